Background: an optimization exercise with open tools, aiming at a short achievable clock period and few clock cycles. Do not read the settings as production practice.
Where RTL was checked, it was by simulation tests only, not by an equivalence proof against the original.
Order is by start time. A run may have started before the one above it ended, and the first run may already hold edits.
The series may have gaps, and a smaller design here may also do less where the tests do not look.
For run 1, only the layout was checked, not whether the RTL still works.
Power figures rest on the tool's default switching activity, not on a simulated workload.

==> flow/design.v <==
module add(sum,carry_overflow,A,B,cin);
	input signed [63:0] A,B;
	input cin;
	output signed [63:0] sum;
	output signed carry_overflow;
	wire [18:0] carry;
	wire [2:0] t1,t2,t3;
	genvar i;
	CLA_FULL c1(sum[3:0],carry[0],A[3:0],B[3:0],cin);
	generate for(i=0;i<14;i=i+1)
		CLA_FULL c2(sum[7+4*i:4+4*i],carry[1+i],A[7+4*i:4+4*i],B[7+4*i:4+4*i],carry[0+i]);
	endgenerate
	CLA_FULL c16(sum[63:60],carry[18],A[63:60],B[63:60],carry[14]);
	generate for(i=0;i<3;i=i+1)
	begin
    		and gate2(t1[i],A[i+60],B[i+60]);
    		and gate3(t2[i],B[i+60],carry[i+14]);
    		and gate4(t3[i],A[i+60],carry[i+14]);
    		or gate5(carry[i+1+14],t1[i],t2[i],t3[i]);
	end
	endgenerate
       	xor(carry_overflow,carry[17],carry[18]);
endmodule 
module PG(p, g, a, b);
	input a, b;
	output p, g;
	and G1 (g, a, b);
	xor G2 (p, a, b);
endmodule
module CLA(g0, p0, g1, p1, g2, p2, g3, p3, c0, c1, c2, c3, c4);
	input g0, p0, g1, p1, g2, p2, g3, p3, c0;
	output c1, c2, c3, c4;
	wire t1, t2, t3, t4, t5, t6, t7, t8, t9, t10;
	and G1(t1, p0, c0);
	or G2(c1, t1, g0);
	and G3(t2, c0, p0, p1);
	and G4(t3, g0, p1);
	or G5(c2, g1, t2, t3);
	and G6(t4, c0, p0, p1, p2);
	and G7(t5, g0, p1, p2);
	and G8(t6, g1, p2);
	or G9(c3, g2, t4, t5, t6);
	and G10(t7, c0, p0, p1, p2, p3);
	and G11(t8, g0, p1, p2, p3);
	and G12(t9, g1, p2, p3);
	and G13(t10, g2, p3);
	or G14(c4, g3, t7, t8, t9, t10);
endmodule
module SUM(p0, c0, p1, c1, p2, c2, p3, c3, sum0, sum1, sum2, sum3);
	input p0, c0, p1, c1, p2, c2, p3, c3;
	output sum0, sum1, sum2, sum3;
	xor G1(sum0, p0, c0);
	xor G2(sum1, p1, c1);
	xor G3(sum2, p2, c2);
	xor G4(sum3, p3, c3);
endmodule
module CLA_FINAL(a3, b3, a2, b2, a1, b1, a0, b0, c0, c4, sum3, sum2, sum1, sum0);
	input a3, b3, a2, b2, a1, b1, a0, b0, c0;
	output c4, sum3, sum2, sum1, sum0;
	wire g0, p0, g1, p1, g2, p2, g3, p3, c1, c2, c3;
	PG B1(p0, g0, a0, b0);
	PG B2(p1, g1, a1, b1);
	PG B3(p2, g2, a2, b2);
	PG B4(p3, g3, a3, b3);
	CLA B5(g0, p0, g1, p1, g2, p2, g3, p3, c0, c1, c2, c3, c4);
	SUM B6(p0, c0, p1, c1, p2, c2, p3, c3, sum0, sum1, sum2, sum3);
endmodule
module CLA_FULL(sum,cout,a,b,cin);
	input [3:0] a,b;
	input cin;
	output [3:0] sum;
	output cout;
	CLA_FINAL F1(a[3], b[3], a[2], b[2], a[1], b[1], a[0], b[0], cin, cout, sum[3], sum[2], sum[1], sum[0]);
endmodule
module sub(sum,carry_overflow,A,B);
input signed [63:0] A,B;
output signed [63:0] sum;
output signed carry_overflow;
genvar i;
wire [63:0] Y;
generate for(i=0;i<64;i=i+1)
    not gate0(Y[i],B[i]);
endgenerate
add s1(sum, carry_overflow,A,Y,1'b1);
endmodule 
module and64(out,A,B);
input [63:0] A,B;
output [63:0] out;
genvar i;
generate for (i = 0; i <64;i=i+1)
 begin
   and g1(out[i],A[i],B[i]);
 end
endgenerate
endmodule
module xor64(out,A,B);
input [63:0] A,B;
output [63:0] out;
genvar i;
generate for (i = 0; i <64;i=i+1)
 begin
   xor g1(out[i],A[i],B[i]);
 end
endgenerate
endmodule
module alu (control,A,B,out,carry_overflow);
input [1:0] control;
input signed [63:0] A,B;
output reg[63:0] out ;
reg [1:0] x;
output reg carry_overflow;
wire [63:0] sum_out,and_out,xor_out,sub_out;
wire carry_sum,carry_sub;
   add module1(sum_out,carry_sum,A,B,1'b0);
   and64 module2(and_out,A,B);
   xor64 module3(xor_out,A,B);
   sub module4(sub_out,carry_sub,B,A);
   always@(*)
   begin
	x=control;
       if(x==2'b00)
	begin
       	out=sum_out;
	    carry_overflow=carry_sum;
	end
       else if(x==2'b01)
       begin
            out=sub_out;
            carry_overflow=carry_sub;
       end
       else if(x==2'b10)
       begin
           out=and_out;
           carry_overflow=1'b0;
       end
       else
        begin
            out=xor_out;
            carry_overflow=1'b0;
	end
   end
endmodule
module fetch(PC, ins, icode, ifun, rA, rB, valC, valP, instr_valid, imem_error);
input [63:0] PC;
input [79:0] ins;           
output reg [3:0] icode;
output reg [3:0] ifun;
output reg [3:0] rA;
output reg [3:0] rB;
output reg [63:0] valC;
output reg [63:0] valP;
output reg instr_valid;
output reg imem_error;
reg need_regids,need_valC;
always @(*)
begin
	icode=ins[7:4];
	ifun=ins[3:0];
	imem_error=(PC>64'd1023);
	if(icode==4'h0)		 
	begin
		instr_valid=1;
		need_regids=0;
		need_valC=0;
	end
	else if(icode==4'h1)	 
	begin
		instr_valid=1;
		need_regids=0;
		need_valC=0;
	end
	else if(icode==4'h2)	 
	begin
		instr_valid=(ifun<4'h7);
		need_regids=1;
		need_valC=0;
	end
	else if(icode==4'h3)	 
	begin
		instr_valid=1;
		need_regids=1;
		need_valC=1;
	end
	else if(icode==4'h4)	 
	begin
		instr_valid=1;
		need_regids=1;
		need_valC=1;
	end
	else if(icode==4'h5)	 
	begin
		instr_valid=1;
		need_regids=1;
		need_valC=1;
	end
	else if(icode==4'h6)	 
	begin
		instr_valid=(ifun<4'h4);
		need_regids=1;
		need_valC=0;
	end
	else if(icode==4'h7)	 
	begin
		instr_valid=(ifun<4'h7);
		need_regids=0;
		need_valC=1;
	end
	else if(icode==4'h8)	 
	begin
		instr_valid=1;
		need_regids=0;
		need_valC=1;
	end
	else if(icode==4'h9)	 
	begin
		instr_valid=1;
		need_regids=0;
		need_valC=0;
	end
	else if(icode==4'hA)	 
	begin
		instr_valid=1;
		need_regids=1;
		need_valC=0;
	end
	else if(icode==4'hB)	 
	begin
		instr_valid=1;
		need_regids=1;
		need_valC=0;
	end
	else
	begin
		instr_valid=0;
		need_regids=0;
		need_valC=0;
	end
	if(need_regids==0)
	begin
		rA=4'hF;
		rB=4'hF;
	end
	else
	begin
		rA=ins[15:12];
		rB=ins[11:8];
	end
	if(need_regids==1)
		valC=ins[79:16];
	else
		valC=ins[71:8];
	valP=PC+{60'b0,need_valC,2'b0,need_regids}+64'd1;
end
endmodule
module Register(icode,Cnd,rA,rB,valA,valB,valE,valM,wen,clk);
input [3:0] icode;
input Cnd;
input [3:0] rA;
input [3:0] rB;
input [63:0] valE;
input [63:0] valM;
input wen;
input clk;
output reg [63:0] valA;
output reg [63:0] valB;
reg [63:0]reg_store[14:0];
reg [3:0] srcA,srcB,destM,destE;
always @(*)
begin
	srcA=4'hF;
	srcB=4'hF;
	if(icode==4'h2)	 
	begin
		srcA=rA;
	end
	else if(icode==4'h4)	 
	begin
		srcA=rA;
		srcB=rB;
	end
	else if(icode==4'h5)	 
	begin
		srcB=rB;
	end
	else if(icode==4'h6)	 
	begin
		srcA=rA;
		srcB=rB;
	end
	else if(icode==4'h8)	 
	begin
		srcB=4;
	end
	else if(icode==4'h9)	 
	begin
		srcA=4;
		srcB=4;
	end
	else if(icode==4'hA)	 
	begin
		srcA=rA;
		srcB=4;
	end
	else if(icode==4'hB)	 
	begin
		srcA=4;
		srcB=4;
	end
	valA=(srcA!=4'hF) ? reg_store[srcA] : 64'b0;
	valB=(srcB!=4'hF) ? reg_store[srcB] : 64'b0;
end
always @(*)
begin
	destM=4'hF;
	destE=4'hF;
	if((icode==4'h2) && (Cnd==1'b1))	 
	begin
		destE=rB;
	end
	else if(icode==4'h3)	 
	begin
		destE=rB;
	end
	else if(icode==4'h5)	 
	begin
		destM=rA;
	end
	else if(icode==4'h6)	 
	begin
		destE=rB;
	end
	else if(icode==4'h8)	 
	begin
		destE=4;
	end
	else if(icode==4'h9)	 
	begin
		destE=4;
	end
	else if(icode==4'hA)	 
	begin
		destE=4;
	end
	else if(icode==4'hB)	 
	begin
		destM=rA;
		destE=4;
	end
end
always @(posedge clk)
begin
	if(wen && destE!=4'hF && destE!=destM)
		reg_store[destE]<=valE;
	if(wen && destM!=4'hF)
		reg_store[destM]<=valM;
end
endmodule
module execute(icode,ifun,valC,valA,valB,valE,Cnd,cc_en,rst,clk);
input [3:0] icode;
input [3:0] ifun;
input [63:0] valC;
input [63:0] valA;
input [63:0] valB;
input cc_en;
input rst;
input clk;
output reg [63:0] valE;
output reg Cnd;
reg [63:0] aluA, aluB;
wire [63:0] alu_out;
reg [1:0] alufun;
wire overflow;
reg ZF,SF,OF;
reg set_cc;
alu ALU(alufun,aluA,aluB,alu_out,overflow);
always @(*)
begin
	alufun=2'b00;
	aluA=64'b0;
	aluB=64'b0;
	set_cc=1'b0;
	if(icode==4'h2)	 
	begin
		aluA=valA;
	end
	else if(icode==4'h3)	 
	begin
		aluA=valC;
	end
	else if(icode==4'h4)	 
	begin
		aluA=valC;
		aluB=valB;
	end
	else if(icode==4'h5)	 
	begin
		aluA=valC;
		aluB=valB;
	end
	else if(icode==4'h6)	 
	begin
		alufun=ifun[1:0];
		aluA=valA;
		aluB=valB;
		set_cc=1'b1;
	end
	else if(icode==4'h8)	 
	begin
		aluA=-64'h8;
		aluB=valB;
	end
	else if(icode==4'h9)	 
	begin
		aluA=64'h8;
		aluB=valB;
	end
	else if(icode==4'hA)	 
	begin
		aluA=-64'h8;
		aluB=valB;
	end
	else if(icode==4'hB)	 
	begin
		aluA=64'h8;
		aluB=valB;
	end
	valE=alu_out;
	Cnd=1'b0;
	if(icode==4'h2 || icode==4'h7)
	begin
		if(ifun==4'h0)
			Cnd=1'b1;
		else if(ifun==4'h1) 
			Cnd=((SF^OF)|ZF);
		else if(ifun==4'h2) 
			Cnd=SF^OF;
		else if(ifun==4'h3) 
			Cnd=ZF;
		else if(ifun==4'h4) 
			Cnd=~ZF;
		else if(ifun==4'h5) 
			Cnd=(~SF^OF);
		else if(ifun==4'h6) 
			Cnd=((~SF^OF)&~ZF);
	end
end
always @(posedge clk)
begin
	if(rst)
	begin
		ZF<=1'b0;
		SF<=1'b0;
		OF<=1'b0;
	end
	else if(set_cc==1'b1 && cc_en==1'b1)
	begin
		ZF<=(valE==64'b0);
		SF<=valE[63];
		OF<=overflow;
	end
end
endmodule
module Memory(icode,valE,valA,valP,instr_valid,imem_error,mem_addr,mem_data,mem_write,stat);
input [3:0] icode;
input [63:0] valE;
input [63:0] valA;
input [63:0] valP;
input instr_valid;
input imem_error;
output reg [63:0] mem_addr;
output reg [63:0] mem_data;
output reg mem_write;
output reg [1:0] stat;
reg mem_read;
reg dmem_error;
always @(*)
begin
	mem_write=1'b0;
	mem_read=1'b0;
	mem_addr=valE;
	mem_data=valA;
	if(icode==4'h4)	 
	begin
		mem_write=1'b1;
		mem_addr=valE;
		mem_data=valA;
	end
	else if(icode==4'h5)	 
	begin
		mem_read=1'b1;
		mem_addr=valE;
	end
	else if(icode==4'h8)	 
	begin
		mem_write=1'b1;
		mem_addr=valE;
		mem_data=valP;
	end
	else if(icode==4'h9)	 
	begin
		mem_read=1'b1;
		mem_addr=valA;
	end
	else if(icode==4'hA)	 
	begin
		mem_write=1'b1;
		mem_addr=valE;
		mem_data=valA;
	end
	else if(icode==4'hB)	 
	begin
		mem_read=1'b1;
		mem_addr=valA;
	end
	dmem_error=(mem_read|mem_write) && (mem_addr>64'd127);
	if(imem_error==1'b1)
		stat=2'b10;
	else if(instr_valid==1'b0)
		stat=2'b11;
	else if(icode==4'h0)
		stat=2'b01;
	else if(dmem_error==1'b1)
		stat=2'b10;
	else
		stat=2'b00;
end
endmodule
module pc_update(PC,icode,Cnd,valC,valM,valP);
input [3:0]icode;
input Cnd;
input [63:0]valC;
input [63:0]valM;
input [63:0]valP;
output reg [63:0]PC;
always @(*)
begin
	if(icode==4'h7 && Cnd==1'b1)	 
        PC=valC;
	else if(icode==4'h8)	 
        PC=valC;
	else if(icode==4'h9)	 
        PC=valM;
	else
        PC=valP;
end
endmodule
module y86_seq(clk, rst, imem_addr, imem_data, dmem_addr, dmem_wdata, dmem_we, dmem_rdata, stat);
input clk;
input rst;
output [63:0] imem_addr;
input [79:0] imem_data;
output [63:0] dmem_addr;
output [63:0] dmem_wdata;
output dmem_we;
input [63:0] dmem_rdata;
output [1:0] stat;
reg [63:0] PC_in;
reg [1:0] stat_reg;
wire [63:0] PC;
wire [3:0] icode;
wire [3:0] ifun;
wire [3:0] rA;
wire [3:0] rB;
wire [63:0] valC;
wire [63:0] valP;
wire [63:0] valA;
wire [63:0] valB;
wire [63:0] valM;
wire [63:0] valE;
wire [63:0] mem_addr;
wire [63:0] mem_data;
wire mem_write;
wire instr_valid;
wire Cnd;
wire imem_error;
wire [1:0] i_stat;
wire commit = (stat_reg==2'b00) && (i_stat==2'b00) && !rst;
assign imem_addr = PC_in;
assign dmem_addr = mem_addr;
assign dmem_wdata = mem_data;
assign dmem_we = mem_write & commit;
assign valM = dmem_rdata;
assign stat = stat_reg;
fetch FETCH(.PC(PC_in),.ins(imem_data),.icode(icode),.ifun(ifun),.rA(rA),.rB(rB),.valC(valC),.valP(valP),.instr_valid(instr_valid),.imem_error(imem_error));
Register REGISTER(.icode(icode),.Cnd(Cnd),.rA(rA),.rB(rB),.valA(valA),.valB(valB),.valE(valE),.valM(valM),.wen(commit),.clk(clk));
execute EXECUTE(.icode(icode),.ifun(ifun),.valC(valC),.valA(valA),.valB(valB),.valE(valE),.Cnd(Cnd),.cc_en(commit),.rst(rst),.clk(clk));
Memory MEMORY(.icode(icode),.valE(valE),.valA(valA),.valP(valP),.instr_valid(instr_valid),.imem_error(imem_error),.mem_addr(mem_addr),.mem_data(mem_data),.mem_write(mem_write),.stat(i_stat));
pc_update PC_UPDATE(.PC(PC),.icode(icode),.Cnd(Cnd),.valC(valC),.valM(valM),.valP(valP));
always @(posedge clk)
begin
	if(rst)
	begin
		PC_in<=64'b0;
		stat_reg<=2'b00;
	end
	else if(stat_reg==2'b00)
	begin
		stat_reg<=i_stat;
		if(commit)
			PC_in<=PC;
	end
end
endmodule
==> flow/run.sh <==
#!/bin/bash
# synth_recipe.tcl (not shown) runs the flow's synth.tcl, then flattens the netlist and writes it again
# the make line also repeats each setting of config.mk as NAME=value (left out here)
make -C /OpenROAD-flow-scripts/flow DESIGN_CONFIG=/design/flow/config.mk WORK_HOME=/design/flow/orfs CLKGATE_MAP_FILE= SYNTH_SCRIPT=/design/flow/synth_recipe.tcl finish
==> flow/config.mk <==
export PLATFORM = sky130hd
export DESIGN_NAME = y86_seq
export DESIGN_NICKNAME = y86_seq
export VERILOG_FILES = /design/flow/design.v
export SDC_FILE = /design/flow/constraint.sdc
export NUM_CORES = 4
export LEC_CHECK = 0
export CAP_MARGIN = 20
export CORE_MARGIN = 2
export CORE_UTILIZATION = 25
export PLACE_DENSITY = 0.45
export SLEW_MARGIN = 20
==> flow/constraint.sdc <==
create_clock -name core_clock -period 32.0 [get_ports {clk}]
set_input_delay 6.4000 -clock core_clock [delete_from_list [all_inputs] [get_ports {clk}]]
set_output_delay 6.4000 -clock core_clock [all_outputs]
set_load 0.01 [all_outputs]
==> flow_metrics.py, run 1 <==
metrics = {
    "logic_synthesis": {
        "avgSynthCellArea_um2": 9.51,
        "seq_area_frac_synth": 0.408,
        "yosysWarnings": 7,
        "synth_flop_cell": "edfxtp_1",
        "ys_ff_latch": 1029,
        "synth-edff-count": 960,
        "synth.cell_area_um2": 74100,
        "synthCells": 7793,
        "async_reset_ff_frac": 0,
        "synth_cell_type_count": 94,
    },
    "route": {
        "ant_nets": 0,
        "detail_route.first_pass.iterations": 7,
        "avgViaCountPerCell": 6.04,
        "drc": 0,
        "vias": 72700,
        "drt_wl_total_um": 458000,
        "drt_iter0_markers": 11800,
        "wl_per_cell_um": 38.0,
    },
    "critical_path": {
        "worstReg2RegStart": "REGISTER.reg_store[0][1]",
        "rrSetupSlack_ns": 10.93,
        "critPathSlowestCell": "a21oi_1",
        "cp.required_ns": 25.60,
        "crit_path_start_kind": "primary input",
        "path_class": "in2out",
        "cpPeakStageDelay_ns": 0.79,
        "crit_fanout": 45,
        "cp.buffers_inverters": 12,
        "cpLargestDelayFamily": "compound AO/OA/AOI/OAI gates",
        "critical_path_arrival_ns": 24.62,
        "crit_path_end_kind": "output port",
        "reg2reg_to": "REGISTER.reg_store[3][11]",
        "r2r_cells": 101,
    },
    "sta": {
        "fin_setup_tns_ns": 0,
        "final-max-slew-violation-count": 0,
        "worstMarginPinSlew_ns": 1.37,
        "min_period_ns": 31.02,
        "timing.fmax_mhz": 32.2,
        "slew_headroom": 0.0856,
        "min_period_over_period": 0.969,
        "hold-worst-slack_ns": 0.519,
        "clock_skew_ns": 0.0635,
        "rsz0062_at_grt": "no",
        "setup_viol_count_final": 0,
        "setup_ws_ns": 0.980,
        "hold_violations": 0,
    },
    "clock_network": {
        "numCtsBuffers": 118,
        "clock_latency_ns": 0.84,
        "clk_pin_slew_ns": 0.06,
        "cts_tree": "built",
        "cts_hold_buffers": 0,
        "cts_sinks": 1029,
        "htreeDepth": 3,
        "cts_buffer_depth": 3,
        "clockRootBuffer": "clkbuf_16",
    },
    "global_routing": {
        "grtUsageMet1": 0.380,
        "met3_usage": 0.0730,
        "grt.total_usage": 0.291,
        "grt_pass1_wl_um": 608000,
        "grt_pass1_vias": 67400,
        "antenna_found_initial": 75,
        "busiest_layer": "met2",
        "overflow": 0,
        "grt_max_degree": 151,
        "use_met2": 0.430,
    },
    "worst_hold_path": {
        "worstHoldStart": "EXECUTE.SF",
        "hp-class": "reg2reg",
        "min_to": "EXECUTE.SF",
        "hold_path_depth": 2,
    },
    "power": {
        "fin_total_pwr_mw": 4.93,
        "power_density_nw_per_um2": 55.9,
        "ir_drop_mv": 0.0475,
        "leakagePower_nw": 31.7,
    },
    "placed_design": {
        "placed_area_um2": 84000,
        "dp_slack_ns": 0.184,
        "place_congestion": 1.02,
        "numPortBuffers": 340,
        "place_inst": 11800,
        "hpwl_um": 304000,
    },
    "run": {
        "cap_viol_max_count": 0,
    },
    "floorplan": {
        "start_util": 0.252,
        "rows": 199,
        "die_w_um": 548,
        "io_pins": 341,
        "fp.dieH_um": 548,
        "core_um2": 294000,
        "die_area_um2": 301000,
    },
    "finish": {
        "drive_gt1_frac": 0.233,
        "syn2layout_area_growth_pct": 19.0,
        "largest_reg_flops": 960,
        "nets": 8338,
        "fin_cells": 12000,
        "postLayoutCoreUtil": 0.300,
        "design_area_um2": 88200,
    },
    "outcome": {
        "status": "complete, no violations",
    },
}
## how the worst max path moves through the flow
stage / to / depth (start not counted) / from / slack, ns
2_1_floorplan: REGISTER.reg_store[11][0] / 103 / imem_data[6] / 0.47
3_3_place_gp: dmem_we / 100 / imem_data[12] / -0.1
3_5_place_dp: dmem_we / 100 / imem_data[12] / 0.18
4_1_cts: dmem_we / 103 / imem_data[12] / 0.07
5_1_grt: dmem_we / 100 / imem_data[12] / 0.01
6_report: dmem_we / 94 / imem_data[5] / 0.98
## final cells by class
class / instances / area [um^2]
tap: 3919 / 4900
antenna: 28 / 70.1
clock buffer: 136 / 3080
clock inverter: 84 / 943
timing repair buffer: 862 / 7660
multi-input combinational: 5842 / 40800
inverter: 145 / 544
sequential: 1029 / 30200
fill: 30600 / 206000
## routing by layer
layer	up-vias	share of wire
met5	-	0.00059
met1	36600	0.39
met2	5474	0.42
li1	29400	-
met4	36	0.072
met3	1202	0.12
## logic make-up (layout without fill, tap and decap cells)
family          after synthesis  in the layout  synth area share
fa+ha+maj                   194            194            0.0359
simple gates               2508           2508             0.146
xor+xnor                    102            102            0.0121
mux                        1143           1143             0.174
flops                      1029           1029             0.408
buf+inv                     922           1227            0.0537
compound gates             1895           1895             0.170
other cells                   0             28                 0
## power by group
part	internal (mW)	switching, mW	total (mW)
logic	0.735	1.11	1.84
clock network	0.841	0.644	1.48
registers	1.60	0.00311	1.60
total	3.18	1.75	4.93
## tightest hold or removal path: cells and delay by family, from the launching register on
kind / cells / cell delay, ns
flip-flops: 1 / 0.32
AO/OA/AOI/OAI: 2 / 0.16
## timing repair
| action | in CTS | in global routing |
|---|---|---|
| setup endpoints to repair | 0 | 3 |
| buffers inserted | 0 | 4 |
| resized for setup | 0 | 35 |
## cells in the final DEF (no fill, tap or decap), types with 31 or more instances in the layout
master / instances
nand2_1: 1309
edfxtp_1: 960
mux2_2: 942
a21oi_1: 538
buf_4: 494
nor2_1: 458
nand3_1: 317
clkdlybuf4s50_1: 317
o21ai_0: 188
a31oi_1: 174
ha_1: 163
inv_1: 142
o22ai_1: 139
mux2i_1: 137
clkbuf_16: 122
and3_1: 116
a221oi_1: 96
a211oi_1: 84
o21bai_1: 77
a311oi_1: 73
dfxtp_1: 69
a22oi_1: 62
nor3_1: 56
xnor2_1: 55
o22a_1: 54
mux2_4: 49
a32oi_1: 48
xor2_1: 47
nor4_1: 45
o211ai_1: 42
a221o_1: 42
nand4_1: 31
fa_1: 31
## synth_stat cells, types with 15 or more instances
cell type / n / area, um^2
nand4_1: 31 / 194
a221oi_1: 99 / 867
nor3_1: 61 / 305
mux2_4: 49 / 736
dfxtp_1: 69 / 1380
xor2_1: 47 / 412
a32oi_1: 48 / 420
or2_2: 15 / 93.8
o31ai_1: 21 / 158
a21o_1: 30 / 225
inv_1: 142 / 533
buf_1: 80 / 300
clkbuf_1: 509 / 1910
nor4_1: 45 / 282
a311oi_1: 73 / 639
nand3_1: 318 / 1590
and3_1: 116 / 726
xnor2_1: 55 / 482
nand2b_1: 24 / 150
or3_1: 26 / 163
buf_4: 72 / 541
nor2b_1: 29 / 181
mux2_2: 942 / 10600
a31oi_1: 178 / 1110
mux2i_1: 137 / 1370
o221ai_1: 30 / 263
o22a_1: 54 / 473
nand2_1: 1313 / 4930
o22ai_1: 143 / 895
o21bai_1: 78 / 586
a21oi_1: 559 / 2800
a22oi_1: 62 / 465
buf_6: 17 / 191
o211ai_1: 42 / 315
edfxtp_1: 960 / 28800
fa_1: 31 / 621
a221o_1: 42 / 420
nor2_1: 473 / 1780
o21ai_0: 204 / 1020
ha_1: 163 / 2040
a211oi_1: 86 / 646
a211o_1: 21 / 184
buf_2: 99 / 495
o21a_1: 19 / 143
==> run 2: changes to the inputs <==
==> flow/design.v (replaced) <==
module y86_seq(clk, rst, imem_addr, imem_data, dmem_addr, dmem_wdata, dmem_we, dmem_rdata, stat);
input clk;
input rst;
output [63:0] imem_addr;
input [79:0] imem_data;
output [63:0] dmem_addr;
output [63:0] dmem_wdata;
output dmem_we;
input [63:0] dmem_rdata;
output [1:0] stat;
localparam [3:0] IHALT=4'h0, INOP=4'h1, ICMOV=4'h2, IIRMOV=4'h3, IRMMOV=4'h4, IMRMOV=4'h5,
                 IOPQ=4'h6, IJXX=4'h7, ICALL=4'h8, IRET=4'h9, IPUSH=4'hA, IPOP=4'hB;
localparam [3:0] RSP=4'h4, RNONE=4'hF;
function cond;
	input [3:0] fn;
	input zf, sf, of;
	begin
		case (fn)
			4'h0: cond = 1'b1;
			4'h1: cond = (sf ^ of) | zf;
			4'h2: cond = sf ^ of;
			4'h3: cond = zf;
			4'h4: cond = ~zf;
			4'h5: cond = ~(sf ^ of);
			default: cond = ~(sf ^ of) & ~zf;
		endcase
	end
endfunction
function [66:0] opq;
	input [1:0] fn;
	input [63:0] a, b;
	reg [63:0] r;
	reg o, z;
	begin
		case (fn)
			2'd0: begin r = b + a; o = (a[63] == b[63]) && (r[63] != a[63]); z = ((a ^ b) == {a[62:0] | b[62:0], 1'b0}); end
			2'd1: begin r = b - a; o = (a[63] != b[63]) && (r[63] != b[63]); z = (a == b); end
			2'd2: begin r = b & a; o = 1'b0; z = (r == 64'd0); end
			default: begin r = b ^ a; o = 1'b0; z = (a == b); end
		endcase
		opq = {o, r[63], z, r};
	end
endfunction
reg [1:0] stat_reg;
reg ZF, SF, OF;
wire [63:0] rf [0:15];
assign rf[15] = 64'd0;
reg [9:0] pc;           
reg pc_adr;             
reg ret_pend;           
reg [3:0] bt_v;
reg [9:0] bt_tag [0:3];
reg [3:0] bt_fn [0:3];
reg [9:0] bt_tgt [0:3];
reg bt_tadr [0:3];
reg [1:0] bt_c [0:3];   
reg bt_sk [0:3];        
reg [1:0] bt_ptr;
reg [3:0] rs_v;
reg [10:0] rs_a [0:3];
reg [1:0] rs_sp;        
reg xv;
reg [3:0] x_ic0, x_fn0, x_rA0, x_rB0;
reg [63:0] x_valC;
reg [10:0] x_valP;
reg x_rp;               
reg [10:0] x_rtgt;
reg [3:1] x_v, x_op, x_mv, x_mve;
reg [3:0] x_fn [1:3];
reg [3:0] x_rA [1:3];
reg [3:0] x_rB [1:3];
reg x_bv;               
reg [1:0] x_bi;         
reg skp;                
reg [3:0] skp_fn;
reg [3:0] x_bfn;
reg x_bpred;            
reg [9:0] x_alt;        
reg x_alt_adr;
assign stat = stat_reg;
assign imem_addr = {54'd0, pc};
wire run = (stat_reg == 2'b00);
reg [63:0] x_a0, x_b0;
reg [63:0] x_a [1:3];
reg [63:0] x_b [1:3];
wire [63:0] a0 = x_a0;
wire [63:0] b0 = x_b0;
wire [63:0] bm8 = b0 - 64'd8;
wire [63:0] bp8 = b0 + 64'd8;
wire [66:0] alu0 = opq(x_fn0[1:0], a0, b0);
reg x_c0;               
reg x_skip0;            
reg [2:0] x_selA [1:3]; 
reg [2:0] x_selB [1:3];
wire cnd0 = x_c0;
wire skip0 = x_skip0;
wire [7:0] lo_bc = {1'b0, b0[6:0]} + {1'b0, x_valC[6:0]};
wire [56:0] hx = b0[63:7] ^ x_valC[63:7];
wire hz0 = (hx == {b0[62:7] | x_valC[62:7], 1'b0});      
wire hz1 = (hx == {57{1'b1}});                              
wire bc_bad = lo_bc[7] ? !hz1 : !hz0;
wire sp_lo_ok = (b0[7:0] >= 8'd8) && (b0[7:0] <= 8'd135);
wire bm8_bad = (b0[63:8] != 56'd0) || !sp_lo_ok;
wire a0_bad = (a0[63:7] != 57'd0);
reg [63:0] e0, wdata0;
reg [6:0] addr0;
reg rd0, wr0, fault0;
reg [3:0] dE0, dM0;
reg zf0, sf0, of0;
always @(*) begin
	e0 = a0; wdata0 = a0; addr0 = lo_bc[6:0]; rd0 = 1'b0; wr0 = 1'b0; fault0 = 1'b0;
	dE0 = RNONE; dM0 = RNONE;
	zf0 = ZF; sf0 = SF; of0 = OF;
	case (x_ic0)
		ICMOV: begin if (cnd0) dE0 = x_rB0; end
		IIRMOV: begin e0 = x_valC; dE0 = x_rB0; end
		IRMMOV: begin wr0 = 1'b1; fault0 = bc_bad; end
		IMRMOV: begin rd0 = 1'b1; dM0 = x_rA0; fault0 = bc_bad; end
		IOPQ: begin e0 = alu0[63:0]; zf0 = alu0[64]; sf0 = alu0[65]; of0 = alu0[66]; dE0 = x_rB0; end
		ICALL: begin e0 = bm8; addr0 = bm8[6:0]; wr0 = 1'b1; wdata0 = {53'd0, x_valP}; dE0 = RSP; fault0 = bm8_bad; end
		IRET: begin e0 = bp8; addr0 = a0[6:0]; rd0 = 1'b1; dE0 = RSP; fault0 = a0_bad; end
		IPUSH: begin e0 = bm8; addr0 = bm8[6:0]; wr0 = 1'b1; dE0 = RSP; fault0 = bm8_bad; end
		IPOP: begin e0 = bp8; addr0 = a0[6:0]; rd0 = 1'b1; dE0 = RSP; dM0 = x_rA0; fault0 = a0_bad; end
		default: ;
	endcase
	if (dE0 == dM0) dE0 = RNONE;
	if (skip0) begin dE0 = RNONE; zf0 = ZF; sf0 = SF; of0 = OF; end
end
wire xfault = xv && fault0;
assign dmem_addr = {57'd0, addr0};
assign dmem_wdata = wdata0;
assign dmem_we = xv && wr0 && !fault0 && run && !rst;
wire [63:0] sa [0:3];
wire [3:0] sd [0:3];            
wire [63:0] se [0:3];           
wire [2:0] scc [0:3];           
assign sa[0] = a0;
assign sd[0] = dE0;
assign se[0] = e0;
assign scc[0] = {of0, sf0, zf0};
genvar gk, gj;
generate for (gk = 1; gk < 4; gk = gk + 1) begin : g_slot
	reg [63:0] a, b;
	integer j;
	always @(*) begin
		a = x_a[gk];
		b = x_b[gk];
		for (j = 0; j < gk; j = j + 1) begin
			if (x_selA[gk][j]) a = sa[j];
			if (x_selB[gk][j]) b = sa[j];
		end
	end
	wire [66:0] alu = opq(x_fn[gk][1:0], a, b);
	wire c = cond(x_fn[gk], scc[gk-1][0], scc[gk-1][1], scc[gk-1][2]);
	assign sa[gk] = a;
	assign sd[gk] = (x_v[gk] && (x_op[gk] || (x_mv[gk] && c))) ? x_rB[gk] : RNONE;
	assign se[gk] = x_op[gk] ? alu[63:0] : a;
	assign scc[gk] = (x_v[gk] && x_op[gk]) ? alu[66:64] : scc[gk-1];
end endgenerate
wire xgo = xv && run;
wire ccZ = xv ? scc[3][0] : ZF;
wire ccS = xv ? scc[3][1] : SF;
wire ccO = xv ? scc[3][2] : OF;
wire btaken = cond(x_bfn, scc[3][0], scc[3][1], scc[3][2]);
wire mispred = xv && x_bv && (btaken != x_bpred);
wire ret_bad = xv && (x_ic0 == IRET) && x_rp && !((dmem_rdata[63:11] == 53'd0) && (dmem_rdata[10:0] == x_rtgt));
genvar gi;
generate for (gi = 0; gi < 15; gi = gi + 1) begin : g_rf
	reg [63:0] r;
	assign rf[gi] = r;
	always @(posedge clk) begin
		if (xgo) begin
			if (sd[3] == gi) r <= se[3];
			else if (sd[2] == gi) r <= se[2];
			else if (sd[1] == gi) r <= se[1];
			else if (dM0 == gi) r <= dmem_rdata;
			else if (dE0 == gi) r <= e0;
		end
	end
end endgenerate
wire [7:0] ib [0:9];
generate for (gi = 0; gi < 10; gi = gi + 1) begin : g_ib
	assign ib[gi] = imem_data[8*gi+7:8*gi];
end endgenerate
wire [3:0] f_ic0 = ib[0][7:4];
wire [3:0] f_fn0 = ib[0][3:0];
wire [3:0] f_rA0 = ib[1][7:4];
wire [3:0] f_rB0 = ib[1][3:0];
reg f_ok0, f_regs0, f_cont0;
always @(*) begin
	f_ok0 = 1'b1; f_regs0 = 1'b0; f_cont0 = 1'b0;
	case (f_ic0)
		IHALT: ;
		INOP: ;
		ICMOV: begin f_ok0 = (f_fn0 < 4'h7); f_regs0 = 1'b1; f_cont0 = 1'b1; end
		IIRMOV, IRMMOV, IMRMOV: f_regs0 = 1'b1;
		IOPQ: begin f_ok0 = (f_fn0 < 4'h4); f_regs0 = 1'b1; f_cont0 = 1'b1; end
		IJXX: f_ok0 = (f_fn0 < 4'h7);
		ICALL: ;
		IRET: ;
		IPUSH: begin f_regs0 = 1'b1; f_cont0 = 1'b1; end
		IPOP: f_regs0 = 1'b1;
		default: f_ok0 = 1'b0;
	endcase
end
wire [63:0] f_valC = f_regs0 ? imem_data[79:16] : imem_data[71:8];
reg [3:0] f_sA0, f_sB0;
always @(*) begin
	f_sA0 = RNONE; f_sB0 = RNONE;
	case (f_ic0)
		ICMOV: f_sA0 = f_rA0;
		IRMMOV: begin f_sA0 = f_rA0; f_sB0 = f_rB0; end
		IMRMOV: f_sB0 = f_rB0;
		IOPQ: begin f_sA0 = f_rA0; f_sB0 = f_rB0; end
		ICALL: f_sB0 = RSP;
		IRET: begin f_sA0 = RSP; f_sB0 = RSP; end
		IPUSH: begin f_sA0 = f_rA0; f_sB0 = RSP; end
		IPOP: begin f_sA0 = RSP; f_sB0 = RSP; end
		default: ;
	endcase
end
wire [3:1] p_op, p_mv;
wire [3:0] p_fn [1:3];
wire [3:0] p_rA [1:3];
wire [3:0] p_rB [1:3];
generate for (gi = 1; gi < 4; gi = gi + 1) begin : g_pos
	assign p_op[gi] = (ib[2*gi][7:4] == IOPQ) && (ib[2*gi][3:0] < 4'h4);
	assign p_mv[gi] = (ib[2*gi][7:4] == ICMOV) && (ib[2*gi][3:0] < 4'h7);
	assign p_fn[gi] = ib[2*gi][3:0];
	assign p_rA[gi] = ib[2*gi+1][7:4];
	assign p_rB[gi] = ib[2*gi+1][3:0];
end endgenerate
wire [3:0] lt0 = (f_ic0 == IOPQ) ? f_rB0 : (f_ic0 == IPUSH) ? RSP : RNONE;
wire cc0 = (f_ic0 == IOPQ);
wire cc1 = cc0 | p_op[1];
wire cc2 = cc1 | p_op[2];
wire [3:0] lt1 = (p_op[1] || (p_mv[1] && cc0)) ? p_rB[1] : RNONE;
wire [3:0] lt2 = (p_op[2] || (p_mv[2] && cc1)) ? p_rB[2] : RNONE;
function hit3;
	input [3:0] r, l0, l1, l2;
	hit3 = (r != RNONE) && (r == l0 || r == l1 || r == l2);
endfunction
wire [3:1] p_fit;
assign p_fit[1] = (p_op[1] && !hit3(p_rA[1], lt0, RNONE, RNONE) && !hit3(p_rB[1], lt0, RNONE, RNONE))
               || (p_mv[1] && !hit3(p_rA[1], lt0, RNONE, RNONE));
assign p_fit[2] = (p_op[2] && !hit3(p_rA[2], lt0, lt1, RNONE) && !hit3(p_rB[2], lt0, lt1, RNONE))
               || (p_mv[2] && !hit3(p_rA[2], lt0, lt1, RNONE));
assign p_fit[3] = (p_op[3] && !hit3(p_rA[3], lt0, lt1, lt2) && !hit3(p_rB[3], lt0, lt1, lt2))
               || (p_mv[3] && !hit3(p_rA[3], lt0, lt1, lt2));
wire [3:1] f_v;
assign f_v[1] = f_cont0 && p_fit[1];
assign f_v[2] = f_v[1] && p_fit[2];
assign f_v[3] = f_v[2] && p_fit[3];
wire [3:1] f_op = p_op;
wire [3:1] f_mv = p_mv;
wire [3:1] f_mve = {p_mv[3] && !cc2, p_mv[2] && !cc1, p_mv[1] && !cc0};
wire [3:0] f_fn [1:3];
wire [3:0] f_rA [1:3];
wire [3:0] f_rB [1:3];
generate for (gi = 1; gi < 4; gi = gi + 1) begin : g_fs
	assign f_fn[gi] = p_fn[gi];
	assign f_rA[gi] = p_rA[gi];
	assign f_rB[gi] = p_rB[gi];
end endgenerate
reg [3:0] f_len;
always @(*) begin
	if (f_ic0 == IIRMOV || f_ic0 == IRMMOV || f_ic0 == IMRMOV) f_len = 4'd10;
	else if (f_ic0 == IJXX || f_ic0 == ICALL) f_len = 4'd9;
	else if (!f_regs0) f_len = 4'd1;
	else if (f_v[3]) f_len = 4'd8;
	else if (f_v[2]) f_len = 4'd6;
	else if (f_v[1]) f_len = 4'd4;
	else f_len = 4'd2;
end
wire [3:0] rid [0:7];
assign rid[0] = f_sA0;
assign rid[1] = f_sB0;
assign rid[2] = f_rA[1];
assign rid[3] = f_rB[1];
assign rid[4] = f_rA[2];
assign rid[5] = f_rB[2];
assign rid[6] = f_rA[3];
assign rid[7] = f_rB[3];
wire [63:0] rdv [0:7];
generate for (gi = 0; gi < 8; gi = gi + 1) begin : g_rd
	reg [63:0] v;
	always @(*) begin
		v = rf[rid[gi]];
		if (xgo && rid[gi] != RNONE) begin
			if (dE0 == rid[gi]) v = e0;
			if (dM0 == rid[gi]) v = dmem_rdata;
			if (sd[1] == rid[gi]) v = se[1];
			if (sd[2] == rid[gi]) v = se[2];
			if (sd[3] == rid[gi]) v = se[3];
		end
	end
	assign rdv[gi] = v;
end endgenerate
wire f_skip0 = skp && cond(skp_fn, ccZ, ccS, ccO);
wire f_c0 = cond(f_fn0, ccZ, ccS, ccO);
wire [3:0] f_rBs [0:3];
wire [3:0] f_byp;
assign f_rBs[0] = f_rB0;
assign f_byp[0] = (f_ic0 == ICMOV) && f_c0 && !f_skip0 && (f_rB0 != RNONE);
generate for (gi = 1; gi < 4; gi = gi + 1) begin : g_byp
	assign f_rBs[gi] = f_rB[gi];
	assign f_byp[gi] = f_v[gi] && f_mve[gi] && cond(f_fn[gi], ccZ, ccS, ccO) && (f_rB[gi] != RNONE);
end endgenerate
reg [2:0] f_selA [1:3];
reg [2:0] f_selB [1:3];
integer sk, sj;
always @(*) begin
	for (sk = 1; sk < 4; sk = sk + 1) begin
		f_selA[sk] = 3'd0; f_selB[sk] = 3'd0;
		for (sj = 0; sj < sk; sj = sj + 1) begin
			f_selA[sk][sj] = f_byp[sj] && (f_rBs[sj] == f_rA[sk]);
			f_selB[sk][sj] = f_byp[sj] && (f_rBs[sj] == f_rB[sk]);
		end
	end
end
reg [1:0] f_fault;
always @(*) begin
	if (pc_adr) f_fault = 2'b10;
	else if (!f_ok0) f_fault = 2'b11;
	else if (f_ic0 == IHALT) f_fault = 2'b01;
	else f_fault = 2'b00;
end
reg [10:1] bt_hit;
reg [1:0] bt_hi [1:10];
reg bt_self;
integer k, o;
always @(*) begin
	bt_self = 1'b0;
	for (o = 1; o <= 10; o = o + 1) begin
		bt_hit[o] = 1'b0; bt_hi[o] = 2'd0;
	end
	for (k = 0; k < 4; k = k + 1) begin
		if (bt_v[k] && bt_tag[k] == pc) bt_self = 1'b1;
		for (o = 1; o <= 10; o = o + 1)
			if (bt_v[k] && {1'b0, bt_tag[k]} == {1'b0, pc} + o) begin bt_hit[o] = 1'b1; bt_hi[o] = k; end
	end
end
wire [11:0] cn [1:10];          
wire [11:0] ca [1:10];          
wire [3:0] cf [1:10];           
wire [10:1] csk;                
wire [10:1] cp;                 
wire [10:1] ch;                 
wire [1:0] cbi [1:10];          
generate for (gi = 1; gi <= 10; gi = gi + 1) begin : g_cand
	wire [10:0] sq = {1'b0, pc} + gi;
	wire [10:0] sb = {1'b0, pc} + gi + 9;
	wire [1:0] bi = bt_hi[gi];
	wire [11:0] tg = {bt_tadr[bi], bt_tgt[bi]};
	reg [11:0] sbc;
	integer kk;
	always @(*) begin
		sbc = {1'b0, sb};
		for (kk = 0; kk < 4; kk = kk + 1)
			if (bt_v[kk] && bt_fn[kk] == 4'h0 && {1'b0, bt_tag[kk]} == sb) sbc = {bt_tadr[kk], bt_tgt[kk]};
	end
	assign cf[gi] = bt_fn[bi];
	assign csk[gi] = bt_sk[bi];
	assign cbi[gi] = bi;
	assign cp[gi] = !bt_sk[bi] && ((bt_fn[bi] == 4'h0) || bt_c[bi][1]);
	assign ch[gi] = bt_hit[gi];
	assign cn[gi] = !bt_hit[gi] ? {1'b0, sq} : cp[gi] ? tg : sbc;
	assign ca[gi] = cp[gi] ? sbc : tg;
end endgenerate
wire f_fold = ch[f_len] && (f_ic0 != IJXX) && (f_ic0 != ICALL) && (f_ic0 != IRET);
wire f_sk = f_fold && csk[f_len];
wire [3:0] f_bfn = cf[f_len];
wire f_bpred = cp[f_len];
wire f_jtaken = cond(f_fn0, ccZ, ccS, ccO);
wire f_tadr = (f_valC[63:10] != 54'd0);
wire [10:0] rs_top = rs_a[rs_sp];
wire f_rp = (f_ic0 == IRET) && rs_v[rs_sp];
reg [11:0] f_next;
always @(*) begin
	if (f_ic0 == ICALL || (f_ic0 == IJXX && f_jtaken)) f_next = {f_tadr, f_valC[9:0]};
	else if (f_ic0 == IRET) f_next = {rs_top[10], rs_top[9:0]};
	else if (f_ic0 == IJXX) f_next = {1'b0, pc} + 12'd9;
	else f_next = cn[f_len];
end
wire [9:0] f_npc = f_next[9:0];
wire f_nadr = f_next[11] | f_next[10];
wire [11:0] f_altv = ca[f_len];
wire [9:0] f_alt = f_altv[9:0];
wire f_altadr = f_altv[11] | f_altv[10];
wire f_real = run && !ret_pend && !mispred && !ret_bad && !xfault;
wire f_issue = f_real && (f_fault == 2'b00);
always @(posedge clk) begin
	if (rst) begin
		stat_reg <= 2'b00;
		ZF <= 1'b0; SF <= 1'b0; OF <= 1'b0;
		pc <= 10'd0; pc_adr <= 1'b0;
		ret_pend <= 1'b0;
		skp <= 1'b0;
		xv <= 1'b0;
		bt_v <= 4'd0;
		bt_ptr <= 2'd0;
		rs_v <= 4'd0;
		rs_sp <= 2'd0;
	end
	else if (run) begin
		if (xfault) stat_reg <= 2'b10;
		else if (f_real) stat_reg <= f_fault;
		if (xgo) begin ZF <= scc[3][0]; SF <= scc[3][1]; OF <= scc[3][2]; end
		if (ret_bad || ret_pend) begin
			pc <= dmem_rdata[9:0]; pc_adr <= (dmem_rdata[63:10] != 54'd0);
		end
		else if (mispred) begin
			pc <= x_alt; pc_adr <= x_alt_adr;
		end
		else begin
			pc <= f_npc; pc_adr <= f_nadr;
		end
		ret_pend <= f_issue && (f_ic0 == IRET) && !f_rp;
		skp <= f_issue && f_sk;
		xv <= f_issue && (f_ic0 != IJXX);
		if (!pc_adr && f_ic0 == IJXX && f_ok0 && !bt_self) begin
			bt_v[bt_ptr] <= 1'b1;
			bt_ptr <= bt_ptr + 2'd1;
			bt_c[bt_ptr] <= (!f_tadr && (f_valC[9:0] <= pc)) ? 2'b10 : 2'b01;
		end
		if (xv && x_bv) begin
			if (btaken && bt_c[x_bi] != 2'b11) bt_c[x_bi] <= bt_c[x_bi] + 2'd1;
			if (!btaken && bt_c[x_bi] != 2'b00) bt_c[x_bi] <= bt_c[x_bi] - 2'd1;
		end
		if (f_issue && f_ic0 == ICALL) begin
			rs_v[rs_sp + 2'd1] <= 1'b1;
			rs_sp <= rs_sp + 2'd1;
		end
		else if (f_issue && f_ic0 == IRET) begin
			rs_v[rs_sp] <= 1'b0;
			rs_sp <= rs_sp - 2'd1;
		end
	end
end
integer m;
always @(posedge clk) begin
	if (!pc_adr && f_ic0 == IJXX && f_ok0 && !bt_self) begin
		bt_tag[bt_ptr] <= pc;
		bt_fn[bt_ptr] <= f_fn0;
		bt_tgt[bt_ptr] <= f_valC[9:0];
		bt_tadr[bt_ptr] <= f_tadr;
		bt_sk[bt_ptr] <= (f_fn0 != 4'h0) && !f_tadr && ({1'b0, f_valC[9:0]} == {1'b0, pc} + 11'd11)
			&& (((ib[9][7:4] == IOPQ) && (ib[9][3:0] < 4'h4)) || ((ib[9][7:4] == ICMOV) && (ib[9][3:0] < 4'h7)));
	end
	if (f_issue && f_ic0 == ICALL)
		rs_a[rs_sp + 2'd1] <= {1'b0, pc} + 11'd9;
	x_ic0 <= f_ic0; x_fn0 <= f_fn0; x_rA0 <= f_rA0; x_rB0 <= f_rB0;
	x_a0 <= rdv[0]; x_b0 <= rdv[1];
	x_valC <= f_valC;
	x_valP <= {1'b0, pc} + 11'd9;
	x_rp <= f_rp;
	x_rtgt <= rs_top;
	x_v <= f_v; x_op <= f_op; x_mv <= f_mv; x_mve <= f_mve;
	for (m = 1; m < 4; m = m + 1) begin
		x_fn[m] <= f_fn[m]; x_rA[m] <= f_rA[m]; x_rB[m] <= f_rB[m];
		x_a[m] <= rdv[2*m]; x_b[m] <= rdv[2*m+1];
		x_selA[m] <= f_selA[m]; x_selB[m] <= f_selB[m];
	end
	x_bv <= f_fold && !f_sk;
	x_bi <= cbi[f_len];
	x_c0 <= f_c0;
	x_skip0 <= f_skip0;
	skp_fn <= cf[f_len];
	x_bfn <= f_bfn;
	x_bpred <= f_bpred;
	x_alt <= f_alt;
	x_alt_adr <= f_altadr;
end
endmodule
--- a/flow/config.mk
+++ b/flow/config.mk
@@ -10,2 +10,3 @@
 export CORE_UTILIZATION = 25
+export MIN_ROUTING_LAYER = met2
 export PLACE_DENSITY = 0.45
==> run 2 against run 1 <==
Effect of this change: the run now fails in global routing; synthesized cell count rose to 4.9 times the previous value; area after synthesis rose to 3.5 times the previous value.
==> flow_metrics.py, run 2 <==
metrics = {
    "clock_network": {
        "post-cts-setup-buffers": 0,
        "clockRootBuffer": "clkbuf_16",
        "cts_buffer_depth": 5,
        "htreeDepth": 5,
        "cts-resized-gates": 0,
        "cts_sinks": 1828,
        "numCtsBuffers": 309,
        "cts_hold_buffers": 0,
    },
    "floorplan": {
        "fp.dieH_um": 1020,
        "io_pins": 341,
        "die_w_um": 1020,
        "start_util": 0.251,
        "rows": 374,
    },
    "logic_synthesis": {
        "yosysWarnings": 41,
        "synth.most_common_cell": "nor2_1",
        "synth_flop_cell": "edfxtp_1",
        "avgSynthCellArea_um2": 6.84,
        "ys_ff_latch": 1828,
        "synth_top_area_share": 0.129,
        "synth-edff-count": 1116,
        "synthCells": 38000,
        "synth_area_leaders": "edfxtp_1 13%, a22oi_1 7.3%, a21oi_1 6.4%, nor2_1 6.2%, clkbuf_1 5.5%",
        "async_reset_ff_frac": 0,
        "seq_area_frac_synth": 0.184,
        "synth.cell_area_um2": 260000,
        "synth_cell_type_count": 138,
        "yosys.area.top_type": "edfxtp_1",
        "synth_common_cells": "4,264 x nor2_1, 3,804 x clkbuf_1, 3,532 x nand2_1",
    },
    "placed_design": {
        "dp_slack_ns": 16.62,
        "numPortBuffers": 229,
        "hpwl_um": 2670000,
        "placed_area_um2": 289000,
        "place_inst": 49600,
        "place_congestion": 1.64,
    },
    "global_routing": {
        "grt_max_degree": 108,
        "grt_pass1_wl_um": 5300000,
        "overflow": 85300,
        "grt.total_usage": 1.13,
        "grt_pass1_vias": 582000,
    },
    "outcome": {
        "firstError": "[ERROR GRT-0116] Global routing finished with congestion. Check the congestion regions in the DRC Viewer.",
        "status": "aborted with a tool error",
        "failed_stage": "global routing",
    },
}
## run 2: cell count changes after synthesis, moves of 717 or more
cell      previous run  this run
a22oi_1             62      2515
a211oi_1            86      1009
clkbuf_1           509      3804
a21oi_1            559      3316
mux2i_1            137       958
nand2_1           1313      3532
inv_1              142      1004
o211ai_1            42      1177
buf_1               80       797
o21ai_0            204      2579
xnor2_1             55      1036
nor2_1             473      4264
## run 2: per-layer routing
| layer | GRT usage | GRT overflow |
|---|---|---|
| met5 | 1.09 | 3647 |
| met4 | 1.02 | 9190 |
| met3 | 1.26 | 48100 |
| met2 | 1.08 | 24300 |
| met1 | - | - |
## run 2: cell families after synthesis
kind of cell,after synthesis,synth area share
other,1,0.0000144
adder cells (fa/ha/maj),879,0.0426
flip-flops,1828,0.184
AO/OA/AOI/OAI,14500,0.372
XOR/XNOR,1375,0.0488
multiplexers,1383,0.0563
buffers and inverters,6274,0.0953
AND/OR/NAND/NOR,11700,0.202
## run 2: how the worst max path moves through the flow
| stage | start | endpoint | cells after the start |
|---|---|---|---|
| after detailed placement | imem_data[4] | pc[7] | 24 |
| after CTS | rst | dmem_we | 5 |
| after global placement | imem_data[4] | pc[7] | 24 |
| after floorplan | rst | dmem_we | 4 |
## run 2: power groups by stage
stage | combinational, mW | sequential (mW) | clock (mW)
2_1_floorplan | 5.50 | 2.85 | 0
3_3_place_gp | 12.2 | 3.17 | 0
4_1_cts | 12.2 | 3.11 | 3.76
3_5_place_dp | 12.1 | 3.16 | 0
Testbench counts for the RTL of run 2, summed over its fixed seeds: cycles 11,934.
==> run 3: changes to the inputs <==
--- a/flow/design.v
+++ b/flow/design.v
@@ -1 +1,7 @@
+module y86_we_gate(we, rst, dmem_we);
+input we;
+input rst;
+output dmem_we;
+assign dmem_we = we & ~rst;
+endmodule
 module y86_seq(clk, rst, imem_addr, imem_data, dmem_addr, dmem_wdata, dmem_we, dmem_rdata, stat);
@@ -67,6 +73,6 @@
 reg [10:0] x_rtgt;
-reg [3:1] x_v, x_op, x_mv, x_mve;
-reg [3:0] x_fn [1:3];
-reg [3:0] x_rA [1:3];
-reg [3:0] x_rB [1:3];
+reg [1:1] x_v, x_op, x_mv, x_mve;
+reg [3:0] x_fn [1:1];
+reg [3:0] x_rA [1:1];
+reg [3:0] x_rB [1:1];
 reg x_bv;               
@@ -83,4 +89,4 @@
 reg [63:0] x_a0, x_b0;
-reg [63:0] x_a [1:3];
-reg [63:0] x_b [1:3];
+reg [63:0] x_a [1:1];
+reg [63:0] x_b [1:1];
 wire [63:0] a0 = x_a0;
@@ -92,4 +98,4 @@
 reg x_skip0;            
-reg [2:0] x_selA [1:3]; 
-reg [2:0] x_selB [1:3];
+reg [0:0] x_selA [1:1]; 
+reg [0:0] x_selB [1:1];
 wire cnd0 = x_c0;
@@ -131,7 +137,8 @@
 assign dmem_wdata = wdata0;
-assign dmem_we = xv && wr0 && !fault0 && run && !rst;
-wire [63:0] sa [0:3];
-wire [3:0] sd [0:3];            
-wire [63:0] se [0:3];           
-wire [2:0] scc [0:3];           
+wire we_x = xv && wr0 && !fault0 && run;
+y86_we_gate WE_GATE(.we(we_x), .rst(rst), .dmem_we(dmem_we));
+wire [63:0] sa [0:1];
+wire [3:0] sd [0:1];            
+wire [63:0] se [0:1];           
+wire [2:0] scc [0:1];           
 assign sa[0] = a0;
@@ -141,3 +148,3 @@
 genvar gk, gj;
-generate for (gk = 1; gk < 4; gk = gk + 1) begin : g_slot
+generate for (gk = 1; gk < 2; gk = gk + 1) begin : g_slot
 	reg [63:0] a, b;
@@ -160,6 +167,6 @@
 wire xgo = xv && run;
-wire ccZ = xv ? scc[3][0] : ZF;
-wire ccS = xv ? scc[3][1] : SF;
-wire ccO = xv ? scc[3][2] : OF;
-wire btaken = cond(x_bfn, scc[3][0], scc[3][1], scc[3][2]);
+wire ccZ = xv ? scc[1][0] : ZF;
+wire ccS = xv ? scc[1][1] : SF;
+wire ccO = xv ? scc[1][2] : OF;
+wire btaken = cond(x_bfn, scc[1][0], scc[1][1], scc[1][2]);
 wire mispred = xv && x_bv && (btaken != x_bpred);
@@ -172,5 +179,3 @@
 		if (xgo) begin
-			if (sd[3] == gi) r <= se[3];
-			else if (sd[2] == gi) r <= se[2];
-			else if (sd[1] == gi) r <= se[1];
+			if (sd[1] == gi) r <= se[1];
 			else if (dM0 == gi) r <= dmem_rdata;
@@ -221,7 +226,7 @@
 end
-wire [3:1] p_op, p_mv;
-wire [3:0] p_fn [1:3];
-wire [3:0] p_rA [1:3];
-wire [3:0] p_rB [1:3];
-generate for (gi = 1; gi < 4; gi = gi + 1) begin : g_pos
+wire [1:1] p_op, p_mv;
+wire [3:0] p_fn [1:1];
+wire [3:0] p_rA [1:1];
+wire [3:0] p_rB [1:1];
+generate for (gi = 1; gi < 2; gi = gi + 1) begin : g_pos
 	assign p_op[gi] = (ib[2*gi][7:4] == IOPQ) && (ib[2*gi][3:0] < 4'h4);
@@ -234,6 +239,2 @@
 wire cc0 = (f_ic0 == IOPQ);
-wire cc1 = cc0 | p_op[1];
-wire cc2 = cc1 | p_op[2];
-wire [3:0] lt1 = (p_op[1] || (p_mv[1] && cc0)) ? p_rB[1] : RNONE;
-wire [3:0] lt2 = (p_op[2] || (p_mv[2] && cc1)) ? p_rB[2] : RNONE;
 function hit3;
@@ -242,20 +243,14 @@
 endfunction
-wire [3:1] p_fit;
+wire [1:1] p_fit;
 assign p_fit[1] = (p_op[1] && !hit3(p_rA[1], lt0, RNONE, RNONE) && !hit3(p_rB[1], lt0, RNONE, RNONE))
                || (p_mv[1] && !hit3(p_rA[1], lt0, RNONE, RNONE));
-assign p_fit[2] = (p_op[2] && !hit3(p_rA[2], lt0, lt1, RNONE) && !hit3(p_rB[2], lt0, lt1, RNONE))
-               || (p_mv[2] && !hit3(p_rA[2], lt0, lt1, RNONE));
-assign p_fit[3] = (p_op[3] && !hit3(p_rA[3], lt0, lt1, lt2) && !hit3(p_rB[3], lt0, lt1, lt2))
-               || (p_mv[3] && !hit3(p_rA[3], lt0, lt1, lt2));
-wire [3:1] f_v;
+wire [1:1] f_v;
 assign f_v[1] = f_cont0 && p_fit[1];
-assign f_v[2] = f_v[1] && p_fit[2];
-assign f_v[3] = f_v[2] && p_fit[3];
-wire [3:1] f_op = p_op;
-wire [3:1] f_mv = p_mv;
-wire [3:1] f_mve = {p_mv[3] && !cc2, p_mv[2] && !cc1, p_mv[1] && !cc0};
-wire [3:0] f_fn [1:3];
-wire [3:0] f_rA [1:3];
-wire [3:0] f_rB [1:3];
-generate for (gi = 1; gi < 4; gi = gi + 1) begin : g_fs
+wire [1:1] f_op = p_op;
+wire [1:1] f_mv = p_mv;
+wire [1:1] f_mve = p_mv[1] && !cc0;
+wire [3:0] f_fn [1:1];
+wire [3:0] f_rA [1:1];
+wire [3:0] f_rB [1:1];
+generate for (gi = 1; gi < 2; gi = gi + 1) begin : g_fs
 	assign f_fn[gi] = p_fn[gi];
@@ -269,4 +264,2 @@
 	else if (!f_regs0) f_len = 4'd1;
-	else if (f_v[3]) f_len = 4'd8;
-	else if (f_v[2]) f_len = 4'd6;
 	else if (f_v[1]) f_len = 4'd4;
@@ -274,3 +267,3 @@
 end
-wire [3:0] rid [0:7];
+wire [3:0] rid [0:3];
 assign rid[0] = f_sA0;
@@ -279,8 +272,4 @@
 assign rid[3] = f_rB[1];
-assign rid[4] = f_rA[2];
-assign rid[5] = f_rB[2];
-assign rid[6] = f_rA[3];
-assign rid[7] = f_rB[3];
-wire [63:0] rdv [0:7];
-generate for (gi = 0; gi < 8; gi = gi + 1) begin : g_rd
+wire [63:0] rdv [0:3];
+generate for (gi = 0; gi < 4; gi = gi + 1) begin : g_rd
 	reg [63:0] v;
@@ -292,4 +281,2 @@
 			if (sd[1] == rid[gi]) v = se[1];
-			if (sd[2] == rid[gi]) v = se[2];
-			if (sd[3] == rid[gi]) v = se[3];
 		end
@@ -300,7 +287,7 @@
 wire f_c0 = cond(f_fn0, ccZ, ccS, ccO);
-wire [3:0] f_rBs [0:3];
-wire [3:0] f_byp;
+wire [3:0] f_rBs [0:1];
+wire [1:0] f_byp;
 assign f_rBs[0] = f_rB0;
 assign f_byp[0] = (f_ic0 == ICMOV) && f_c0 && !f_skip0 && (f_rB0 != RNONE);
-generate for (gi = 1; gi < 4; gi = gi + 1) begin : g_byp
+generate for (gi = 1; gi < 2; gi = gi + 1) begin : g_byp
 	assign f_rBs[gi] = f_rB[gi];
@@ -308,8 +295,8 @@
 end endgenerate
-reg [2:0] f_selA [1:3];
-reg [2:0] f_selB [1:3];
+reg [0:0] f_selA [1:1];
+reg [0:0] f_selB [1:1];
 integer sk, sj;
 always @(*) begin
-	for (sk = 1; sk < 4; sk = sk + 1) begin
-		f_selA[sk] = 3'd0; f_selB[sk] = 3'd0;
+	for (sk = 1; sk < 2; sk = sk + 1) begin
+		f_selA[sk] = 1'd0; f_selB[sk] = 1'd0;
 		for (sj = 0; sj < sk; sj = sj + 1) begin
@@ -407,3 +394,3 @@
 		else if (f_real) stat_reg <= f_fault;
-		if (xgo) begin ZF <= scc[3][0]; SF <= scc[3][1]; OF <= scc[3][2]; end
+		if (xgo) begin ZF <= scc[1][0]; SF <= scc[1][1]; OF <= scc[1][2]; end
 		if (ret_bad || ret_pend) begin
@@ -458,3 +445,3 @@
 	x_v <= f_v; x_op <= f_op; x_mv <= f_mv; x_mve <= f_mve;
-	for (m = 1; m < 4; m = m + 1) begin
+	for (m = 1; m < 2; m = m + 1) begin
 		x_fn[m] <= f_fn[m]; x_rA[m] <= f_rA[m]; x_rB[m] <= f_rB[m];
==> flow/flow/run.sh (new file) <==
#!/bin/bash
# The standard layout (standard synthesis, floorplan, placement, CTS, routing), with:
#  - the port buffers made of sky130_fd_sc_hd__buf_4 cells instead of the cell buffer_ports
#    picks on its own (every port still gets its buffer);
#  - timing repair asked to leave 19 ns of setup slack where it can (the clock, its period and
#    the constraints are the design's own), free to resize cells to other footprints, without
#    cloning gates.
# Everything ORFS prints goes to standard_flow.log; each step's own log stays under orfs/logs.
set -euo pipefail
bash standard.sh 'BUFFER_PORTS_ARGS=-buffer_cell sky130_fd_sc_hd__buf_4' SETUP_SLACK_MARGIN=19 \
  SKIP_GATE_CLONING=1 MATCH_CELL_FOOTPRINT=0 finish > standard_flow.log 2>&1
==> flow/standard.sh (new file) <==
#!/bin/bash
# synth_recipe.tcl (not shown) runs the flow's synth.tcl, then flattens the netlist and writes it again
# the make line also repeats each setting of config.mk as NAME=value (left out here)
make -C /OpenROAD-flow-scripts/flow DESIGN_CONFIG=/design/flow/config.mk WORK_HOME=/design/flow/orfs CLKGATE_MAP_FILE= SYNTH_SCRIPT=/design/flow/synth_recipe.tcl "${@:-finish}"
--- a/flow/config.mk
+++ b/flow/config.mk
@@ -8,6 +8,8 @@
 export CAP_MARGIN = 20
+export CELL_PAD_IN_SITES_DETAIL_PLACEMENT = 1
+export CELL_PAD_IN_SITES_GLOBAL_PLACEMENT = 1
 export CORE_MARGIN = 2
-export CORE_UTILIZATION = 25
-export MIN_ROUTING_LAYER = met2
-export PLACE_DENSITY = 0.45
+export CORE_UTILIZATION = 22
+export PLACE_DENSITY = 0.4
 export SLEW_MARGIN = 20
+export SYNTH_HIERARCHICAL = 1
removed: flow/run.sh
==> run 3 against run 2 <==
Effect of this change: synthesized cell count shrank 44%; the layout now fails its checks (antenna rules); area after synthesis shrank 38%.
==> flow_metrics.py, run 3 <==
metrics = {
    "logic_synthesis": {
        "synth_simple_gate_area_frac": 0.188,
        "synth.cell_area_um2": 162000,
        "seq_area_frac_synth": 0.260,
        "synthXorXnorAreaFrac": 0.0581,
        "synth_top_family_by_area": "compound AO/OA/AOI/OAI gates",
        "synth_area_leaders": "edfxtp_1 21%, mux2i_1 6.3%, a22oi_1 5.3%, dfxtp_1 5.2%, nand2_1 5.2%",
        "synth-edff-count": 1116,
        "synth_cell_type_count": 138,
        "ys_ff_latch": 1540,
        "synth.most_common_cell": "nand2_1",
        "async_reset_ff_frac": 0,
        "synth_common_cells": "2,229 x nand2_1, 1,985 x nor2_1, 1,678 x clkbuf_1",
        "avgSynthCellArea_um2": 7.66,
        "synth_flop_cell": "edfxtp_1",
        "synthMuxAreaShare": 0.0788,
        "yosys.area.top_type": "edfxtp_1",
        "synthCells": 21100,
        "synth_compound_area_frac": 0.305,
        "synth_top_area_share": 0.207,
        "yosysWarnings": 77,
        "synth_fa_ha_area_frac": 0.0386,
    },
    "global_routing": {
        "grt_pass1_wl_um": 2060000,
        "grt.total_usage": 0.416,
        "overflow": 0,
        "grt_max_degree": 121,
        "antenna_found_initial": 195,
        "grt_pass1_vias": 190000,
    },
    "critical_path": {
        "cp.required_ns": 25.60,
        "crit_fanout": 2,
        "cpLargestDelayFamily": "buffers and inverters",
        "critPathSlowestCell": "nor2b_4",
        "crit_path_end_kind": "output port",
        "cpPeakStageDelay_ns": 0.12,
        "path_class": "in2out",
        "cp.buffers_inverters": 2,
        "crit_path_start_kind": "primary input",
        "path_cells": "buf_16 > nor2b_4 > buf_6",
        "critical_path_arrival_ns": 6.75,
    },
    "clock_network": {
        "clockRootBuffer": "clkbuf_16",
        "clock_latency_ns": 1.10,
        "numCtsBuffers": 222,
        "cts_tree": "built",
        "clk_pin_slew_ns": 0.06,
        "htreeDepth": 4,
        "cts_hold_buffers": 0,
        "cts_buffer_depth": 4,
        "cts_sinks": 1540,
    },
    "floorplan": {
        "core_um2": 734000,
        "fp.dieH_um": 862,
        "start_util": 0.220,
        "die_w_um": 862,
        "die_area_um2": 742000,
        "rows": 315,
        "io_pins": 341,
    },
    "route": {
        "vias": 206000,
        "drt_wl_total_um": 1620000,
        "drc": 0,
        "drt_iter0_markers": 35600,
        "ant_nets": 1,
        "wl_per_cell_um": 52.9,
        "avgViaCountPerCell": 6.72,
        "detail_route.first_pass.iterations": 12,
    },
    "finish": {
        "drive_gt1_frac": 0.119,
        "nets": 21100,
        "largest_reg_flops": 960,
        "multi_input_area_um2": 111000,
        "seq_area_um2": 42100,
        "regMostFlops": "g_rf.r",
        "final_cell_mix": "2,214 x nand2_1, 1,908 x nor2_1, 1,623 x a21oi_1",
        "final_common_cell": "nand2_1",
        "syn2layout_area_growth_pct": 14.9,
        "fin_cells": 30600,
        "postLayoutCoreUtil": 0.253,
        "fillers": 86500,
    },
    "sta": {
        "slew_headroom": 0.0952,
        "min_period_ns": 13.15,
        "final-max-slew-violation-count": 0,
        "clock_skew_ns": 0.166,
        "min_period_over_period": 0.411,
        "hold_violations": 0,
        "rsz0062_at_grt": "yes",
        "setup_viol_count_final": 0,
        "worstMarginPinSlew_ns": 1.36,
        "timing.fmax_mhz": 76.0,
        "fin_setup_tns_ns": 0,
    },
    "worst_hold_path": {
        "hp-class": "reg2reg",
    },
    "placed_design": {
        "hpwl_um": 1130000,
        "place_inst": 30100,
        "place_congestion": 1.05,
        "numPortBuffers": 229,
    },
    "power": {
        "leakagePower_nw": 67.6,
        "ir_drop_mv": 0.0528,
        "power_density_nw_per_um2": 60.9,
    },
    "outcome": {
        "so_faults": "antenna rules",
        "status": "failed layout checks",
    },
    "run": {
        "cap_viol_max_count": 0,
    },
}
==> run 3: layout make-up <==
| cell class | count | area share |
|---|---|---|
| antenna | 152 | 0.00205 |
| clock buffer | 312 | 0.0339 |
| clock inverter | 103 | 0.00509 |
| inverter | 589 | 0.0119 |
| multi-input combinational | 16800 | 0.600 |
| sequential | 1540 | 0.226 |
| tap | 9827 | 0.0661 |
| timing repair buffer | 1282 | 0.0551 |
==> run 3: path summary, 6_finish.rpt <==
| kind | from | end | slack (ns) | depth (start not counted) |
|---|---|---|---|---|
| worst min-delay path | ret_pend | ret_pend | 0.48 | 2 |
| worst max register to register | x_b0[5] | g_rf[8].r[37] | 20.34 | 22 |
| worst max-delay path | rst | dmem_we | 18.85 | 3 |
| worst min register to register | ret_pend | ret_pend | 0.48 | 2 |
==> run 3: power by group <==
group          switching [mW]  leakage, nW  internal [mW]
logic                    4.44         50.3           1.66
clock network            1.22         3.54           1.45
registers               0.248         13.7           2.30
==> run 3: layer usage <==
layer  track usage  part of all wire  up-vias
li1              -                 -    78100
met1         0.513              0.38   106000
met2         0.590              0.40    16900
met3         0.121              0.11     5164
met4         0.358              0.11       74
met5       0.00115           0.00062        -
==> run 3: worst min-delay path, cell delays in order (launching register included) <==
cell and delay [ns]:
dfxtp_1 0.32, nand2_1 0.06, a21oi_1 0.05
==> run 3: cell families after synthesis <==
logic type / count (synthesis)
and+or+nand+nor: 6631
AOI/OAI and AO/OA: 7376
muxes: 1229
xor gates and xnor gates: 998
buffers and inverters: 2841
DFF: 1540
adders and majority gates: 497
other: 1
==> run 3: per-module statistics from Yosys, one instance, submodules excluded <==
module	area, um^2	flip-flops and latches	cells inside	times used
y86_seq	162000	1540	21100	1
y86_we_gate	13.8	0	1	1
==> run 3: repair_timing <==
action                     CTS  global route
buffers inserted             2             0
pin swaps                    0             0
setup endpoints to repair    1             2
gates resized for setup      5             1
==> run 3: per-stage QoR <==
| stage | cell area (um^2) | setup slack (ns) | power [mW] | hold WS [ns] |
|---|---|---|---|---|
| final | 186000 | 18.85 | 11.3 | 0.476 |
| after global routing | 186000 | 18.84 | 11.4 | 0.501 |
| after CTS | 185000 | 18.84 | 11.0 | 0.477 |
| after detailed placement | 178000 | 18.51 | 8.36 | 0.468 |
| after global placement | 178000 | 18.38 | 8.35 | 0.454 |
| after floorplan | 162000 | 19.09 | 5.46 | 0.432 |
Testbench counts for the RTL of run 3, summed over its fixed seeds: cycles 14,481.
==> run 4: changes to the inputs <==
--- a/flow/design.v
+++ b/flow/design.v
@@ -148,3 +148,3 @@
 genvar gk, gj;
-generate for (gk = 1; gk < 2; gk = gk + 1) begin : g_slot
+generate for (gk = 1; gk < 1; gk = gk + 1) begin : g_slot
 	reg [63:0] a, b;
@@ -167,6 +167,6 @@
 wire xgo = xv && run;
-wire ccZ = xv ? scc[1][0] : ZF;
-wire ccS = xv ? scc[1][1] : SF;
-wire ccO = xv ? scc[1][2] : OF;
-wire btaken = cond(x_bfn, scc[1][0], scc[1][1], scc[1][2]);
+wire ccZ = xv ? scc[0][0] : ZF;
+wire ccS = xv ? scc[0][1] : SF;
+wire ccO = xv ? scc[0][2] : OF;
+wire btaken = cond(x_bfn, scc[0][0], scc[0][1], scc[0][2]);
 wire mispred = xv && x_bv && (btaken != x_bpred);
@@ -179,4 +179,3 @@
 		if (xgo) begin
-			if (sd[1] == gi) r <= se[1];
-			else if (dM0 == gi) r <= dmem_rdata;
+			if (dM0 == gi) r <= dmem_rdata;
 			else if (dE0 == gi) r <= e0;
@@ -247,3 +246,3 @@
 wire [1:1] f_v;
-assign f_v[1] = f_cont0 && p_fit[1];
+assign f_v[1] = 1'b0;
 wire [1:1] f_op = p_op;
@@ -267,9 +266,7 @@
 end
-wire [3:0] rid [0:3];
+wire [3:0] rid [0:1];
 assign rid[0] = f_sA0;
 assign rid[1] = f_sB0;
-assign rid[2] = f_rA[1];
-assign rid[3] = f_rB[1];
-wire [63:0] rdv [0:3];
-generate for (gi = 0; gi < 4; gi = gi + 1) begin : g_rd
+wire [63:0] rdv [0:1];
+generate for (gi = 0; gi < 2; gi = gi + 1) begin : g_rd
 	reg [63:0] v;
@@ -280,3 +277,2 @@
 			if (dM0 == rid[gi]) v = dmem_rdata;
-			if (sd[1] == rid[gi]) v = se[1];
 		end
@@ -394,3 +390,3 @@
 		else if (f_real) stat_reg <= f_fault;
-		if (xgo) begin ZF <= scc[1][0]; SF <= scc[1][1]; OF <= scc[1][2]; end
+		if (xgo) begin ZF <= scc[0][0]; SF <= scc[0][1]; OF <= scc[0][2]; end
 		if (ret_bad || ret_pend) begin
@@ -447,3 +443,2 @@
 		x_fn[m] <= f_fn[m]; x_rA[m] <= f_rA[m]; x_rB[m] <= f_rB[m];
-		x_a[m] <= rdv[2*m]; x_b[m] <= rdv[2*m+1];
 		x_selA[m] <= f_selA[m]; x_selB[m] <= f_selB[m];
==> run 4 against run 3 <==
Effect of this change: core utilization increased by 0.27 points; die area decreased by 33%; synthesized cell count decreased by 37%; now clean on timing, DRC and antenna; sequential share of layout area increased by 8.7 points; routed wire length decreased by 44%; non-clock buffer count decreased by 489; final area decreased by 33%; clock skew decreased by 0.031 ns; clock power decreased by 13%; cell count decreased by 36%; setup slack improved by 0.048 ns; register-to-register slack improved by 2.3 ns.
==> flow_metrics.py, run 4 <==
metrics = {
    "power": {
        "power_density_nw_per_um2": 59.0,
        "fin_total_pwr_mw": 7.40,
        "leakagePower_nw": 44.5,
        "ir_drop_mv": 0.0443,
    },
    "sta": {
        "min_period_over_period": 0.409,
        "min_period_ns": 13.10,
        "worstMarginPinSlew_ns": 1.31,
        "clock_skew_ns": 0.134,
        "final-max-slew-violation-count": 0,
        "rsz0062_at_grt": "yes",
        "fin_setup_tns_ns": 0,
        "timing.fmax_mhz": 76.3,
        "hold_violations": 0,
        "slew_headroom": 0.120,
        "setup_viol_count_final": 0,
    },
    "finish": {
        "nets": 13500,
        "syn2layout_area_growth_pct": 15.8,
        "regMostFlops": "g_rf.r",
        "final_common_cell": "nor2_1",
        "final_cell_mix": "1,560 x nor2_1, 1,476 x nand2_1, 1,248 x a21oi_1",
        "largest_reg_flops": 960,
        "drive_gt1_frac": 0.116,
    },
    "route": {
        "wl_per_cell_um": 45.8,
        "drt_iter0_markers": 16600,
        "drc": 0,
        "drt_wl_total_um": 901000,
        "ant_nets": 0,
        "vias": 119000,
        "avgViaCountPerCell": 6.07,
        "detail_route.first_pass.iterations": 6,
    },
    "logic_synthesis": {
        "synth_flop_cell": "edfxtp_1",
        "synth_cell_type_count": 132,
        "yosys.area.top_type": "edfxtp_1",
        "synthXorXnorAreaFrac": 0.0620,
        "synthMuxAreaShare": 0.0307,
        "synth_compound_area_frac": 0.253,
        "seq_area_frac_synth": 0.362,
        "synth_simple_gate_area_frac": 0.192,
        "synth.cell_area_um2": 108000,
        "ys_ff_latch": 1399,
        "synth_common_cells": "1,627 x nor2_1, 1,486 x nand2_1, 1,259 x a21oi_1",
        "synth-edff-count": 1116,
        "synth_top_family_by_area": "compound AO/OA/AOI/OAI gates",
        "synth_fa_ha_area_frac": 0.0350,
        "synth_top_area_share": 0.310,
        "synth_area_leaders": "edfxtp_1 31%, a21oi_1 5.8%, nor2_1 5.6%, dfxtp_1 5.2%, nand2_1 5.2%",
        "async_reset_ff_frac": 0,
        "synthCells": 13200,
        "synth.most_common_cell": "nor2_1",
        "yosysWarnings": 75,
        "avgSynthCellArea_um2": 8.19,
    },
    "global_routing": {
        "grt.total_usage": 0.347,
        "antenna_found_initial": 108,
        "grt_max_degree": 63,
        "grt_pass1_vias": 116000,
        "overflow": 0,
        "grt_pass1_wl_um": 1170000,
    },
    "critical_path": {
        "cp.required_ns": 25.60,
        "crit_fanout": 2,
        "critical_path_arrival_ns": 6.70,
        "crit_path_start_kind": "primary input",
        "r2r_cells": 16,
        "crit_path_end_kind": "output port",
        "path_class": "in2out",
    },
    "floorplan": {
        "io_pins": 341,
        "fp.dieH_um": 705,
        "rows": 257,
        "die_area_um2": 497000,
        "die_w_um": 705,
        "core_um2": 490000,
        "start_util": 0.221,
    },
    "clock_network": {
        "clock_latency_ns": 0.98,
        "cts_tree": "built",
        "clockRootBuffer": "clkbuf_16",
        "cts_hold_buffers": 0,
        "cts_sinks": 1399,
        "htreeDepth": 4,
        "clk_pin_slew_ns": 0.06,
        "numCtsBuffers": 190,
        "cts_buffer_depth": 4,
    },
    "worst_hold_path": {
        "hold_path_depth": 2,
        "hp-class": "reg2reg",
    },
    "placed_design": {
        "place_congestion": 1.01,
        "hpwl_um": 632000,
        "numPortBuffers": 229,
    },
    "outcome": {
        "status": "complete, no violations",
    },
    "run": {
        "cap_viol_max_count": 0,
    },
}
run 4: changes by cell type after synthesis, sizes merged, moves of 272 or more:
| cell | change |
|---|---|
| o21ai | -682 |
| mux2i | -771 |
| xnor2 | -272 |
| clkbuf | -763 |
| nand3 | -278 |
| a21oi | -409 |
| a22oi | -570 |
| nand2 | -742 |
| nor2 | -361 |
run 4: cell families (layout without fill, tap and decap cells):
| logic type | after synthesis | in the layout |
|---|---|---|
| simple gates | 4604 | 4604 |
| buf+inv | 1684 | 1520 |
| other cells | 1 | 147 |
| xor+xnor | 699 | 699 |
| fa+ha+maj | 301 | 301 |
| compound gates | 4222 | 4222 |
| mux | 307 | 307 |
| flops | 1399 | 1399 |
run 4: power by group:
part	switching [mW]	leakage (nW)	total, mW	internal [mW]
registers	0.202	12.5	2.28	2.08
clock network	0.999	3.13	2.31	1.32
logic	2.02	28.8	2.80	0.787
total	3.22	44.5	7.40	4.18
run 4: layout make-up:
type,instances,area (um^2)
Sequential cell,1399,39200
Antenna cell,36,90.1
Fill cell,56900,364000
Multi-Input combinational cell,10200,64000
Tap cell,6475,8100
Inverter,377,1420
Clock inverter,105,1160
Timing Repair Buffer,793,6080
Clock buffer,245,5230
run 4: repair_timing:
action                                  in CTS  in global routing
setup buffers                                1                  0
endpoints found under the setup margin       1                  1
gates resized for setup                      5                  0
run 4: path summary, 6_finish.rpt:
check            from         end  slack (ns)
max               rst     dmem_we       18.90
min          ret_pend    ret_pend        0.47
max reg2reg  x_b0[20]  rs_a[3][6]       22.63
min reg2reg  ret_pend    ret_pend        0.47
run 4: metrics by stage:
stage          cell area, um^2   util  std cells  worst slack [ns]  hold WS (ns)
2_1_floorplan           109000      -      13300             19.09         0.428
3_3_place_gp            119000  0.242      19300             18.67         0.450
3_5_place_dp            119000  0.242      19300             18.67         0.459
4_1_cts                 125000  0.256      19600             18.89         0.470
5_1_grt                 125000  0.256      19600             18.88         0.496
6_report                125000  0.256      19700             18.90         0.468
run 4: Yosys stat by module, one instance, submodules excluded:
module	cells inside	times used	flops+latches	cell area, um^2
y86_seq	13200	1	1399	108000
y86_we_gate	1	1	0	13.8
run 4: critical path, cell delays in order:
cell and delay (ns):
buf_16 0.10, nor2b_4 0.10, buf_6 0.10
run 4: per-layer routing:
| layer | up-vias | part of all wire | GRT usage | wire (um) |
|---|---|---|---|---|
| met2 | 7370 | 0.43 | 0.534 | 391000 |
| met5 | - | 0.00038 | 0 | 339 |
| met4 | 50 | 0.083 | 0.239 | 75000 |
| met1 | 61900 | 0.40 | 0.435 | 360000 |
| met3 | 1990 | 0.084 | 0.0692 | 75300 |
| li1 | 48200 | - | - | - |
Testbench counts for the RTL of run 4, summed over its fixed seeds: cycles 20,231.

==> separate check: timing with driven ports <==
Ports are ideal in the flow. The routed layouts listed here were re-timed in OpenROAD. Step 1: set_driving_cell puts a clkbuf_16 on clk and a buf_2 on each other input, an assumption about the parent block. Step 2 adds t to the input delays and takes it off the output delays; t is the mean of the earliest and latest rising clock arrival at the registers after step 1. Input paths then give back, and output paths get back, about the clock's delay inside the block. a / b / c = ideal ports / drivers / drivers and shift; a / b = the first two.
| run | t (ns) | setup slack, ns | worst setup path at the end | slew at the worst register clock pin (ns) |
|---|---|---|---|---|
| run 1 | 0.917 | 0.980 / 0.871 / 0.871 | input to output | 0.07 / 0.07 |
| run 3 | 1.164 | 18.848 / 18.787 / 18.086 | input to register | 0.08 / 0.08 |
| run 4 | 1.044 | 18.896 / 18.834 / 18.800 | input to register | 0.08 / 0.08 |
The setup slack of run 3, which loses most, moves by -0.061 ns with the drivers and by -0.762 ns with both steps.
